Background: an optimization exercise with open tools, aiming at small area, a short achievable clock period and few clock cycles. Do not read the settings as production practice. Function was checked by simulation only, so behaviour that the tests miss may differ from the original. Runs are listed by start time; runs that overlapped did not see each other's results, and the first one shown may already differ from the original design. Not every run is shown, and edits may drop behaviour that the tests do not exercise.

## flow/design.v

```verilog
module incrementerby4(clk, en, rst, ld, ld_data, out);
    input clk, en, rst, ld;
    output reg [7:0] out;
    input [7:0] ld_data;
    always @(posedge clk) begin
        if (rst) begin
            out <= ld_data;
        end
        else if (ld) begin
            out <= ld_data;
        end 
        else if (en) begin
            out <= out + 4;
        end
    end
endmodule
module adder (a, b, out);
    input [7:0] a, b;
    output [7:0] out;
    assign out = a + b;    
endmodule
module adder12 (a, b, out);
    input [11:0] a, b;
    output [11:0] out;
    assign out = a + b;    
endmodule
module buffer_4 (clk, wr_en, wr_adr, wr_data, rd_adr, rd_data);
    parameter SIZE = 16;
    input clk, wr_en;
    input [7:0] wr_adr, rd_adr;
    input [31:0] wr_data;
    output [7:0] rd_data;
    reg [7:0] mem [0:SIZE-1];
    assign rd_data = mem[rd_adr];
    always @(posedge clk) begin
        if (wr_en) begin
            mem[wr_adr] <= wr_data[31 : 24];
            mem[wr_adr + 1] <= wr_data[23 : 16];
            mem[wr_adr + 2] <= wr_data[15 : 8];
            mem[wr_adr + 3] <= wr_data[7 : 0];
        end
    end
endmodule
module buffer_8 (clk, wr_en, wr_adr, wr_data, rd_adr, rd_data);
    parameter SIZE = 64;
    input clk, wr_en;
    input [7:0] wr_adr, rd_adr;
    input [31:0] wr_data;
    output [31:0] rd_data;
    reg [7:0] mem [0:SIZE-1];
    assign rd_data = {mem[rd_adr], mem[rd_adr + 1], mem[rd_adr + 2], mem[rd_adr + 3]};
    always @(posedge clk) begin
        if (wr_en) begin
            mem[wr_adr] <= wr_data[31 : 24];
            mem[wr_adr + 1] <= wr_data[23 : 16];
            mem[wr_adr + 2] <= wr_data[15 : 8];
            mem[wr_adr + 3] <= wr_data[7 : 0];
        end
    end
endmodule
module counter #(parameter MAX_COUNT = 16)(clk, rst, en, carry, count);
    input clk, rst, en;
    output reg carry;
    output reg [7:0] count;
    always @(posedge clk) begin
        if (rst) begin
            count <= 0;
        end
        else if (en) begin
            if (count == MAX_COUNT - 1) begin
                count <= 0;
            end
            else begin
                count <= count + 1;
            end
        end
    end
    assign carry = (count == MAX_COUNT - 1);
endmodule
module decoder (a, out);
    parameter N = 4;
    input [7:0] a;
    output reg [N-1:0] out;
    reg [N-1:0] i;
    always @(*) begin
        for (i = 0; i < N; i = i + 1) begin
            if (i == a) begin
                out[i] = 1;
            end
            else begin
                out[i] = 0;
            end
        end
    end
endmodule
module multiplier (a, b, out);
    input [7:0] a, b;
    wire [15:0] result;
    assign result = a * b;
    output [7:0] out;
    assign out = {result[15:8]};
endmodule
module mux2_1 (a, b, sel, out);
    input [7:0] a, b;
    input sel;
    output [7:0] out;
    assign out = sel ? a : b;
endmodule
module register1word(clk, en, rst, write_data, out);
    input clk, en, rst;
    input [11:0] write_data;
    output reg [11:0] out;
    always @(posedge clk) begin
        if (rst) begin
            out <= 0;
        end else if (en) begin
            out <= write_data;
        end
    end
endmodule
module register4word(clk, en, rst, addr, write_data, out);
    input clk, en, rst;
    input [7:0] addr;
    input [7:0] write_data;
    reg [7:0] data [0:3];
    output [31:0] out;
    always @(posedge clk) begin
        if (rst) begin
            data[0] <= 0;
            data[1] <= 0;
            data[2] <= 0;
            data[3] <= 0;
        end 
        else if (en) begin
            data[addr] <= write_data;
        end
    end
    assign out = {data[0], data[1], data[2], data[3]};
endmodule
module mac (clk, rst, rst_acc, acc_en, img_pixel, filter_value, out);
    input clk, rst, rst_acc, acc_en;
    input [7:0] img_pixel, filter_value;
    output [7:0] out;
    wire [11:0] acc_out, acc_in;
    wire [7:0] mult_res;
    multiplier mult(img_pixel, filter_value, mult_res);
    adder12 addr4({4'b0000, mult_res}, acc_out, acc_in);
    register1word acc(clk, acc_en, rst | rst_acc, acc_in, acc_out);
    assign out = acc_out[11:4];
endmodule
module PE (clk, rst, rst_acc, rst_res_reg, res_buffer_en, acc_en,
           img_pixel, filter_value, res_index, out);
    input clk, rst, rst_acc, rst_res_reg, acc_en, res_buffer_en;
    input [7:0] img_pixel, filter_value, res_index;
    output [31:0] out;
    wire [7:0] mac_out;
    mac mac1 (clk, rst, rst_acc, acc_en, img_pixel, filter_value, mac_out);
    register4word res_buffer(clk, res_buffer_en, rst | rst_res_reg, res_index, mac_out, out);
endmodule
module controller(clk, reset, start, co_cntr16_img, co_cntr4_filter, co_cntr_filters,
                 co_cntr43, co_row_cntr, co_col_cntr, co_cntr16, co_cntr_reg4, co_cntr13, cntr43_res,
                 rst, rst_acc, rst_res_reg, mem_en, cntr16_img_en, cntr_filters_en, cntr4_filter_en, wr_file, adr_sel, mem_offset_sel, filter_wr_en,
                 img_wr_en, row_cntr_en, col_cntr_en, cntr43_en, cntr16_en, img_slice_en, acc_en, cntr_reg4_en, res_buffer_en,
                 cntr13_en, inc_en, inc_ld, done);
    input clk, reset, start;
    output reg rst, mem_en, cntr16_img_en, cntr_filters_en, cntr4_filter_en, adr_sel, filter_wr_en, wr_file;
    output reg img_wr_en, row_cntr_en, col_cntr_en, cntr43_en, cntr16_en, img_slice_en, acc_en, cntr_reg4_en, res_buffer_en;
    output reg cntr13_en, inc_en, inc_ld, done, rst_acc, rst_res_reg;
    output reg[1:0] mem_offset_sel;
    input co_cntr16_img, co_cntr4_filter, co_cntr_filters, co_cntr43, co_row_cntr, co_col_cntr, co_cntr16, co_cntr_reg4, co_cntr13;
    input [7:0] cntr43_res;
    reg[3:0] ns;
    reg[3:0] ps;
    always @(*) begin
        case(ps)
            4'b0000:   ns <= ~start ? 4'b0000 : 4'b0001;
            4'b0001:   ns <= start ? 4'b0001 : 4'b0010;
            4'b0010:   ns <= ~co_cntr4_filter ? 4'b0010 : 4'b1011;
            4'b1011:   ns <= ~co_cntr_filters ? 4'b0010 : 4'b0011;
            4'b0011:   ns <= ~co_cntr16_img ? 4'b0011 : 4'b0100;
            4'b0100:   ns <= ~co_row_cntr ? 4'b0100 : 4'b0101;
            4'b0101:   ns <= ~co_cntr16 ? 4'b0101 : 4'b0110;
            4'b0110 :  ns <= (cntr43_res == 42 || co_cntr_reg4) ? 4'b0111 : 4'b1010;
            4'b0111 : ns <= co_cntr43 ? 4'b1001 : 4'b1010;
            4'b1010 : ns <= ~co_cntr13 ? 4'b0100 : 4'b1000;
            4'b1000 : ns <= 4'b0011; 
            4'b1001: ns <= 4'b0000;
            default: ns <= 4'b0000;
        endcase
    end
    always @(*) begin
        {rst, mem_en, cntr16_img_en, cntr_filters_en, cntr4_filter_en, adr_sel, filter_wr_en,
        img_wr_en, row_cntr_en, col_cntr_en, cntr43_en, cntr16_en, img_slice_en, acc_en,
        cntr_reg4_en, res_buffer_en, cntr13_en, inc_en, inc_ld, done, mem_offset_sel, wr_file, rst_acc, rst_res_reg} = 0;
        case(ps)
            4'b0001:begin  rst = 1; inc_ld = 1;   end
            4'b0010: begin cntr4_filter_en = 1; adr_sel = 1; filter_wr_en = 1; mem_offset_sel = 0; end
            4'b0011 : begin  cntr16_img_en = 1; img_wr_en = 1; mem_offset_sel = 1;  end
            4'b1011: begin cntr_filters_en = 1; end
            4'b0100: begin row_cntr_en = 1; img_slice_en = 1; end
            4'b0101: begin acc_en = 1; cntr16_en = 1; end
            4'b0110: begin cntr_reg4_en = 1; res_buffer_en = 1; rst_acc = 1;end
            4'b0111: begin mem_en = 1; cntr43_en = 1; mem_offset_sel = 2; rst_res_reg = 1; end
            4'b1010: begin col_cntr_en = 1; cntr13_en = 1; end
            4'b1000: begin inc_en = 1; end
            4'b1001: begin done = 1; wr_file = 1; end
        endcase
    end
    always @(posedge clk) begin
         if (reset)
             ps <= 4'b0000;
         else
             ps <= ns;
     end
endmodule
module datapath(clk, rst, x, y, z, rst_acc, rst_res_reg, mem_en, cntr16_img_en, cntr_filters_en,
          cntr4_filter_en, filter_wr_en, img_wr_en, cntr43_en, row_cntr_en,
          col_cntr_en, cntr16_en, img_slice_en, acc_en, cntr_reg4_en, res_buffer_en, cntr13_en,
          inc_en, inc_ld, wr_file, adr_sel, mem_offset_sel, co_cntr16_img,
          co_cntr4_filter, co_cntr_filters, co_cntr43, co_row_cntr, co_col_cntr, co_cntr16, co_cntr_reg4, co_cntr13, cntr43_res,
          mem_rd_adr, mem_rd_data, out_we, out_adr, out_data);
    parameter NUM_FILTERS = 4;
    input clk, rst, mem_en, cntr16_img_en, cntr_filters_en, cntr4_filter_en, adr_sel, filter_wr_en, wr_file;
    input img_wr_en, row_cntr_en, col_cntr_en, cntr43_en, cntr16_en, img_slice_en, acc_en, cntr_reg4_en, res_buffer_en;
    input cntr13_en, inc_en, inc_ld, rst_acc, rst_res_reg;
    input [1:0] mem_offset_sel;
    input [7:0] x,y,z;
    output co_cntr16_img, co_cntr4_filter, co_cntr_filters, co_cntr43, co_row_cntr, co_col_cntr, co_cntr16, co_cntr_reg4, co_cntr13;
    output [7:0] cntr43_res;
    output [7:0] mem_rd_adr;
    input [31:0] mem_rd_data;
    output out_we;
    output [7:0] out_adr;
    output [32*NUM_FILTERS-1:0] out_data;
    wire[NUM_FILTERS - 1: 0] filters_wr_en;
    wire [7:0] mem_wr_adr, mem_offset_out, cntr4_filter_res, cntr16_img_res, mem_cntr_res;
    wire [7:0] img_rd_adr, row_cntr_res, col_cntr_res, cntr16_res, img_slice_rd_data;
    wire [7:0] mult_res, cntr_reg4_res, cntr13_res, x_offset;
    wire [31:0] img_rd_data;
    wire [7:0] filters_rd_data[0:NUM_FILTERS-1], filter_adr, cntr_filters_res, mem_filter_adr;
    assign out_we = mem_en;
    assign out_adr = mem_wr_adr;
    assign mem_offset_out = (mem_offset_sel == 0) ? y :
                            (mem_offset_sel == 1) ? x_offset :
                            (mem_offset_sel == 2) ? z : 0;
    counter #(NUM_FILTERS) cntr_filters(clk, rst, cntr_filters_en, co_cntr_filters, cntr_filters_res);
    decoder #(NUM_FILTERS) dcdr(cntr_filters_res, filters_wr_en);
    counter #(4) cntr4_filter (clk, rst, cntr4_filter_en, co_cntr4_filter, cntr4_filter_res);
    counter #(16) cntr16_img (clk, rst, cntr16_img_en, co_cntr16_img, cntr16_img_res);
    mux2_1 mux(mem_filter_adr, cntr16_img_res, adr_sel, mem_cntr_res);
    adder addr1(mem_offset_out, mem_cntr_res, mem_rd_adr);
    adder addr5(cntr4_filter_res, cntr_filters_res << 2, mem_filter_adr);
    genvar i;
    generate
        for (i = 0; i < NUM_FILTERS; i = i + 1) begin : gen_filters
            buffer_4 filter_buffer(clk, filters_wr_en[i] & filter_wr_en, cntr4_filter_res << 2, mem_rd_data, cntr16_res, filters_rd_data[i]);
            PE pe(clk, rst, rst_acc, rst_res_reg, res_buffer_en, acc_en,
                  img_slice_rd_data, filters_rd_data[i], cntr_reg4_res, out_data[32*i +: 32]);
        end
    endgenerate
    buffer_8 img_buffer(clk, img_wr_en, cntr16_img_res << 2, mem_rd_data, img_rd_adr, img_rd_data);
    counter #(43) cntr43 (clk, rst, cntr43_en, co_cntr43, cntr43_res);
    adder addr2(cntr43_res, mem_offset_out, mem_wr_adr);
    counter #(4) row_cntr (clk, rst, row_cntr_en, co_row_cntr, row_cntr_res);
    counter #(13) col_cntr (clk, rst, col_cntr_en, co_col_cntr, col_cntr_res);
    adder addr3(row_cntr_res << 4, col_cntr_res, img_rd_adr);
    counter #(16) cntr16 (clk, rst, cntr16_en, co_cntr16, cntr16_res);
    buffer_4 img_slice(clk, img_slice_en, row_cntr_res << 2, img_rd_data, cntr16_res, img_slice_rd_data);
    counter #(4) cntr_reg4 (clk, rst, cntr_reg4_en, co_cntr_reg4, cntr_reg4_res);
    counter #(13) cntr13 (clk, rst, cntr13_en, co_cntr13, cntr13_res);
    incrementerby4 inc(clk, inc_en, rst, inc_ld, x, x_offset);
endmodule
module convolution(clk, reset, start, x, y, z, done, mem_rd_adr, mem_rd_data, out_we, out_adr, out_data);
    parameter NUM_FILTERS = 4;
    input clk, reset, start;
    output [7:0] mem_rd_adr;
    input [31:0] mem_rd_data;
    output out_we;
    output [7:0] out_adr;
    output [32*NUM_FILTERS-1:0] out_data;
    input [7:0] x, y, z;
    output done;
    wire rst, rst_acc, mem_en, cntr16_img_en, cntr_filters_en, cntr4_filter_en, adr_sel, filter_wr_en, rst_res_reg;
    wire img_wr_en, row_cntr_en, col_cntr_en, cntr43_en, cntr16_en, img_slice_en, acc_en, cntr_reg4_en, res_buffer_en;
    wire cntr13_en, inc_en, inc_ld, wr_file;
    wire [1:0] mem_offset_sel;
    wire co_cntr16_img, co_cntr4_filter, co_cntr_filters, co_cntr43, co_row_cntr, co_col_cntr, co_cntr16, co_cntr_reg4, co_cntr13;
    wire [7:0] cntr43_res;
    datapath #(NUM_FILTERS) dp(clk, rst, x, y, z, rst_acc, rst_res_reg, mem_en, cntr16_img_en, cntr_filters_en, cntr4_filter_en, filter_wr_en, img_wr_en, cntr43_en, row_cntr_en,
          col_cntr_en, cntr16_en, img_slice_en, acc_en, cntr_reg4_en, res_buffer_en, cntr13_en,
          inc_en, inc_ld, wr_file, adr_sel, mem_offset_sel, co_cntr16_img,
          co_cntr4_filter, co_cntr_filters, co_cntr43, co_row_cntr, co_col_cntr, co_cntr16, co_cntr_reg4, co_cntr13, cntr43_res,
          mem_rd_adr, mem_rd_data, out_we, out_adr, out_data);
    controller cu(clk, reset, start, co_cntr16_img, co_cntr4_filter, co_cntr_filters, co_cntr43, co_row_cntr, co_col_cntr,
                 co_cntr16, co_cntr_reg4, co_cntr13, cntr43_res,
                 rst, rst_acc, rst_res_reg, mem_en, cntr16_img_en, cntr_filters_en, cntr4_filter_en, wr_file, adr_sel, mem_offset_sel, filter_wr_en,
                 img_wr_en, row_cntr_en, col_cntr_en, cntr43_en, cntr16_en, img_slice_en, acc_en, cntr_reg4_en, res_buffer_en,
                 cntr13_en, inc_en, inc_ld, done);
endmodule
```

## flow/run.sh

```bash
#!/bin/bash
# synth_recipe.tcl (not shown) runs the flow's synth.tcl, then flattens the netlist and writes it again
# the make line also repeats each setting of config.mk as NAME=value (left out here)
make -C /OpenROAD-flow-scripts/flow DESIGN_CONFIG=/design/flow/config.mk WORK_HOME=/design/flow/orfs CLKGATE_MAP_FILE= SYNTH_SCRIPT=/design/flow/synth_recipe.tcl finish
```

## flow/config.mk

```make
export PLATFORM = sky130hd
export DESIGN_NAME = convolution
export DESIGN_NICKNAME = convolution
export VERILOG_FILES = /design/flow/design.v
export SDC_FILE = /design/flow/constraint.sdc
export NUM_CORES = 4
export LEC_CHECK = 0
export CAP_MARGIN = 20
export CORE_MARGIN = 2
export CORE_UTILIZATION = 40
export SLEW_MARGIN = 20
```

## flow/constraint.sdc

```tcl
create_clock -name core_clock -period 9.0 [get_ports {clk}]
set_input_delay 1.8000 -clock core_clock [delete_from_list [all_inputs] [get_ports {clk}]]
set_output_delay 1.8000 -clock core_clock [all_outputs]
set_load 0.01 [all_outputs]
```

==> results of run 1 <==
synth_stat cells (all sizes together), types with 6 or more instances:
cell    instances
o31a            7
nor2b          19
dfxtp         139
nand3b          8
buf            94
xnor2          90
fa            147
or2            50
and2          103
inv           213
nor4            6
mux2           21
o21bai         10
a211oi          8
nand2         203
o22ai           8
o21a            7
nor3           28
a21oi          97
a21boi          6
nor3b           9
edfxtp       1288
or3            12
o21ai          87
nand3          59
xor2           60
mux2i          81
clkbuf        185
o221ai         16
nand2b         12
ha            213
nor2          386
mux4          806
a21o           30
and3           63
nand4          23
logic make-up (layout without fill, tap and decap cells):
logic type      Yosys count  in the layout  share of synthesized area, %
flops                  1427           1427                         54.45
simple gates            997            997                         6.213
mux                     908            908                         25.22
buf+inv                 492            849                         2.536
fa+ha+maj               360            360                         7.365
compound gates          304            304                         2.493
xor+xnor                150            150                         1.725
other cells               0              1                             0
sequential cells by signal, indices dropped and copies added (netlist names), 2 cells and up, named ones only:
name,flops
dp.cntr_reg4.count,8
dp.img_slice.mem,128
dp.row_cntr.count,8
dp.cntr_filters.count,8
dp.cntr16_img.count,8
dp.gen_filters.pe.res_buffer.data,128
dp.cntr4_filter.count,8
dp.cntr13.count,8
dp.col_cntr.count,8
dp.mem_offset_sel,2
dp.gen_filters.pe.mac1.acc.out,48
dp.img_buffer.mem,512
dp.gen_filters.filter_buffer.mem,512
dp.inc.out,8
dp.cntr43.count,8
dp.cntr16.count,8
cu.ps,4
through the flow:
step	utilization (%)	instance area, µm²	hold slack [ns]	instances
3_3_place_gp	43.17	81830	0.4720	7222
2_1_floorplan	-	76140	0.4583	4638
6_report	45.87	86970	0.4940	7507
4_1_cts	45.85	86920	0.4948	7504
5_1_grt	45.87	86960	0.5193	7506
3_5_place_dp	43.17	81830	0.4843	7222
cell usage in the layout (no fill, tap or decap), drive strengths merged, types with 28 or more instances in the layout:
master	n
clkdlybuf4s50	204
xor2	60
a21oi	97
or2	50
ha	213
o21ai	87
a21o	30
mux2i	81
and2	103
inv	227
clkbuf	185
nor2	386
dfxtp	139
buf	150
mux4	806
xnor2	90
nand2	203
edfxtp	1288
fa	147
nand3	59
and3	63
nor3	28
clkinv	61
how the worst max path moves through the flow:
| stage | cells after the start | endpoint | slack, ns |
|---|---|---|---|
| finish | 32 | dp.gen_filters[3].pe.mac1.acc.out[10] | 0.90 |
| floorplan | 37 | dp.gen_filters[3].pe.mac1.acc.out[8] | 0.89 |
| global placement | 32 | dp.gen_filters[3].pe.mac1.acc.out[10] | 1.0 |
| detailed placement | 32 | dp.gen_filters[3].pe.mac1.acc.out[10] | 0.91 |
| CTS | 32 | dp.gen_filters[3].pe.mac1.acc.out[8] | 0.85 |
| global route | 31 | dp.gen_filters[3].pe.mac1.acc.out[10] | 0.23 |
area by class of cell:
class                      instances  area, µm²  area share, %
sequential                      1427      41490          47.70
tap                             2511       3142          3.613
multi-input combinational       2719      33100          38.06
clock inverter                    97       1117          1.285
antenna                            1      2.502       0.002877
clock buffer                     185       3969          4.564
inverter                         213      800.8         0.9208
timing repair buffer             354       3347          3.849
tightest hold or removal path, stage by stage (launching register included):
cell and delay [ns]:
dfxtp_1 0.31, o21ai_0 0.07, a21oi_1 0.06
routing by layer:
metal | share of wire, % | vias up | GRT usage, %
li1 | - | 18826 | -
met1 | 42 | 23383 | 28.02
met2 | 49 | 1639 | 33.11
met3 | 6.7 | 293 | 3.349
met4 | 2.5 | 0 | 5.678
met5 | 0 | - | 0
==> impl_metrics.py, run 1 <==
metrics = {
    "synth": {
        "async_reset_ff_share_pct": 0,
        "netlist_instances": 4638,
        "yosys_warnings": 16,
        "synth_nets": 5057,
        "synth_top_area_cell": "edfxtp_1",
        "ys_top_cells_by_area": "edfxtp_1 (51%), mux4_2 (24%), fa_1 (3.9%)",
        "synth_top_area_share_pct": 50.80,
        "syn_avg_cell_area_um2": 16.42,
        "synth_cell_types": 71,
        "ys_seq_area_share_pct": 54.45,
        "syn_area_um2": 76140,
        "synth_seq_cells": 1427,
        "ys.flop_type": "edfxtp_1",
        "synth_edf_count": 1288,
    },
    "sta": {
        "tightest_slew_ns": 1.253,
        "max_freq_ghz": 0.1235,
        "period_share_pct": 89.97,
        "setup_slack_ns": 0.9030,
        "drv_slew": 0,
        "hold_viol": 0,
        "fin_crit_ns": 8.097,
        "slew_headroom_pct": 16.49,
        "tns_ns": 0,
        "rsz0062_at_grt": "false",
        "skew_ns": 0.03949,
        "setup_violations": 0,
    },
    "critical_path": {
        "required_ns": 9.65,
        "cpLargestDelayFamily": "adder cells",
        "slowest_stage": "dfxtp_4",
        "ff2ff_path_depth": 32,
        "timing.rr.end": "dp.gen_filters[3].pe.mac1.acc.out[10]",
        "worst_ep_arrival_time_ns": 8.75,
        "startpoint_type": "flip-flop",
        "critPathMaxStageDelay_ns": 0.60,
        "reg2reg_slack_ns": 0.90,
        "cp-end-kind": "flip-flop",
        "cp_num_buf_inv": 5,
        "crit_fanout": 31,
        "crit_type": "reg -> reg",
        "path_common_cell": "fa_1",
    },
    "global_routing": {
        "grt_pass1_wl_um": 293800,
        "first_global_vias": 45162,
        "grt_usage_pct": 20.25,
        "grt_max_degree": 147,
        "overflow": 0,
        "antenna_found_initial": 5,
    },
    "cts": {
        "cts_tree": "yes",
        "cts_resized": 0,
        "cts_inserted_buffers": 153,
        "hold_buffers": 0,
        "path_clk_slew_ns": 0.06,
        "clk_latency_ns": 0.81,
        "cts.sink_count": 1427,
        "cts_post_setup_buffers_inserted": 0,
        "ctsHtreeMaxLevel": 4,
        "clockBufferDepth": 3,
        "ctsRootBufferMaster": "clkbuf_16",
    },
    "floorplanning": {
        "die-area_um2": 193900,
        "core-area_um2": 189600,
        "placementRows": 160,
        "initial_core_util_pct": 40.16,
        "die_h_um": 440.3,
        "pin_count": 205,
        "die_width_um": 440.3,
    },
    "routing": {
        "drt_wl_total_um": 194900,
        "drt_iter0_markers": 4150,
        "detailroute.via_count": 44141,
        "routed_via_density": 5.880,
        "ant_nets": 0,
        "first_pass_iters": 5,
        "wire_per_inst_um": 25.96,
        "drc": 0,
    },
    "hold_path": {
        "hold_end": "dp.cntr16.count[7]",
        "hold_start": "dp.cntr16.count[7]",
        "hp-class": "reg -> reg",
        "min_path_cells": 2,
    },
    "run_status": {
        "outcome": "timing/DRC/antenna clean",
    },
    "final_layout": {
        "final_nets": 5287,
        "area_growth_syn_to_layout_pct": 14.22,
        "n_fill_cell": 16151,
        "drive_gt1_share_pct": 26.75,
    },
    "place": {
        "gp_congestion": 0.8153,
        "hpwl_um": 125500,
        "io_buffers": 204,
        "dp_slack_ns": 0.9093,
    },
    "run": {
        "drv_cap": 0,
    },
}
Testbench counts, summed over its fixed seeds: cycles 192,144.
Power of run 1 is not shown: the default activity estimate is doubtful for this run.
==> run 2: too many edits to list; what changed since run 1 <==
flow/design.v: 299 -> 2150 lines; modules unchanged: 0
  fa3: new, 6 lines
  mj3: new, 5 lines
  dot_s0: new, 1941 lines, shown in part
  dot_s1: new, 82 lines
  convolution: edited, 27 -> 116 lines
  removed: incrementerby4, adder, adder12, buffer_4, buffer_8, counter, decoder, multiplier, mux2_1, register1word, register4word, mac, PE, controller, datapath
==> module fa3 as of run 2 <==
module fa3 (a, b, c, s, co);
    input a, b, c;
    output s, co;
    assign s = a ^ b ^ c;
    assign co = (a & b) | (a & c) | (b & c);
endmodule
==> module mj3 as of run 2 <==
module mj3 (a, b, c, y);
    input a, b, c;
    output y;
    assign y = (a & b) | (a & c) | (b & c);
endmodule
==> module dot_s0 as of run 2, first 60 of 1941 lines <==
module dot_s0(input [127:0] p, input [127:0] w, output [93:0] co);
  wire n16 = ~(p[0] & w[0]);
  wire n17 = ~(p[0] & w[1]);
  wire n18 = ~(p[0] & w[2]);
  wire n19 = ~(p[0] & w[3]);
  wire n20 = ~(p[0] & w[4]);
  wire n21 = ~(p[0] & w[5]);
  wire n22 = ~(p[0] & w[6]);
  wire n23 = ~(p[0] & w[7]);
  wire n24 = ~(p[1] & w[0]);
  wire n25 = ~(p[1] & w[1]);
  wire n26 = ~(p[1] & w[2]);
  wire n27 = ~(p[1] & w[3]);
  wire n28 = ~(p[1] & w[4]);
  wire n29 = ~(p[1] & w[5]);
  wire n30 = ~(p[1] & w[6]);
  wire n31 = ~(p[1] & w[7]);
  wire n32 = ~(p[2] & w[0]);
  wire n33 = ~(p[2] & w[1]);
  wire n34 = ~(p[2] & w[2]);
  wire n35 = ~(p[2] & w[3]);
  wire n36 = ~(p[2] & w[4]);
  wire n37 = ~(p[2] & w[5]);
  wire n38 = ~(p[2] & w[6]);
  wire n39 = ~(p[2] & w[7]);
  wire n40 = ~(p[3] & w[0]);
  wire n41 = ~(p[3] & w[1]);
  wire n42 = ~(p[3] & w[2]);
  wire n43 = ~(p[3] & w[3]);
  wire n44 = ~(p[3] & w[4]);
  wire n45 = ~(p[3] & w[5]);
  wire n46 = ~(p[3] & w[6]);
  wire n47 = ~(p[3] & w[7]);
  wire n48 = ~(p[4] & w[0]);
  wire n49 = ~(p[4] & w[1]);
  wire n50 = ~(p[4] & w[2]);
  wire n51 = ~(p[4] & w[3]);
  wire n52 = ~(p[4] & w[4]);
  wire n53 = ~(p[4] & w[5]);
  wire n54 = ~(p[4] & w[6]);
  wire n55 = ~(p[4] & w[7]);
  wire n56 = ~(p[5] & w[0]);
  wire n57 = ~(p[5] & w[1]);
  wire n58 = ~(p[5] & w[2]);
  wire n59 = ~(p[5] & w[3]);
  wire n60 = ~(p[5] & w[4]);
  wire n61 = ~(p[5] & w[5]);
  wire n62 = ~(p[5] & w[6]);
  wire n63 = ~(p[5] & w[7]);
  wire n64 = ~(p[6] & w[0]);
  wire n65 = ~(p[6] & w[1]);
  wire n66 = ~(p[6] & w[2]);
  wire n67 = ~(p[6] & w[3]);
  wire n68 = ~(p[6] & w[4]);
  wire n69 = ~(p[6] & w[5]);
  wire n70 = ~(p[6] & w[6]);
  wire n71 = ~(p[6] & w[7]);
  wire n72 = ~(p[7] & w[0]);
  wire n73 = ~(p[7] & w[1]);
  wire n74 = ~(p[7] & w[2]);
==> module dot_s1 as of run 2 <==
module dot_s1(input [93:0] ci, output [7:0] res);
  wire n2014, n2015; fa3 u2014 (ci[0], ci[1], ci[2], n2014, n2015);
  wire n2016, n2017; fa3 u2016 (ci[3], ci[4], ci[5], n2016, n2017);
  wire n2018, n2019; fa3 u2018 (ci[6], ci[7], ci[8], n2018, n2019);
  wire n2020, n2021; fa3 u2020 (ci[9], ci[10], ci[11], n2020, n2021);
  wire n2022, n2023; fa3 u2022 (ci[12], ci[13], ci[14], n2022, n2023);
  wire n2024, n2025; fa3 u2024 (ci[15], ci[16], ci[17], n2024, n2025);
  wire n2026, n2027; fa3 u2026 (ci[18], ci[19], ci[20], n2026, n2027);
  wire n2028, n2029; fa3 u2028 (ci[21], ci[22], ci[23], n2028, n2029);
  wire n2030, n2031; fa3 u2030 (ci[24], ci[25], ci[26], n2030, n2031);
  wire n2032, n2033; fa3 u2032 (ci[27], ci[28], ci[29], n2032, n2033);
  wire n2034, n2035; fa3 u2034 (ci[30], ci[31], ci[32], n2034, n2035);
  wire n2036, n2037; fa3 u2036 (ci[33], n2014, n2016, n2036, n2037);
  wire n2038, n2039; fa3 u2038 (n2018, n2020, n2022, n2038, n2039);
  wire n2040, n2041; fa3 u2040 (n2024, n2026, n2028, n2040, n2041);
  wire n2042, n2043; fa3 u2042 (n2030, n2032, n2034, n2042, n2043);
  wire n2044, n2045; fa3 u2044 (n2036, n2038, n2040, n2044, n2045);
  wire n2232, n2233; fa3 u2232 (ci[34], ci[35], ci[36], n2232, n2233);
  wire n2234, n2235; fa3 u2234 (ci[37], ci[38], n2015, n2234, n2235);
  wire n2236, n2237; fa3 u2236 (n2017, n2019, n2021, n2236, n2237);
  wire n2238, n2239; fa3 u2238 (n2023, n2025, n2232, n2238, n2239);
  wire n2240, n2241; fa3 u2240 (n2027, n2029, n2031, n2240, n2241);
  wire n2242, n2243; fa3 u2242 (n2033, n2035, n2037, n2242, n2243);
  wire n2244, n2245; fa3 u2244 (n2039, n2234, n2236, n2244, n2245);
  wire n2246, n2247; fa3 u2246 (n2238, n2041, n2043, n2246, n2247);
  wire n2248, n2249; fa3 u2248 (n2240, n2242, n2244, n2248, n2249);
  wire n2250, n2251; fa3 u2250 (n2045, n2246, n2248, n2250, n2251);
  wire n2416, n2417; fa3 u2416 (ci[39], ci[40], ci[41], n2416, n2417);
  wire n2418, n2419; fa3 u2418 (ci[42], ci[43], ci[44], n2418, n2419);
  wire n2420, n2421; fa3 u2420 (ci[45], ci[46], ci[47], n2420, n2421);
  wire n2422, n2423; fa3 u2422 (n2233, n2416, n2418, n2422, n2423);
  wire n2424, n2425; fa3 u2424 (n2420, n2235, n2237, n2424, n2425);
  wire n2426, n2427; fa3 u2426 (n2239, n2422, n2241, n2426, n2427);
  wire n2428, n2429; fa3 u2428 (n2243, n2245, n2424, n2428, n2429);
  wire n2430, n2431; fa3 u2430 (n2247, n2426, n2249, n2430, n2431);
  wire n2432, n2433; fa3 u2432 (n2428, n2251, n2430, n2432, n2433);
  wire n2570, n2571; fa3 u2570 (ci[48], ci[49], ci[50], n2570, n2571);
  wire n2572, n2573; fa3 u2572 (ci[51], ci[52], ci[53], n2572, n2573);
  wire n2574, n2575; fa3 u2574 (ci[54], ci[55], ci[56], n2574, n2575);
  wire n2576, n2577; fa3 u2576 (ci[57], n2417, n2419, n2576, n2577);
  wire n2578, n2579; fa3 u2578 (n2421, n2570, n2572, n2578, n2579);
  wire n2580, n2581; fa3 u2580 (n2574, n2423, n2576, n2580, n2581);
  wire n2582, n2583; fa3 u2582 (n2578, n2425, n2580, n2582, n2583);
  wire n2584, n2585; fa3 u2584 (n2427, n2429, n2582, n2584, n2585);
  wire n2586, n2587; fa3 u2586 (n2431, n2584, n2433, n2586, n2587);
  wire n2694, n2695; fa3 u2694 (ci[58], ci[59], ci[60], n2694, n2695);
  wire n2696, n2697; fa3 u2696 (ci[61], ci[62], ci[63], n2696, n2697);
  wire n2698, n2699; fa3 u2698 (ci[64], ci[65], ci[66], n2698, n2699);
  wire n2700, n2701; fa3 u2700 (ci[67], n2571, n2573, n2700, n2701);
  wire n2702, n2703; fa3 u2702 (n2575, n2694, n2696, n2702, n2703);
  wire n2704, n2705; fa3 u2704 (n2698, n2577, n2579, n2704, n2705);
  wire n2706, n2707; fa3 u2706 (n2700, n2702, n2581, n2706, n2707);
  wire n2708, n2709; fa3 u2708 (n2704, n2583, n2706, n2708, n2709);
  wire n2710, n2711; fa3 u2710 (n2585, n2708, n2587, n2710, n2711);
  wire n2788, n2789; fa3 u2788 (ci[68], ci[69], ci[70], n2788, n2789);
  wire n2790, n2791; fa3 u2790 (ci[71], ci[72], ci[73], n2790, n2791);
  wire n2792, n2793; fa3 u2792 (ci[74], ci[75], ci[76], n2792, n2793);
  wire n2794, n2795; fa3 u2794 (n2695, n2697, n2699, n2794, n2795);
  wire n2796, n2797; fa3 u2796 (n2788, n2790, n2792, n2796, n2797);
  wire n2798, n2799; fa3 u2798 (n2701, n2703, n2794, n2798, n2799);
  wire n2800, n2801; fa3 u2800 (n2796, n2705, n2798, n2800, n2801);
  wire n2802, n2803; fa3 u2802 (n2707, n2800, n2709, n2802, n2803);
  wire n2852, n2853; fa3 u2852 (ci[77], ci[78], ci[79], n2852, n2853);
  wire n2854, n2855; fa3 u2854 (ci[80], ci[81], ci[82], n2854, n2855);
  wire n2856, n2857; fa3 u2856 (n2789, n2791, n2793, n2856, n2857);
  wire n2858, n2859; fa3 u2858 (n2852, n2854, n2795, n2858, n2859);
  wire n2860, n2861; fa3 u2860 (n2797, n2856, n2799, n2860, n2861);
  wire n2862, n2863; fa3 u2862 (n2858, n2801, n2860, n2862, n2863);
  wire n2884, n2885; fa3 u2884 (ci[83], ci[84], ci[85], n2884, n2885);
  wire n2886, n2887; fa3 u2886 (ci[86], n2853, n2855, n2886, n2887);
  wire n2888, n2889; fa3 u2888 (n2884, n2857, n2886, n2888, n2889);
  wire n2890, n2891; fa3 u2890 (n2859, n2888, n2861, n2890, n2891);
  wire n2898, n2899; fa3 u2898 (ci[87], ci[88], ci[89], n2898, n2899);
  wire n2900, n2901; fa3 u2900 (ci[90], n2885, n2898, n2900, n2901);
  wire n2902, n2903; fa3 u2902 (n2887, n2900, n2889, n2902, n2903);
  wire n2904, n2905; fa3 u2904 (ci[91], ci[92], ci[93], n2904, n2905);
  wire n2906, n2907; fa3 u2906 (n2899, n2904, n2901, n2906, n2907);
  wire [11:0] ra = {1'b0, ~n2905, ~n2903, ~n2891, ~n2863, ~n2803, ~n2711, ~n2710, ~n2586, ~n2432, ~n2250, ~n2042};
  wire [11:0] rb = {1'b0, ~n2907, ~n2906, ~n2902, ~n2890, ~n2862, ~n2802, 1'b0, 1'b0, 1'b0, 1'b0, ~n2044};
  wire [11:0] acc = ra + rb;
  assign res = acc[11:4];
endmodule
==> module convolution as of run 2 <==
module convolution(clk, reset, start, x, y, z, done, mem_rd_adr, mem_rd_data, out_we, out_adr, out_data);
    parameter NUM_FILTERS = 4;
    localparam LAT = 1;
    input clk, reset, start;
    output [7:0] mem_rd_adr;
    input [31:0] mem_rd_data;
    output out_we;
    output [7:0] out_adr;
    output [32*NUM_FILTERS-1:0] out_data;
    input [7:0] x, y, z;
    output done;
    reg        busy;
    reg [7:0]  t;                   
    reg [3:0]  c, s;                
    reg        frd, ird, bfill, trans, comp, lastn;
    reg [3:0]  fc;                  
    reg [5:0]  ic;                  
    reg [1:0]  nmod;                
    reg [LAT:0] dq, dl;             
    reg [7:0]  ra, wadr;
    wire [7:0] tn = t + 8'd1;
    wire       cwrap = (c == 4'd12);
    wire       comp_start = (tn == 8'd26);
    wire [3:0] cn = (comp_start | cwrap) ? 4'd0 : c + 4'd1;
    wire [3:0] sn = comp_start ? 4'd0 : (cwrap ? s + 4'd1 : s);
    wire       in_comp = (tn >= 8'd26) && (tn <= 8'd194);
    wire       frd_n = (tn >= 8'd2) && (tn <= 8'd17);
    wire       bfill_n = (tn >= 8'd18) && (tn <= 8'd33);
    wire       nrd_n = in_comp && (sn < 4'd12) && (cn >= 4'd8) && (cn <= 4'd11);
    wire       ird_n = bfill_n || nrd_n;
    wire       trans_n = in_comp && (sn < 4'd12) && (cn == 4'd12);
    wire [3:0] fc_n = fc + {3'd0, frd};
    wire [5:0] ic_n = ic + {5'd0, ird};
    wire [5:0] iidx = bfill_n ? {2'b00, ic_n[1:0], ic_n[3:2]} : ic_n;
    always @(posedge clk) begin
        if (reset) begin
            busy <= 1'b0;
            frd <= 1'b0; ird <= 1'b0; bfill <= 1'b0; trans <= 1'b0; comp <= 1'b0; lastn <= 1'b0;
            dq <= 0; dl <= 0;
        end else if (!busy) begin
            busy <= start;
            frd <= 1'b0; ird <= 1'b0; bfill <= 1'b0; trans <= 1'b0; comp <= 1'b0; lastn <= 1'b0;
            dq <= 0; dl <= 0;
        end else begin
            frd <= frd_n; ird <= ird_n; bfill <= bfill_n; trans <= trans_n; comp <= in_comp;
            lastn <= (tn == 8'd194);
            dq <= {dq[LAT-1:0], comp & ((nmod == 2'd3) | lastn)};
            dl <= {dl[LAT-1:0], comp & lastn};
            if (dl[LAT]) busy <= 1'b0;
        end
    end
    always @(posedge clk) begin
        if (!busy) begin
            t <= 8'd1; fc <= 4'd0; ic <= 6'd0; nmod <= 2'd0; wadr <= z;
        end else begin
            t <= tn; c <= cn; s <= sn;
            fc <= fc_n; ic <= ic_n;
            if (comp) nmod <= nmod + 2'd1;
            if (dq[LAT]) wadr <= wadr + 8'd1;
        end
        ra <= frd_n ? y + {4'd0, fc_n} : x + {2'd0, iidx};
    end
    assign mem_rd_adr = ra;
    assign out_we = dq[LAT];
    assign done = dl[LAT];
    assign out_adr = wadr;
    reg [31:0] FW [0:15];        
    reg [7:0]  R [0:3][0:15];    
    reg [7:0]  N [0:15];         
    integer i, j;
    always @(posedge clk) begin
        if (frd) begin
            for (i = 0; i < 15; i = i + 1) FW[i] <= FW[i+1];
            FW[15] <= mem_rd_data;
        end
        if (ird && !bfill)
            for (j = 0; j < 4; j = j + 1)
                N[{ic[1:0], 2'b00} + j] <= mem_rd_data[31 - 8*j -: 8];
        for (i = 0; i < 4; i = i + 1)
            for (j = 0; j < 16; j = j + 1)
                if (trans)
                    R[i][j] <= (i == 3) ? N[j] : R[i+1][(j + 4) % 16];
                else if (bfill && ic[1:0] == i && j >= 7 - i && j <= 10 - i)
                    R[i][j] <= mem_rd_data[31 - 8*(j - 7 + i) -: 8];
                else
                    R[i][j] <= R[i][(j + 1) % 16];
    end
    wire [127:0] win;
    genvar g, gr, gk;
    generate
        for (gr = 0; gr < 4; gr = gr + 1) begin : gen_wr
            for (gk = 0; gk < 4; gk = gk + 1) begin : gen_wk
                assign win[8*(4*gr+gk) +: 8] = R[gr][gk];
            end
        end
        for (g = 0; g < NUM_FILTERS; g = g + 1) begin : gen_f
            wire [127:0] wf;
            wire [7:0] res;
            reg  [31:0] O;
            for (gr = 0; gr < 4; gr = gr + 1) begin : gen_r
                for (gk = 0; gk < 4; gk = gk + 1) begin : gen_k
                    assign wf[8*(4*gr+gk) +: 8] = FW[4*g+gr][31 - 8*gk -: 8];
                end
            end
            wire [93:0] pc1;
            reg  [93:0] pr1;
            dot_s0 st0 (.p(win), .w(wf), .co(pc1));
            dot_s1 st1 (.ci(pr1), .res(res));
            always @(posedge clk) begin
                pr1 <= pc1;
                O <= dl[LAT-1] ? {res, 24'd0} : {O[23:0], res};
            end
            assign out_data[32*g +: 32] = O;
        end
    endgenerate
endmodule
--- a/flow/config.mk
+++ b/flow/config.mk
@@ -11 +11,2 @@
 export SLEW_MARGIN = 20
+export SYNTH_HIERARCHICAL = 1
==> run 2 against run 1 <==
Synthesized area rose by 91%; cell count grew 120%; first-iteration DRC count grew to 3.2 times the previous value; register-to-register slack improved by 2.4 ns; sequential share of layout area down 21 points; clock-buffer cell count grew 98; via count increased by 120%; synthesized cell count grew to 2.6 times the previous value.
==> impl_metrics.py, run 2 <==
metrics = {
    "global_routing": {
        "overflow": 0,
        "grt_max_degree": 218,
        "antenna_found_initial": 51,
        "grt_pass1_wl_um": 784500,
        "first_global_vias": 103667,
        "grt_usage_pct": 30.27,
    },
    "cts": {
        "clockBufferDepth": 4,
        "cts_tree": "yes",
        "ctsRootBufferMaster": "clkbuf_16",
        "cts_inserted_buffers": 203,
        "cts_resized": 0,
        "path_clk_slew_ns": 0.06,
        "hold_buffers": 0,
        "clk_latency_ns": 1.02,
        "ctsHtreeMaxLevel": 4,
        "cts.sink_count": 1711,
        "cts_post_setup_buffers_inserted": 0,
    },
    "synth": {
        "ys_top_cells_by_area": "fa_1 (48%), dfxtp_1 (14%), edfxtp_1 (14%)",
        "ys_top_cells_by_count": "nand2_1 (4052), fa_1 (3514), dfxtp_1 (1055)",
        "synth_edf_count": 656,
        "post-synth-top-count-cell": "nand2_1",
        "synth_cell_types": 62,
        "ys_seq_area_share_pct": 28.01,
        "synth_top_area_share_pct": 48.28,
        "synth_seq_cells": 1711,
        "synth_top_area_cell": "fa_1",
        "synth_nets": 15675,
        "syn_avg_cell_area_um2": 12.09,
        "async_reset_ff_share_pct": 0,
        "ys.flop_type": "dfxtp_1",
        "yosys_warnings": 57,
        "syn_area_um2": 145700,
        "netlist_instances": 12055,
    },
    "floorplanning": {
        "initial_core_util_pct": 40.20,
        "pin_count": 205,
        "placementRows": 221,
        "die_width_um": 607.6,
        "die-area_um2": 369100,
        "core-area_um2": 362500,
        "die_h_um": 607.6,
    },
    "routing": {
        "drt_wl_total_um": 555100,
        "detailroute.via_count": 96310,
        "drt_iter0_markers": 13181,
        "drc": 0,
        "first_pass_iters": 7,
        "routed_via_density": 5.939,
        "wire_per_inst_um": 34.23,
        "ant_nets": 0,
    },
    "critical_path": {
        "timing.rr.end": "gen_f[3].O[30]",
        "reg2reg_slack_ns": 3.30,
        "required_ns": 9.77,
        "worst_ep_arrival_time_ns": 6.47,
        "r2r_start": "gen_f[3].pr1[9]",
        "cp-end-kind": "flip-flop",
        "crit_fanout": 5,
        "ff2ff_path_depth": 15,
        "crit_type": "reg -> reg",
        "startpoint_type": "flip-flop",
    },
    "hold_path": {
        "hp-class": "reg -> reg",
        "min_path_cells": 1,
        "hold_start": "dq[0]",
        "hold_end": "dq[1]",
    },
    "place": {
        "hpwl_um": 396000,
        "io_buffers": 204,
        "gp_congestion": 1.020,
    },
    "sta": {
        "slew_headroom_pct": 13.12,
        "fin_crit_ns": 5.700,
        "max_freq_ghz": 0.1754,
        "skew_ns": 0.1469,
        "tightest_slew_ns": 1.303,
        "tns_ns": 0,
        "hold_viol": 0,
        "period_share_pct": 63.34,
        "rsz0062_at_grt": "false",
        "drv_slew": 0,
        "setup_violations": 0,
    },
    "final_layout": {
        "most-common-layout-cells": "nand2_1 (4052), fa_1 (3514), dfxtp_1 (924)",
        "regArea_um2": 41020,
        "multi_input_area_um2": 98030,
        "n_fill_cell": 33353,
        "final_common_cell": "nand2_1",
        "area_growth_syn_to_layout_pct": 6.717,
        "drive_gt1_share_pct": 10.48,
        "final_nets": 14844,
        "reg_top3": "FW x512, R x512, gen_f.pr1 x376",
    },
    "run_status": {
        "outcome": "timing/DRC/antenna clean",
    },
    "run": {
        "drv_cap": 0,
    },
}
-- run 2: cell families (layout without fill, tap and decap cells) --
| kind of cell | Yosys count | in the layout | synth area share, % |
|---|---|---|---|
| XOR/XNOR | 53 | 53 | 0.3186 |
| other | 0 | 26 | 0 |
| flip-flops | 1711 | 1711 | 28.01 |
| buffers and inverters | 1451 | 792 | 4.736 |
| adder cells (fa/ha/maj) | 3561 | 3561 | 48.68 |
| AND/OR/NAND/NOR | 4487 | 4487 | 13.07 |
| multiplexers | 561 | 561 | 4.217 |
| AO/OA/AOI/OAI | 231 | 231 | 0.9617 |
-- run 2: final cells by class --
cell class / count / area share (%)
multi-input cells: 8893 / 63.04
well taps: 4794 / 3.857
repair buffers: 350 / 2.050
inverters: 65 / 0.1569
clock inverters: 94 / 0.6735
diodes: 26 / 0.04184
clock buffers: 283 / 3.803
flip-flops and latches: 1711 / 26.38
-- run 2: worst max-delay path by stage --
stage,start,endpoint,cells past startpoint
finish,gen_f[3].pr1[9],gen_f[3].O[30],15
floorplan,frd,ra[7],9
global placement,gen_f[0].pr1[6],gen_f[0].O[30],15
global route,gen_f[3].pr1[9],gen_f[3].O[28],15
CTS,gen_f[3].pr1[9],gen_f[3].O[30],15
detailed placement,gen_f[0].pr1[6],gen_f[0].O[31],15
-- run 2: metrics by stage --
| step | instance area, µm² | hold slack, ns | instances | setup slack [ns] | util, % |
|---|---|---|---|---|---|
| 3_3_place_gp | 148500 | 0.4166 | 15813 | 3.370 | 40.96 |
| 3_5_place_dp | 148500 | 0.4169 | 15813 | 3.387 | 40.96 |
| 4_1_cts | 155400 | 0.4312 | 16190 | 3.350 | 42.88 |
| 2_1_floorplan | 145700 | 0.4057 | 12055 | 0.3842 | - |
| 6_report | 155500 | 0.4268 | 16216 | 3.300 | 42.90 |
| 5_1_grt | 155400 | 0.4441 | 16192 | 3.135 | 42.88 |
-- run 2: layer usage --
layer,track usage (%),vias up,routed length [µm]
met2,43.69,7899,233500
met4,23.27,36,54570
li1,-,35462,-
met1,35.90,50565,186100
met3,12.46,2348,80700
met5,0.06531,-,310
-- run 2: worst max-delay path, cell delays in order, from the launching register on --
cell,delay (ns)
dfxtp_1,0.32
fa_1,0.52
fa_1,0.45
fa_1,0.57
fa_1,0.42
fa_1,0.40
fa_1,0.41
fa_1,0.55
fa_1,0.42
inv_1,0.06
ha_1,0.24
nor4b_2,0.18
a21o_4,0.26
a211oi_2,0.28
xnor2_1,0.11
mux2_2,0.26
-- run 2: Yosys stat by module (local to each module, per instance) --
module	flops+latches	cells inside	copies in the design
dot_s0	0	1342	4
dot_s1	0	47	4
fa3	0	1	3512
convolution	1711	2987	1
Testbench counts for the RTL of run 2, summed over its fixed seeds: cycles 9,456.
Power of run 2 is not shown: the default activity estimate is doubtful for this run.
--- run 3: outline of the changes from run 2 ---
flow/design.v: 2150 -> 1432 lines; modules unchanged: 2
  ao222n: new, 5 lines
  ao22n: new, 5 lines
  dot_s0: edited, 1941 -> 1116 lines, shown in part
  dot_s1: edited, 82 -> 125 lines
  dot_s2: new, 18 lines
  convolution: edited, 116 -> 152 lines
==> module ao222n as of run 3 <==
module ao222n (a1, a2, b1, b2, c1, c2, y);
    input a1, a2, b1, b2, c1, c2;
    output y;
    assign y = ~((a1 & a2) | (b1 & b2) | (c1 & c2));
endmodule
==> module ao22n as of run 3 <==
module ao22n (a1, a2, b1, b2, y);
    input a1, a2, b1, b2;
    output y;
    assign y = ~((a1 & a2) | (b1 & b2));
endmodule
==> module dot_s0 as of run 3, first 20 of 1116 lines <==
module dot_s0(input [127:0] p, input [127:0] w, input [159:0] p3, output [166:0] co);
  wire s1_0_0 = w[0] & ~w[1]; wire s2_0_0 = w[1] & ~w[0]; wire s3_0_0 = w[0] & w[1];
  wire s1_0_1 = w[2] & ~w[3]; wire s2_0_1 = w[3] & ~w[2]; wire s3_0_1 = w[2] & w[3];
  wire s1_0_2 = w[4] & ~w[5]; wire s2_0_2 = w[5] & ~w[4]; wire s3_0_2 = w[4] & w[5];
  wire s1_0_3 = w[6] & ~w[7]; wire s2_0_3 = w[7] & ~w[6]; wire s3_0_3 = w[6] & w[7];
  wire s1_1_0 = w[8] & ~w[9]; wire s2_1_0 = w[9] & ~w[8]; wire s3_1_0 = w[8] & w[9];
  wire s1_1_1 = w[10] & ~w[11]; wire s2_1_1 = w[11] & ~w[10]; wire s3_1_1 = w[10] & w[11];
  wire s1_1_2 = w[12] & ~w[13]; wire s2_1_2 = w[13] & ~w[12]; wire s3_1_2 = w[12] & w[13];
  wire s1_1_3 = w[14] & ~w[15]; wire s2_1_3 = w[15] & ~w[14]; wire s3_1_3 = w[14] & w[15];
  wire s1_2_0 = w[16] & ~w[17]; wire s2_2_0 = w[17] & ~w[16]; wire s3_2_0 = w[16] & w[17];
  wire s1_2_1 = w[18] & ~w[19]; wire s2_2_1 = w[19] & ~w[18]; wire s3_2_1 = w[18] & w[19];
  wire s1_2_2 = w[20] & ~w[21]; wire s2_2_2 = w[21] & ~w[20]; wire s3_2_2 = w[20] & w[21];
  wire s1_2_3 = w[22] & ~w[23]; wire s2_2_3 = w[23] & ~w[22]; wire s3_2_3 = w[22] & w[23];
  wire s1_3_0 = w[24] & ~w[25]; wire s2_3_0 = w[25] & ~w[24]; wire s3_3_0 = w[24] & w[25];
  wire s1_3_1 = w[26] & ~w[27]; wire s2_3_1 = w[27] & ~w[26]; wire s3_3_1 = w[26] & w[27];
  wire s1_3_2 = w[28] & ~w[29]; wire s2_3_2 = w[29] & ~w[28]; wire s3_3_2 = w[28] & w[29];
  wire s1_3_3 = w[30] & ~w[31]; wire s2_3_3 = w[31] & ~w[30]; wire s3_3_3 = w[30] & w[31];
  wire s1_4_0 = w[32] & ~w[33]; wire s2_4_0 = w[33] & ~w[32]; wire s3_4_0 = w[32] & w[33];
  wire s1_4_1 = w[34] & ~w[35]; wire s2_4_1 = w[35] & ~w[34]; wire s3_4_1 = w[34] & w[35];
  wire s1_4_2 = w[36] & ~w[37]; wire s2_4_2 = w[37] & ~w[36]; wire s3_4_2 = w[36] & w[37];
==> module dot_s1 as of run 3 <==
module dot_s1(input [166:0] ci, output [28:0] co);
  wire n57; mj3 u57 (ci[0], ci[1], ci[2], n57);
  wire n115; mj3 u115 (ci[3], ci[4], ci[5], n115);
  wire n173; mj3 u173 (ci[6], ci[7], ci[8], n173);
  wire n231; mj3 u231 (ci[9], ci[10], ci[11], n231);
  wire n289; mj3 u289 (ci[12], ci[13], ci[14], n289);
  wire n347; mj3 u347 (ci[15], ci[16], ci[17], n347);
  wire n405; mj3 u405 (ci[18], ci[19], ci[20], n405);
  wire n463; mj3 u463 (ci[21], ci[22], ci[23], n463);
  wire n521; mj3 u521 (ci[24], ci[25], ci[26], n521);
  wire n579; mj3 u579 (ci[27], ci[28], ci[29], n579);
  wire n637; mj3 u637 (ci[30], ci[31], ci[32], n637);
  wire n695; mj3 u695 (ci[33], ci[34], ci[35], n695);
  wire n753; mj3 u753 (ci[36], ci[37], ci[38], n753);
  wire n811; mj3 u811 (ci[39], ci[40], ci[41], n811);
  wire n869; mj3 u869 (ci[42], ci[43], ci[44], n869);
  wire n927; mj3 u927 (ci[45], ci[46], ci[47], n927);
  wire n1014, n1015; fa3 u1014 (ci[48], ci[49], ci[50], n1014, n1015);
  wire n1016, n1017; fa3 u1016 (ci[51], ci[52], ci[53], n1016, n1017);
  wire n1018, n1019; fa3 u1018 (ci[54], ci[55], ci[56], n1018, n1019);
  wire n1020, n1021; fa3 u1020 (ci[57], n57, n115, n1020, n1021);
  wire n1022, n1023; fa3 u1022 (n173, n231, n289, n1022, n1023);
  wire n1024, n1025; fa3 u1024 (n347, n405, n463, n1024, n1025);
  wire n1026, n1027; fa3 u1026 (n521, n579, n637, n1026, n1027);
  wire n1028, n1029; fa3 u1028 (n695, n753, n811, n1028, n1029);
  wire n1030, n1031; fa3 u1030 (n869, n927, n1014, n1030, n1031);
  wire n1032, n1033; fa3 u1032 (n1016, n1018, n1020, n1032, n1033);
  wire n1034, n1035; fa3 u1034 (n1022, n1024, n1026, n1034, n1035);
  wire n1036, n1037; fa3 u1036 (n1028, n1030, n1032, n1036, n1037);
  wire n1126, n1127; fa3 u1126 (ci[58], ci[59], ci[60], n1126, n1127);
  wire n1128, n1129; fa3 u1128 (ci[61], ci[62], ci[63], n1128, n1129);
  wire n1130, n1131; fa3 u1130 (ci[64], ci[65], ci[66], n1130, n1131);
  wire n1132, n1133; fa3 u1132 (ci[67], ci[68], ci[69], n1132, n1133);
  wire n1134, n1135; fa3 u1134 (ci[70], ci[71], ci[72], n1134, n1135);
  wire n1136, n1137; fa3 u1136 (ci[73], ci[74], ci[75], n1136, n1137);
  wire n1138, n1139; fa3 u1138 (ci[76], n1015, n1017, n1138, n1139);
  wire n1140, n1141; fa3 u1140 (n1019, n1126, n1128, n1140, n1141);
  wire n1142, n1143; fa3 u1142 (n1130, n1132, n1134, n1142, n1143);
  wire n1144, n1145; fa3 u1144 (n1136, n1021, n1023, n1144, n1145);
  wire n1146, n1147; fa3 u1146 (n1025, n1027, n1029, n1146, n1147);
  wire n1148, n1149; fa3 u1148 (n1031, n1138, n1140, n1148, n1149);
  wire n1150, n1151; fa3 u1150 (n1142, n1033, n1035, n1150, n1151);
  wire n1152, n1153; fa3 u1152 (n1144, n1146, n1148, n1152, n1153);
  wire n1154, n1155; fa3 u1154 (n1037, n1150, n1152, n1154, n1155);
  wire n1230, n1231; fa3 u1230 (ci[77], ci[78], ci[79], n1230, n1231);
  wire n1232, n1233; fa3 u1232 (ci[80], ci[81], ci[82], n1232, n1233);
  wire n1234, n1235; fa3 u1234 (ci[83], ci[84], ci[85], n1234, n1235);
  wire n1236, n1237; fa3 u1236 (ci[86], ci[87], ci[88], n1236, n1237);
  wire n1238, n1239; fa3 u1238 (ci[89], ci[90], ci[91], n1238, n1239);
  wire n1240, n1241; fa3 u1240 (ci[92], ci[93], ci[94], n1240, n1241);
  wire n1242, n1243; fa3 u1242 (n1127, n1129, n1131, n1242, n1243);
  wire n1244, n1245; fa3 u1244 (n1133, n1135, n1137, n1244, n1245);
  wire n1246, n1247; fa3 u1246 (n1230, n1232, n1234, n1246, n1247);
  wire n1248, n1249; fa3 u1248 (n1236, n1238, n1240, n1248, n1249);
  wire n1250, n1251; fa3 u1250 (n1139, n1141, n1143, n1250, n1251);
  wire n1252, n1253; fa3 u1252 (n1242, n1244, n1246, n1252, n1253);
  wire n1254, n1255; fa3 u1254 (n1248, n1145, n1147, n1254, n1255);
  wire n1256, n1257; fa3 u1256 (n1149, n1250, n1252, n1256, n1257);
  wire n1258, n1259; fa3 u1258 (n1151, n1254, n1153, n1258, n1259);
  wire n1330, n1331; fa3 u1330 (ci[95], ci[96], ci[97], n1330, n1331);
  wire n1332, n1333; fa3 u1332 (ci[98], ci[99], ci[100], n1332, n1333);
  wire n1334, n1335; fa3 u1334 (ci[101], ci[102], ci[103], n1334, n1335);
  wire n1336, n1337; fa3 u1336 (ci[104], ci[105], ci[106], n1336, n1337);
  wire n1338, n1339; fa3 u1338 (ci[107], ci[108], ci[109], n1338, n1339);
  wire n1340, n1341; fa3 u1340 (ci[110], ci[111], n1231, n1340, n1341);
  wire n1342, n1343; fa3 u1342 (n1233, n1235, n1237, n1342, n1343);
  wire n1344, n1345; fa3 u1344 (n1239, n1241, n1330, n1344, n1345);
  wire n1346, n1347; fa3 u1346 (n1332, n1334, n1336, n1346, n1347);
  wire n1348, n1349; fa3 u1348 (n1338, n1243, n1245, n1348, n1349);
  wire n1350, n1351; fa3 u1350 (n1247, n1249, n1340, n1350, n1351);
  wire n1352, n1353; fa3 u1352 (n1342, n1344, n1346, n1352, n1353);
  wire n1354, n1355; fa3 u1354 (n1251, n1253, n1348, n1354, n1355);
  wire n1356, n1357; fa3 u1356 (n1350, n1352, n1255, n1356, n1357);
  wire n1412, n1413; fa3 u1412 (ci[112], ci[113], ci[114], n1412, n1413);
  wire n1414, n1415; fa3 u1414 (ci[115], ci[116], ci[117], n1414, n1415);
  wire n1416, n1417; fa3 u1416 (ci[118], ci[119], ci[120], n1416, n1417);
  wire n1418, n1419; fa3 u1418 (ci[121], ci[122], ci[123], n1418, n1419);
  wire n1420, n1421; fa3 u1420 (ci[124], ci[125], ci[126], n1420, n1421);
  wire n1422, n1423; fa3 u1422 (ci[127], n1331, n1333, n1422, n1423);
  wire n1424, n1425; fa3 u1424 (n1335, n1337, n1339, n1424, n1425);
  wire n1426, n1427; fa3 u1426 (n1412, n1414, n1416, n1426, n1427);
  wire n1428, n1429; fa3 u1428 (n1418, n1420, n1341, n1428, n1429);
  wire n1430, n1431; fa3 u1430 (n1343, n1345, n1347, n1430, n1431);
  wire n1432, n1433; fa3 u1432 (n1422, n1424, n1426, n1432, n1433);
  wire n1434, n1435; fa3 u1434 (n1349, n1351, n1353, n1434, n1435);
  wire n1436, n1437; fa3 u1436 (n1428, n1430, n1432, n1436, n1437);
  wire n1438, n1439; fa3 u1438 (n1355, n1434, n1436, n1438, n1439);
  wire n1486, n1487; fa3 u1486 (ci[128], ci[129], ci[130], n1486, n1487);
  wire n1488, n1489; fa3 u1488 (ci[131], ci[132], ci[133], n1488, n1489);
  wire n1490, n1491; fa3 u1490 (ci[134], ci[135], ci[136], n1490, n1491);
  wire n1492, n1493; fa3 u1492 (ci[137], ci[138], ci[139], n1492, n1493);
  wire n1494, n1495; fa3 u1494 (ci[140], n1413, n1415, n1494, n1495);
  wire n1496, n1497; fa3 u1496 (n1417, n1419, n1421, n1496, n1497);
  wire n1498, n1499; fa3 u1498 (n1486, n1488, n1490, n1498, n1499);
  wire n1500, n1501; fa3 u1500 (n1492, n1423, n1425, n1500, n1501);
  wire n1502, n1503; fa3 u1502 (n1427, n1494, n1496, n1502, n1503);
  wire n1504, n1505; fa3 u1504 (n1498, n1429, n1431, n1504, n1505);
  wire n1506, n1507; fa3 u1506 (n1433, n1500, n1502, n1506, n1507);
  wire n1508, n1509; fa3 u1508 (n1435, n1437, n1504, n1508, n1509);
  wire n1540, n1541; fa3 u1540 (ci[141], ci[142], ci[143], n1540, n1541);
  wire n1542, n1543; fa3 u1542 (ci[144], ci[145], ci[146], n1542, n1543);
  wire n1544, n1545; fa3 u1544 (ci[147], ci[148], ci[149], n1544, n1545);
  wire n1546, n1547; fa3 u1546 (ci[150], n1487, n1489, n1546, n1547);
  wire n1548, n1549; fa3 u1548 (n1491, n1493, n1540, n1548, n1549);
  wire n1550, n1551; fa3 u1550 (n1542, n1544, n1495, n1550, n1551);
  wire n1552, n1553; fa3 u1552 (n1497, n1499, n1546, n1552, n1553);
  wire n1554, n1555; fa3 u1554 (n1548, n1501, n1503, n1554, n1555);
  wire n1556, n1557; fa3 u1556 (n1550, n1552, n1505, n1556, n1557);
  wire n1584, n1585; fa3 u1584 (ci[151], ci[152], ci[153], n1584, n1585);
  wire n1586, n1587; fa3 u1586 (ci[154], ci[155], ci[156], n1586, n1587);
  wire n1588, n1589; fa3 u1588 (ci[157], ci[158], n1541, n1588, n1589);
  wire n1590, n1591; fa3 u1590 (n1543, n1545, n1584, n1590, n1591);
  wire n1592, n1593; fa3 u1592 (n1586, n1547, n1549, n1592, n1593);
  wire n1594, n1595; fa3 u1594 (n1588, n1590, n1551, n1594, n1595);
  wire n1596, n1597; fa3 u1596 (n1553, n1592, n1555, n1596, n1597);
  wire n1608, n1609; fa3 u1608 (ci[159], ci[160], ci[161], n1608, n1609);
  wire n1610, n1611; fa3 u1610 (ci[162], ci[163], n1585, n1610, n1611);
  wire n1612, n1613; fa3 u1612 (n1587, n1608, n1589, n1612, n1613);
  wire n1614, n1615; fa3 u1614 (n1591, n1610, n1593, n1614, n1615);
  wire n1616, n1617; fa3 u1616 (n1612, n1595, n1614, n1616, n1617);
  wire n1620, n1621; fa3 u1620 (ci[164], ci[165], ci[166], n1620, n1621);
  wire n1622, n1623; fa3 u1622 (n1609, n1620, n1611, n1622, n1623);
  wire n1624, n1625; fa3 u1624 (n1613, n1622, n1615, n1624, n1625);
  assign co = {n1154, n1036, n1034, n1625, n1623, n1621, n1624, n1617, n1616, n1597, n1596, n1557, n1594, n1556, n1509, n1554, n1507, n1508, n1439, n1506, n1438, n1357, n1259, n1356, n1354, n1257, n1258, n1155, n1256};
endmodule
==> module dot_s2 as of run 3 <==
module dot_s2(input [28:0] ci, output [7:0] res);
  wire n1260, n1261; fa3 u1260 (ci[0], ci[1], ci[2], n1260, n1261);
  wire n1358, n1359; fa3 u1358 (ci[3], ci[4], ci[5], n1358, n1359);
  wire n1360, n1361; fa3 u1360 (ci[6], n1358, n1261, n1360, n1361);
  wire n1440, n1441; fa3 u1440 (ci[7], ci[8], n1359, n1440, n1441);
  wire n1510, n1511; fa3 u1510 (ci[9], ci[10], ci[11], n1510, n1511);
  wire n1558, n1559; fa3 u1558 (ci[12], ci[13], ci[14], n1558, n1559);
  wire n1560, n1561; fa3 u1560 (ci[15], n1511, n1558, n1560, n1561);
  wire n1598, n1599; fa3 u1598 (ci[16], ci[17], ci[18], n1598, n1599);
  wire n1600, n1601; fa3 u1600 (n1559, n1598, n1561, n1600, n1601);
  wire n1618, n1619; fa3 u1618 (ci[19], ci[20], n1599, n1618, n1619);
  wire n1626, n1627; fa3 u1626 (ci[21], ci[22], n1619, n1626, n1627);
  wire n1628, n1629; fa3 u1628 (ci[23], ci[24], ci[25], n1628, n1629);
  wire [11:0] ra = {~n1629, ~n1627, ~n1626, ~n1601, ~n1600, ~n1560, ~n1441, ~n1361, ~n1360, ~n1260, ~ci[28], ~ci[26]};
  wire [11:0] rb = {1'b0, ~n1628, 1'b0, ~n1618, 1'b0, 1'b0, ~n1510, ~n1440, 1'b0, 1'b0, 1'b0, ~ci[27]};
  wire [11:0] acc = ra + rb;
  assign res = acc[11:4];
endmodule
==> module convolution as of run 3 <==
module convolution(clk, reset, start, x, y, z, done, mem_rd_adr, mem_rd_data, out_we, out_adr, out_data);
    parameter NUM_FILTERS = 4;
    localparam LAT = 2;
    input clk, reset, start;
    output [7:0] mem_rd_adr;
    input [31:0] mem_rd_data;
    output out_we;
    output [7:0] out_adr;
    output [32*NUM_FILTERS-1:0] out_data;
    input [7:0] x, y, z;
    output done;
    reg        busy;
    reg [7:0]  t;                   
    reg [3:0]  c, s;                
    reg        frd, ird, bfill, trans, comp, lastn;
    reg        trans_r0, trans_r1, trans_r2, trans_r3, trans_t01, trans_t23;
    reg [3:0]  fc;                  
    reg [5:0]  ic;                  
    reg [1:0]  nmod;                
    reg [LAT:0] dq, dl;             
    reg [7:0]  ra, wadr;
    wire [7:0] tn = t + 8'd1;
    wire       cwrap = (c == 4'd12);
    wire       comp_start = (t == 8'd24);
    wire [3:0] cn = (comp_start | cwrap) ? 4'd0 : c + 4'd1;
    wire [3:0] sn = comp_start ? 4'd0 : (cwrap ? s + 4'd1 : s);
    wire       in_comp = (t >= 8'd24) && (t <= 8'd192);
    wire       frd_n = (t >= 8'd1) && (t <= 8'd16);
    wire       bfill_n = (t >= 8'd17) && (t <= 8'd32);
    wire       nrd_n = in_comp && (t >= 8'd33) && (cn[1:0] == 2'd0) && (cn != 4'd12 || sn < 4'd12);
    wire       ird_n = bfill_n || nrd_n;
    wire       trans_n = in_comp && (sn < 4'd12) && (cn == 4'd12);
    wire [3:0] fc_n = fc + {3'd0, frd};
    wire [5:0] ic_n = ic + {5'd0, ird};
    wire [5:0] iidx = bfill_n ? {2'b00, ic_n[1:0], ic_n[3:2]} : ic_n;
    always @(posedge clk) begin
        if (reset) begin
            busy <= 1'b0;
            frd <= 1'b0; ird <= 1'b0; bfill <= 1'b0; trans <= 1'b0; comp <= 1'b0; lastn <= 1'b0;
            trans_r0 <= 1'b0; trans_r1 <= 1'b0; trans_r2 <= 1'b0; trans_r3 <= 1'b0;
            trans_t01 <= 1'b0; trans_t23 <= 1'b0;
            dq <= 0; dl <= 0;
        end else if (!busy) begin
            busy <= start;
            frd <= 1'b0; ird <= 1'b0; bfill <= 1'b0; trans <= 1'b0; comp <= 1'b0; lastn <= 1'b0;
            trans_r0 <= 1'b0; trans_r1 <= 1'b0; trans_r2 <= 1'b0; trans_r3 <= 1'b0;
            trans_t01 <= 1'b0; trans_t23 <= 1'b0;
            dq <= 0; dl <= 0;
        end else begin
            frd <= frd_n; ird <= ird_n; bfill <= bfill_n; trans <= trans_n; comp <= in_comp;
            trans_r0 <= in_comp && (sn != 4'd12) && (cn == 4'd12);
            trans_r1 <= (t >= 8'd24) && (t <= 8'd179) && (cn == 4'd12);
            trans_r2 <= in_comp && (sn < 4'd12) && (cn[3:2] == 2'b11) && (cn[1:0] == 2'b00);
            trans_r3 <= (t >= 8'd25) && (t <= 8'd192) && (s <= 4'd11) && (c == 4'd11);
            trans_t01 <= (t >= 8'd25) && (t < 8'd180) && (c == 4'd11);
            trans_t23 <= (t >= 8'd25) && (t <= 8'd192) && (s != 4'd12) && (c == 4'd11);
            lastn <= (t == 8'd192);
            dq <= {dq[LAT-1:0], comp & ((nmod == 2'd3) | lastn)};
            dl <= {dl[LAT-1:0], comp & lastn};
            if (dl[LAT]) busy <= 1'b0;
        end
    end
    always @(posedge clk) begin
        if (!busy) begin
            t <= 8'd1; fc <= 4'd0; ic <= 6'd0; nmod <= 2'd0; wadr <= z;
        end else begin
            t <= tn; c <= cn; s <= sn;
            fc <= fc_n; ic <= ic_n;
            if (comp) nmod <= nmod + 2'd1;
            if (dq[LAT]) wadr <= wadr + 8'd1;
        end
        ra <= frd_n ? y + {4'd0, fc_n} : x + {2'd0, iidx};
    end
    assign mem_rd_adr = ra;
    assign out_we = dq[LAT];
    assign done = dl[LAT];
    assign out_adr = wadr;
    reg [31:0] FW [0:15];        
    reg [7:0]  R [0:3][0:15];    
    reg [9:0]  T3 [0:3][0:3];    
    integer i, j;
    always @(posedge clk) begin
        if (frd) begin
            for (i = 0; i < 15; i = i + 1) FW[i] <= FW[i+1];
            FW[15] <= mem_rd_data;
        end
        for (i = 0; i < 4; i = i + 1)
            for (j = 0; j < 16; j = j + 1)
                R[i][j] <= Rn[i][j];
        for (i = 0; i < 4; i = i + 1)
            for (j = 0; j < 4; j = j + 1)
                if (i < 2 ? trans_t01 : trans_t23)
                    T3[i][j] <= (i == 3) ? mul3(mem_rd_data[31 - 8*j -: 8]) : mul3(R[i+1][j + 4]);
                else if (j == 3 && i == 3 && ird && (!bfill || ic[1:0] == 2'd3))
                    T3[i][j] <= mul3(mem_rd_data[31:24]);
                else if (j == 3)
                    T3[i][j] <= mul3(R[i][4]);
                else
                    T3[i][j] <= T3[i][j+1];
    end
    function [9:0] mul3(input [7:0] a);
        mul3 = {2'b00, a} + {1'b0, a, 1'b0};
    endfunction
    reg [7:0] Rn [0:3][0:15];
    wire [3:0] trtr = {trans_r3, trans_r2, trans_r1, trans_r0};
    always @(*) begin
        for (i = 0; i < 4; i = i + 1)
            for (j = 0; j < 16; j = j + 1)
                if (trtr[i] && i < 3)
                    Rn[i][j] = R[i+1][(j + 4) % 16];
                else if (trtr[i] && j < 4)
                    Rn[i][j] = mem_rd_data[31 - 8*j -: 8];
                else if (ird && (bfill ? ic[1:0] == i : i == 3) && j >= 6 - i && j <= 9 - i)
                    Rn[i][j] = mem_rd_data[31 - 8*(j - 6 + i) -: 8];
                else
                    Rn[i][j] = R[i][(j + 1) % 16];
    end
    wire [127:0] win;            
    wire [159:0] win3;           
    genvar g, gr, gk;
    generate
        for (gr = 0; gr < 4; gr = gr + 1) begin : gen_wr
            for (gk = 0; gk < 4; gk = gk + 1) begin : gen_wk
                assign win[8*(4*gr+gk) +: 8] = R[gr][gk];
                assign win3[10*(4*gr+gk) +: 10] = T3[gr][gk];
            end
        end
        for (g = 0; g < NUM_FILTERS; g = g + 1) begin : gen_f
            wire [127:0] wf;
            wire [7:0] res;
            reg  [31:0] O;
            for (gr = 0; gr < 4; gr = gr + 1) begin : gen_r
                for (gk = 0; gk < 4; gk = gk + 1) begin : gen_k
                    assign wf[8*(4*gr+gk) +: 8] = FW[4*g+gr][31 - 8*gk -: 8];
                end
            end
            wire [166:0] pc1;
            reg  [166:0] pr1;
            wire [28:0] pc2;
            reg  [28:0] pr2;
            dot_s0 st0 (.p(win), .w(wf), .p3(win3), .co(pc1));
            dot_s1 st1 (.ci(pr1), .co(pc2));
            dot_s2 st2 (.ci(pr2), .res(res));
            always @(posedge clk) begin
                pr1 <= pc1;
                pr2 <= pc2;
                O <= dl[LAT-1] ? {res, 24'd0} : {O[23:0], res};
            end
            assign out_data[32*g +: 32] = O;
        end
    endgenerate
endmodule
--- a/flow/config.mk
+++ b/flow/config.mk
@@ -8,5 +8,9 @@
 export CAP_MARGIN = 20
+export CELL_PAD_IN_SITES_DETAIL_PLACEMENT = 1
+export CELL_PAD_IN_SITES_GLOBAL_PLACEMENT = 1
 export CORE_MARGIN = 2
 export CORE_UTILIZATION = 40
-export SLEW_MARGIN = 20
+export PLACE_DENSITY = 0.5
+export SETUP_SLACK_MARGIN = 5
+export SLEW_MARGIN = 50
 export SYNTH_HIERARCHICAL = 1
==> run 3 against run 2 <==
Still clean; largest cell class unchanged; synthesized cell count decreased by 12%; critical path depth decreased by 14; clock-buffer cell count increased by 103; first-iteration DRC count increased by 100%; non-clock buffer count increased by 174; routed wire length increased by 38%; critical path type is now reg -> out; critical endpoint is now out_adr[3].
==> impl_metrics.py, run 3 <==
metrics = {
    "routing": {
        "first_pass_iters": 17,
        "wire_per_inst_um": 49.96,
        "drt_wl_total_um": 766100,
        "detailroute.via_count": 109656,
        "routed_via_density": 7.152,
        "ant_nets": 0,
        "drt_iter0_markers": 26848,
        "drc": 0,
    },
    "cts": {
        "hold_buffers": 0,
        "cts_tree": "yes",
        "path_clk_slew_ns": 0.06,
        "clk_latency_ns": 0.97,
        "cts_resized": 0,
        "cts.sink_count": 2142,
        "cts_post_setup_buffers_inserted": 0,
        "ctsRootBufferMaster": "clkbuf_16",
        "ctsHtreeMaxLevel": 5,
        "cts_inserted_buffers": 271,
        "clockBufferDepth": 4,
    },
    "sta": {
        "skew_ns": 0.06092,
        "setup_violations": 0,
        "max_freq_ghz": 0.2689,
        "tns_ns": 0,
        "period_share_pct": 41.32,
        "slew_headroom_pct": 41.90,
        "fin_crit_ns": 3.719,
        "hold_viol": 0,
        "drv_slew": 0,
        "tightest_slew_ns": 0.8714,
        "rsz0062_at_grt": "false",
        "finalHoldWorstSlack_ns": 0.3330,
    },
    "place": {
        "gp_congestion": 1.035,
        "io_buffers": 204,
        "hpwl_um": 568800,
        "dp.cells": 14767,
        "placed_area_um2": 141900,
    },
    "final_layout": {
        "drive_gt1_share_pct": 18.00,
        "largest_register_ffs": 668,
        "n_fill_cell": 34868,
        "stdcell_area_um2": 151500,
        "final_nets": 12559,
        "area_growth_syn_to_layout_pct": 10.17,
        "reg_top3": "gen_f.pr1 x668, FW x512, R x512",
        "regArea_um2": 48520,
        "multi_input_area_um2": 82460,
        "layout.cells.non_filler": 15333,
        "final_common_cell": "fa_1",
        "regMostFlops": "gen_f.pr1",
        "most-common-layout-cells": "fa_1 (1806), a222oi_1 (1728), dfxtp_1 (1449)",
    },
    "global_routing": {
        "antenna_found_initial": 84,
        "overflow": 0,
        "grt_max_degree": 72,
        "grt_usage_pct": 42.95,
        "grt_pass1_wl_um": 1002000,
        "first_global_vias": 109611,
    },
    "synth": {
        "syn_avg_cell_area_um2": 12.95,
        "yosys_warnings": 107,
        "netlist_instances": 10619,
        "syn_area_um2": 137500,
        "synth_nets": 12678,
    },
    "floorplanning": {
        "pin_count": 205,
        "placementRows": 215,
        "die_h_um": 590.4,
        "initial_core_util_pct": 40.13,
        "die_width_um": 590.4,
        "die-area_um2": 348500,
        "core-area_um2": 342700,
    },
    "run": {
        "drv_cap": 0,
    },
    "critical_path": {
        "cp_num_buf_inv": 1,
        "cpLargestDelayFamily": "buffers and inverters",
        "critPathMaxStageDelay_ns": 0.57,
        "crit_fanout": 5,
        "path_depth": 1,
        "reg2reg_slack_ns": 5.34,
        "crit_type": "reg -> out",
        "path_cells": "clkdlybuf4s50_1",
        "startpoint_type": "flip-flop",
        "worst_ep_arrival_time_ns": 1.92,
        "ff2ff_path_depth": 5,
        "slowest_stage": "clkdlybuf4s50_1",
        "required_ns": 7.20,
        "cp-end-kind": "output port",
    },
    "hold_path": {
        "hp-class": "reg -> reg",
        "min_path_cells": 0,
    },
    "run_status": {
        "outcome": "timing/DRC/antenna clean",
    },
}
-- run 3: worst paths after layout --
check | from | to
worst min register to register | R[60][2] | R[59][2]
worst min-delay path | R[60][2] | R[59][2]
worst max-delay path | wadr[3] | out_adr[3]
worst max register to register | FW[15][21] | gen_f[3].pr1[57]
-- run 3: per-layer routing --
metal,vias to the layer above,track usage [%],wire length (µm)
met2,9347,59.86,309900
met4,20,31.64,68700
li1,41038,-,-
met1,57214,54.07,282100
met5,-,0.7389,228
met3,2037,16.16,105100
-- run 3: stage by stage --
stage               setup WS [ns]  utilization [%]
finish                      5.281            44.21
global route                5.115            44.18
CTS                         5.206            44.08
detailed placement          4.553            41.41
global placement            4.518            41.21
floorplan                   3.305                -
-- run 3: layout make-up --
type | count | share of cell area [%]
antenna | 58 | 0.09578
clock buffer | 386 | 5.242
clock inverter | 105 | 0.7927
inverter | 165 | 0.4087
multi-input combinational | 7396 | 54.42
sequential | 2142 | 32.02
tap | 4557 | 3.763
timing repair buffer | 524 | 3.260
Testbench counts for the RTL of run 3, summed over its fixed seeds: cycles 9,456.
Power of run 3 is not shown: the default activity estimate is doubtful for this run.
==> inputs of run 4 (changes only) <==
==> flow/flow/run.sh (new file) <==
#!/bin/bash
set -euo pipefail
bash standard.sh SETUP_SLACK_MARGIN=5.45 finish > flow_make.log 2>&1
==> flow/standard.sh (new file) <==
#!/bin/bash
# synth_recipe.tcl (not shown) runs the flow's synth.tcl, then flattens the netlist and writes it again
# the make line also repeats each setting of config.mk as NAME=value (left out here)
make -C /OpenROAD-flow-scripts/flow DESIGN_CONFIG=/design/flow/config.mk WORK_HOME=/design/flow/orfs CLKGATE_MAP_FILE= SYNTH_SCRIPT=/design/flow/synth_recipe.tcl "${@:-finish}"
--- a/flow/config.mk
+++ b/flow/config.mk
@@ -13,4 +13,3 @@
 export PLACE_DENSITY = 0.5
-export SETUP_SLACK_MARGIN = 5
-export SLEW_MARGIN = 50
+export SLEW_MARGIN = 20
 export SYNTH_HIERARCHICAL = 1
removed: flow/run.sh
==> run 4 against run 3 <==
Still clean on timing, DRC and antenna; synthesized area unchanged; setup slack gained 0.081 ns; non-clock buffer count down 30; fmax grew 2.2%; highest routed layer unchanged.
==> impl_metrics.py, run 4 <==
metrics = {
    "run_status": {
        "outcome": "timing/DRC/antenna clean",
    },
    "synth": {
        "synth_nets": 12678,
        "syn_area_um2": 137500,
        "netlist_instances": 10619,
        "syn_avg_cell_area_um2": 12.95,
        "yosys_warnings": 107,
    },
    "floorplanning": {
        "initial_core_util_pct": 40.13,
        "die_width_um": 590.4,
        "core-area_um2": 342700,
        "die-area_um2": 348500,
        "die_h_um": 590.4,
        "placementRows": 215,
        "pin_count": 205,
    },
    "critical_path": {
        "slowest_stage": "dfxtp_2",
        "crit_fanout": 16,
        "cpLargestDelayFamily": "adder cells",
        "worst_ep_arrival_time_ns": 4.46,
        "critPathMaxStageDelay_ns": 1.16,
        "startpoint_type": "flip-flop",
        "path_cells": "a222oi_1 -> fa_1 -> fa_1 -> fa_1",
        "crit_type": "reg -> reg",
        "path_common_cell": "fa_1",
        "cp-end-kind": "flip-flop",
        "cp_num_buf_inv": 0,
        "required_ns": 9.83,
    },
    "sta": {
        "slew_headroom_pct": 9.125,
        "fin_crit_ns": 3.638,
        "skew_ns": 0.05325,
        "setup_slack_ns": 5.362,
        "rsz0062_at_grt": "true",
        "setup_violations": 0,
        "tns_ns": 0,
        "tightest_slew_ns": 1.363,
        "max_freq_ghz": 0.2749,
        "hold_viol": 0,
        "period_share_pct": 40.42,
        "drv_slew": 0,
    },
    "run": {
        "drv_cap": 0,
    },
    "hold_path": {
        "hp-class": "reg -> reg",
    },
    "global_routing": {
        "overflow": 0,
        "grt_max_degree": 133,
        "first_global_vias": 109538,
        "antenna_found_initial": 82,
        "grt_usage_pct": 42.97,
        "grt_pass1_wl_um": 1002000,
    },
    "routing": {
        "wire_per_inst_um": 49.95,
        "drt_iter0_markers": 25967,
        "first_pass_iters": 15,
        "detailroute.via_count": 109405,
        "ant_nets": 0,
        "drc": 0,
        "routed_via_density": 7.136,
        "drt_wl_total_um": 765800,
    },
    "place": {
        "dp.cells": 14740,
        "dp_slack_ns": 4.530,
        "io_buffers": 204,
        "hpwl_um": 565500,
        "gp_congestion": 1.035,
    },
    "cts": {
        "clk_latency_ns": 0.97,
        "cts_tree": "yes",
        "path_clk_slew_ns": 0.07,
        "cts.sink_count": 2142,
        "ctsRootBufferMaster": "clkbuf_16",
        "cts_inserted_buffers": 269,
        "hold_buffers": 0,
        "ctsHtreeMaxLevel": 5,
        "clockBufferDepth": 4,
    },
    "final_layout": {
        "largest_register_ffs": 668,
        "drive_gt1_share_pct": 17.63,
        "regMostFlops": "gen_f.pr1",
        "most-common-layout-cells": "fa_1 (1805), a222oi_1 (1728), dfxtp_1 (1454)",
        "n_fill_cell": 34886,
        "reg_top3": "gen_f.pr1 x668, FW x512, R x512",
        "final_nets": 12527,
        "layout.cells.non_filler": 15331,
        "final_common_cell": "fa_1",
        "area_growth_syn_to_layout_pct": 9.488,
    },
}
==> run 4: worst paths after layout <==
path	depth (start not counted)	start	endpoint	slack [ns]
worst min-delay path	0	R[60][5]	R[59][5]	0.33
worst max register to register	4	T3[12][7]	gen_f[0].pr1[150]	5.36
worst max-delay path	4	T3[12][7]	gen_f[0].pr1[150]	5.36
worst min register to register	0	R[60][5]	R[59][5]	0.33
==> run 4: layout make-up <==
class	count	area (µm²)	area share (%)
tap	4557	5702	3.786
multi-input combinational	7396	82430	54.74
antenna	87	217.7	0.1446
inverter	165	619.3	0.4113
timing repair buffer	494	4145	2.753
clock inverter	105	1224	0.8126
clock buffer	385	7844	5.209
sequential	2142	48410	32.15
==> run 4: repair_timing <==
action	4_1_cts	5_1_grt
endpoints found under the setup margin	151	31
resized for setup	148	20
pin swaps	1	2
setup buffers	6	7
hold endpoints to repair	0	0
==> run 4: routing by layer <==
layer,routed length (µm),track usage [%],part of all wire [%],vias to the layer above
li1,-,-,-,41021
met1,281400,53.21,37,57086
met2,311300,59.86,41,9238
met3,106000,17.42,14,2041
met4,66860,31.95,8.7,19
met5,256,0.3831,0.033,-
==> run 4: stage by stage <==
stage	hold slack [ns]	instance area (µm²)	util [%]
CTS	0.3399	150200	43.83
finish	0.3292	150600	43.94
global route	0.3340	150400	43.88
floorplan	0.3257	137600	-
global placement	0.3288	141200	41.21
detailed placement	0.3340	141200	41.21
Power of run 4 is not shown: the default activity estimate is doubtful for this run.

re-timing with driven ports:
The results above use ideal ports. As a check the final layouts listed here were re-extracted and re-timed, cells and wires unchanged. Step 1 (the two cells are an assumption about what drives the block):
set clk [get_ports {clk}]
set_driving_cell -lib_cell sky130_fd_sc_hd__clkbuf_16 $clk
set_driving_cell -lib_cell sky130_fd_sc_hd__buf_2 [delete_from_list [all_inputs] $clk]
Step 2, shift: input delay + t, output delay - t, t = (earliest + latest rising clock arrival at the registers) / 2. This alone moves slack from input paths to output paths. Three values: no drivers, after step 1, after step 2; two values: the first two.
run | shift t [ns] | setup slack, ns | worst hold slack (ns) | latest minus earliest clock arrival (ns) | slew at the worst register clock pin (ns)
run 1 | 0.881 | 0.903 / 0.903 / 0.903 | 0.494 / 0.494 / 0.494 | 0.040 / 0.040 | 0.07 / 0.07
run 2 | 1.062 | 3.300 / 3.300 / 3.300 | 0.427 / 0.427 / 0.427 | 0.148 / 0.148 | 0.07 / 0.07
run 3 | 1.052 | 5.281 / 5.172 / 4.513 | 0.333 / 0.333 / 0.333 | 0.063 / 0.063 | 0.07 / 0.07
run 4 | 1.067 | 5.362 / 5.362 / 4.577 | 0.329 / 0.329 / 0.329 | 0.055 / 0.055 | 0.07 / 0.07
After both steps every run listed still meets setup and hold. For run 4, which loses most, drivers alone change the setup slack by 0.000 ns; drivers and shift together by -0.785 ns.
